What follows belongs to an exercise in optimizing a design on an open flow for small area, a short achievable clock period and few clock cycles; a production flow would make more cautious choices.
RTL that was checked went through simulation tests only; none was proved equivalent to the original.
Order is by start time. A run may have started before the one above it ended, and the first run may already hold edits.
Some runs may be left out. An edit can pass the tests and still lose a function that they never use.
For run 3, only the layout was checked, not whether the RTL still works.

==> design.v <==
module padder1(in, byte_num, out);
  input      [31:0] in;
  input      [1:0]  byte_num;
  output reg [31:0] out;
  always @ (*)
    case (byte_num)
    0: out = 32'h6000000;
    1: out = {in[31:24], 24'h060000};
    2: out = {in[31:16], 16'h0600};
    3: out = {in[31:8],   8'h06};
    endcase
endmodule
module padder(clk, reset, in, in_ready, is_last, byte_num, buffer_full, out, out_ready, f_ack);
    input              clk, reset;
    input      [31:0]  in;
    input              in_ready, is_last;
    input      [1:0]   byte_num;
    output             buffer_full;  
    output reg [575:0] out;          
    output             out_ready;    
    input              f_ack;        
    reg                state;       
    reg                done;         
    reg        [17:0]  i;            
    wire       [31:0]  v0;           
    reg        [31:0]  v1;           
    wire               accept,       
                       update;
    assign buffer_full = i[17];
    assign out_ready = buffer_full;
    assign accept = (~ state) & in_ready & (~ buffer_full);  
    assign update = (accept | (state & (~ buffer_full))) & (~ done);  
    always @ (posedge clk)
      if (reset)
        out <= 0;
      else if (update)
        out <= {out[575-32:0], v1};
    always @ (posedge clk)
      if (reset)
        i <= 0;
      else if (f_ack | update)
        i <= {i[16:0], 1'b1} & {18{~ f_ack}};
    always @ (posedge clk)
      if (reset)
        state <= 0;
      else if (is_last)
        state <= 1;
    always @ (posedge clk)
      if (reset)
        done <= 0;
      else if (state & out_ready)
        done <= 1;
    padder1 p0 (in, byte_num, v0);
    always @ (*)
      begin
        if (state)
          begin
            v1 = 0;
            v1[7] = v1[7] | i[16];  
          end
        else if (is_last == 0)
          v1 = in;
        else
          begin
            v1 = v0;
            v1[7] = v1[7] | i[16];
          end
      end
endmodule
module rconst(i, rc);
    input      [23:0] i;
    output reg [63:0] rc;
    always @ (i)
      begin
        rc = 0;
        rc[0] = i[0] | i[4] | i[5] | i[6] | i[7] | i[10] | i[12] | i[13] | i[14] | i[15] | i[20] | i[22];
        rc[1] = i[1] | i[2] | i[4] | i[8] | i[11] | i[12] | i[13] | i[15] | i[16] | i[18] | i[19];
        rc[3] = i[2] | i[4] | i[7] | i[8] | i[9] | i[10] | i[11] | i[12] | i[13] | i[14] | i[18] | i[19] | i[23];
        rc[7] = i[1] | i[2] | i[4] | i[6] | i[8] | i[9] | i[12] | i[13] | i[14] | i[17] | i[20] | i[21];
        rc[15] = i[1] | i[2] | i[3] | i[4] | i[6] | i[7] | i[10] | i[12] | i[14] | i[15] | i[16] | i[18] | i[20] | i[21] | i[23];
        rc[31] = i[3] | i[5] | i[6] | i[10] | i[11] | i[12] | i[19] | i[20] | i[22] | i[23];
        rc[63] = i[2] | i[3] | i[6] | i[7] | i[13] | i[14] | i[15] | i[16] | i[17] | i[19] | i[20] | i[21] | i[23];
      end
endmodule
module round(in, round_const, out);
    input  [1599:0] in;
    input  [63:0]   round_const;
    output [1599:0] out;
    wire   [63:0]   a[4:0][4:0];
    wire   [63:0]   b[4:0];
    wire   [63:0]   c[4:0][4:0], d[4:0][4:0], e[4:0][4:0], f[4:0][4:0], g[4:0][4:0];
    genvar x, y;
    generate
      for(y=0; y<5; y=y+1)
        begin : L0
          for(x=0; x<5; x=x+1)
            begin : L1
              assign a[x][y] = in[1599 - 64*(5*y+x) : 1599 - 64*(5*y+x) - 63];
            end
        end
    endgenerate
    generate
      for(x=0; x<5; x=x+1)
        begin : L2
          assign b[x] = a[x][0] ^ a[x][1] ^ a[x][2] ^ a[x][3] ^ a[x][4];
        end
    endgenerate
    generate
      for(y=0; y<5; y=y+1)
        begin : L3
          for(x=0; x<5; x=x+1)
            begin : L4
              assign c[x][y] = a[x][y] ^ b[(x == 0 ? 4 : x - 1)] ^ {b[(x == 4 ? 0 : x + 1)][62:0], b[(x == 4 ? 0 : x + 1)][63]};
            end
        end
    endgenerate
    assign d[0][0] = c[0][0];
    assign d[1][0] = {c[1][0][62:0], c[1][0][63]};
    assign d[2][0] = {c[2][0][63-62:0], c[2][0][63:63-62+1]};
    assign d[3][0] = {c[3][0][63-28:0], c[3][0][63:63-28+1]};
    assign d[4][0] = {c[4][0][63-27:0], c[4][0][63:63-27+1]};
    assign d[0][1] = {c[0][1][63-36:0], c[0][1][63:63-36+1]};
    assign d[1][1] = {c[1][1][63-44:0], c[1][1][63:63-44+1]};
    assign d[2][1] = {c[2][1][63-6:0], c[2][1][63:63-6+1]};
    assign d[3][1] = {c[3][1][63-55:0], c[3][1][63:63-55+1]};
    assign d[4][1] = {c[4][1][63-20:0], c[4][1][63:63-20+1]};
    assign d[0][2] = {c[0][2][63-3:0], c[0][2][63:63-3+1]};
    assign d[1][2] = {c[1][2][63-10:0], c[1][2][63:63-10+1]};
    assign d[2][2] = {c[2][2][63-43:0], c[2][2][63:63-43+1]};
    assign d[3][2] = {c[3][2][63-25:0], c[3][2][63:63-25+1]};
    assign d[4][2] = {c[4][2][63-39:0], c[4][2][63:63-39+1]};
    assign d[0][3] = {c[0][3][63-41:0], c[0][3][63:63-41+1]};
    assign d[1][3] = {c[1][3][63-45:0], c[1][3][63:63-45+1]};
    assign d[2][3] = {c[2][3][63-15:0], c[2][3][63:63-15+1]};
    assign d[3][3] = {c[3][3][63-21:0], c[3][3][63:63-21+1]};
    assign d[4][3] = {c[4][3][63-8:0], c[4][3][63:63-8+1]};
    assign d[0][4] = {c[0][4][63-18:0], c[0][4][63:63-18+1]};
    assign d[1][4] = {c[1][4][63-2:0], c[1][4][63:63-2+1]};
    assign d[2][4] = {c[2][4][63-61:0], c[2][4][63:63-61+1]};
    assign d[3][4] = {c[3][4][63-56:0], c[3][4][63:63-56+1]};
    assign d[4][4] = {c[4][4][63-14:0], c[4][4][63:63-14+1]};
    assign e[0][0] = d[0][0];
    assign e[0][2] = d[1][0];
    assign e[0][4] = d[2][0];
    assign e[0][1] = d[3][0];
    assign e[0][3] = d[4][0];
    assign e[1][3] = d[0][1];
    assign e[1][0] = d[1][1];
    assign e[1][2] = d[2][1];
    assign e[1][4] = d[3][1];
    assign e[1][1] = d[4][1];
    assign e[2][1] = d[0][2];
    assign e[2][3] = d[1][2];
    assign e[2][0] = d[2][2];
    assign e[2][2] = d[3][2];
    assign e[2][4] = d[4][2];
    assign e[3][4] = d[0][3];
    assign e[3][1] = d[1][3];
    assign e[3][3] = d[2][3];
    assign e[3][0] = d[3][3];
    assign e[3][2] = d[4][3];
    assign e[4][2] = d[0][4];
    assign e[4][4] = d[1][4];
    assign e[4][1] = d[2][4];
    assign e[4][3] = d[3][4];
    assign e[4][0] = d[4][4];
    generate
      for(y=0; y<5; y=y+1)
        begin : L5
          for(x=0; x<5; x=x+1)
            begin : L6
              assign f[x][y] = e[x][y] ^ ((~ e[(x == 4 ? 0 : x + 1)][y]) & e[(x == 3 ? 0 : x == 4 ? 1 : x + 2)][y]);
            end
        end
    endgenerate
    generate
      for(x=0; x<64; x=x+1)
        begin : L60
          if(x==0 || x==1 || x==3 || x==7 || x==15 || x==31 || x==63)
            assign g[0][0][x] = f[0][0][x] ^ round_const[x];
          else
            assign g[0][0][x] = f[0][0][x];
        end
    endgenerate
    generate
      for(y=0; y<5; y=y+1)
        begin : L7
          for(x=0; x<5; x=x+1)
            begin : L8
              if(x!=0 || y!=0)
                assign g[x][y] = f[x][y];
            end
        end
    endgenerate
    generate
      for(y=0; y<5; y=y+1)
        begin : L99
          for(x=0; x<5; x=x+1)
            begin : L100
              assign out[1599 - 64*(5*y+x) : 1599 - 64*(5*y+x) - 63] = g[x][y];
            end
        end
    endgenerate
endmodule
module f_permutation(clk, reset, in, in_ready, ack, out, out_ready);
    input               clk, reset;
    input      [575:0]  in;
    input               in_ready;
    output              ack;
    output reg [1599:0] out;
    output reg          out_ready;
    reg        [22:0]   i;  
    wire       [1599:0] round_in, round_out;
    wire       [63:0]   rc;  
    wire                update;
    wire                accept;
    reg                 calc;  
    assign accept = in_ready & (~ calc);  
    always @ (posedge clk)
      if (reset) i <= 0;
      else       i <= {i[21:0], accept};
    always @ (posedge clk)
      if (reset) calc <= 0;
      else       calc <= (calc & (~ i[22])) | accept;
    assign update = calc | accept;
    assign ack = accept;
    always @ (posedge clk)
      if (reset)
        out_ready <= 0;
      else if (accept)
        out_ready <= 0;
      else if (i[22])  
        out_ready <= 1;
    assign round_in = accept ? {in ^ out[1599:1599-575], out[1599-576:0]} : out;
    rconst
      rconst_ ({i, accept}, rc);
    round
      round_ (round_in, rc, round_out);
    always @ (posedge clk)
      if (reset)
        out <= 0;
      else if (update)
        out <= round_out;
endmodule
module keccak(clk, reset, in, in_ready, is_last, byte_num, buffer_full, out, out_ready);
    input              clk, reset;
    input      [31:0]  in;
    input              in_ready, is_last;
    input      [1:0]   byte_num;
    output             buffer_full;  
    output     [511:0] out;
    output reg         out_ready;
    reg                state;     
    wire       [575:0] padder_out,
                       padder_out_1;  
    wire               padder_out_ready;
    wire               f_ack;
    wire      [1599:0] f_out;
    wire               f_out_ready;
    wire       [511:0] out1;       
    reg        [22:0]  i;          
    genvar w, b;
    assign out1 = f_out[1599:1599-511];
    always @ (posedge clk)
      if (reset)
        i <= 0;
      else
        i <= {i[21:0], state & f_ack};
    always @ (posedge clk)
      if (reset)
        state <= 0;
      else if (is_last)
        state <= 1;
    generate
      for(w=0; w<8; w=w+1)
        begin : L0
          for(b=0; b<8; b=b+1)
            begin : L1
              assign out[(((w)*64 + (b)*8) + 7):((w)*64 + (b)*8)] = out1[(((w)*64 + (7-b)*8) + 7):((w)*64 + (7-b)*8)];
            end
        end
    endgenerate
    generate
      for(w=0; w<9; w=w+1)
        begin : L2
          for(b=0; b<8; b=b+1)
            begin : L3
              assign padder_out[(((w)*64 + (b)*8) + 7):((w)*64 + (b)*8)] = padder_out_1[(((w)*64 + (7-b)*8) + 7):((w)*64 + (7-b)*8)];
            end
        end
    endgenerate
    always @ (posedge clk)
      if (reset)
        out_ready <= 0;
      else if (i[22])
        out_ready <= 1;
    padder
      padder_ (clk, reset, in, in_ready, is_last, byte_num, buffer_full, padder_out_1, padder_out_ready, f_ack);
    f_permutation
      f_permutation_ (clk, reset, padder_out, padder_out_ready, f_ack, f_out, f_out_ready);
endmodule
==> run.sh <==
#!/bin/bash
# synth_recipe.tcl (not shown) runs the flow's synth.tcl, then flattens the netlist and writes it again
# the make line also repeats each setting of config.mk as NAME=value (left out here)
make -C /OpenROAD-flow-scripts/flow DESIGN_CONFIG=/design/flow/config.mk WORK_HOME=/design/flow/orfs CLKGATE_MAP_FILE= SYNTH_SCRIPT=/design/flow/synth_recipe.tcl finish
==> config.mk <==
export PLATFORM = sky130hd
export DESIGN_NAME = keccak
export DESIGN_NICKNAME = keccak
export VERILOG_FILES = /design/flow/design.v
export SDC_FILE = /design/flow/constraint.sdc
export NUM_CORES = 4
export LEC_CHECK = 0
export CAP_MARGIN = 30
export CORE_MARGIN = 2
export CORE_UTILIZATION = 30
export PLACE_DENSITY = 0.35
export SLEW_MARGIN = 30
==> constraint.sdc <==
create_clock -name core_clock -period 6.0 [get_ports {clk}]
set_input_delay 1.2000 -clock core_clock [delete_from_list [all_inputs] [get_ports {clk}]]
set_output_delay 1.2000 -clock core_clock [all_outputs]
set_load 0.01 [all_outputs]
==> results_tabular.tex, run 1 <==
\begin{tabular}{lr}
\hline
Metric & Value \\
\hline
\multicolumn{2}{l}{\textbf{Routing}} \\
Final wirelength & 1600000 um \\
Number of search-and-repair iterations in the first detailed-routing pass & 8 \\
Detailed router's first-iteration violation count & 28758 \\
Average via count per standard cell & 6.07 \\
Routed length per instance & 62.9 um \\
Number of vias in the routed layout & 153942 \\
Final ANT Viol Nets & 0 \\
DRC viols & 0 \\
\multicolumn{2}{l}{\textbf{Final layout}} \\
Number of nets in the final layout & 17613 \\
Multi-input gate area in the final layout & 0.114 mm\^{}2 \\
Ratio of cells with drive above 1 in the final layout & 0.126 \\
Seq. cell area & 0.0450 mm\^{}2 \\
Number of fill cells in the layout & 56537 \\
Layout Area Growth over Synthesis & 17.9\% \\
\multicolumn{2}{l}{\textbf{Clocking}} \\
CTS buffer count & 323 \\
Clock latency on the worst-skew pair & 1100 ps \\
Clock tree sinks & 2244 \\
Resized Gates After CTS & 0 \\
Buffer levels on the longest clock path & 4 \\
Post-CTS setup buffer count & 0 \\
\# hold bufs at CTS & 0 \\
CTS tree & yes \\
CTS H-tree lvls & 5 \\
Clock input transition at the sequential cells of the worst setup and hold paths & 60 ps \\
Library cell used as clock root buffer & clkbuf\_16 \\
\multicolumn{2}{l}{\textbf{Yosys}} \\
Number of synthesized flops with an enable pin & 0 \\
Simple-gate portion of the synthesized area & 0.144 \\
Fraction of synthesized cell area in xor and xnor cells & 0.447 \\
Top-area cell type share of the netlist area & 0.269 \\
Ranking of synthesized cells by area & dfxtp\_1 27\%, xnor3\_1 25\%, xnor2\_1 8.8\% \\
Async set-reset flop share out of synthesis & 0 \\
Count of yosys warnings during synthesis & 6 \\
Compound-Gate Fraction of Synth Area & 0.0881 \\
Post-synthesis mux area share & 0.000240 \\
Synthesized area divided by synthesized cell count & 9.84 um\^{}2 \\
Most frequently used flop master after synthesis & dfxtp\_1 \\
Combinational family with the most area after synthesis & XOR/XNOR gates \\
Post-synthesis instance total & 16962 \\
Number of distinct library cells after synthesis & 62 \\
Area of the mapped netlist & 0.167 mm\^{}2 \\
Synthesized-area fraction occupied by adder cells & 0 \\
Sequential share of the synthesized area & 0.269 \\
Synth area leader & dfxtp\_1 \\
Number of storage elements in the synthesis netlist & 2244 \\
\multicolumn{2}{l}{\textbf{STA}} \\
Setup Skew & 78.1 ps \\
Number of pins with negative max-slew slack in the final report & 0 \\
Final Critical Period & 5300 ps \\
Slew of the pin with the lowest slew margin & 1290 ps \\
Setup repair after global routing missed its margin & false \\
Max transition margin & 0.142 \\
Final sum of negative setup slack & 0 ps \\
Final period util & 0.884 \\
Final setup violating endpoints & 0 \\
Final hold violation count & 0 \\
Max Clock Freq & 0.189 GHz \\
\multicolumn{2}{l}{\textbf{Worst setup path}} \\
Count of cells along the worst register-to-register path & 10 \\
Reg2Reg Launch Point & f\_permutation\_.calc\$\_SDFF\_PP0\_ \\
Critical path required time & 6880 ps \\
CP max-delay cell & xor3\_1 \\
Critical R2R Capture & f\_permutation\_.out[68]\$\_SDFFE\_PP0P\_ \\
Cell mode on critical path & buf\_4 \\
Cell depth of the worst setup path & 10 \\
Arr. time, crit path & 6180 ps \\
Family with the most delay on the worst path & XOR/XNOR gates \\
Sort of element at the start of the critical path & register \\
Critical Path Fanout Max & 45 \\
Startpoint-to-endpoint class of the critical path & register to register \\
Number of buffers and inverters on the critical path & 3 \\
Sequence of cells on the critical path & nand2b\_4, buf\_12, nor2\_1, xor3\_1, buf\_4, xnor3\_1, nor2b\_1, xnor2\_1, buf\_4, a211oi\_1 \\
Capturing element of the worst setup path & f\_permutation\_.out[68]\$\_SDFFE\_PP0P\_ \\
Crit end category & register \\
Startpoint of the most critical setup path & f\_permutation\_.calc\$\_SDFF\_PP0\_ \\
Register-to-register path setup slack & 700 ps \\
Critical Path Max Stage Delay & 920 ps \\
\multicolumn{2}{l}{\textbf{Floorplan}} \\
Starting utilization of the core area & 0.302 \\
Row cnt & 273 \\
Number of top-level pins & 552 \\
Die H & 750 um \\
Die X & 750 um \\
Floorplan die area & 0.562 mm\^{}2 \\
Placeable Area & 0.553 mm\^{}2 \\
\multicolumn{2}{l}{\textbf{Worst hold path}} \\
Hold Path Class & register to register \\
\multicolumn{2}{l}{\textbf{Placement}} \\
Dpl hpwl & 1370000 um \\
Gpl congestion & 1.15 \\
IO Port Bufs & 551 \\
\multicolumn{2}{l}{\textbf{Global routing}} \\
Pin count of the biggest net entering global routing & 183 \\
First-pass GRT wire length & 1880000 um \\
Via count of the first global-routing pass & 128473 \\
Total grt overflow & 0 \\
Global routing usage summed across all routing layers & 0.548 \\
Antenna violations before repair & 283 \\
\multicolumn{2}{l}{\textbf{Outcome}} \\
Status & timing/DRC/antenna clean \\
\multicolumn{2}{l}{\textbf{Run}} \\
Max-capacitance violation count & 0 \\
\hline
\end{tabular}
[how the worst min path moves through the flow]
stage | to | slack, ps | startpoint | cells past startpoint
2_1_floorplan | out_ready$_SDFFE_PP0P_ | 410 | i[22]$_SDFF_PP0_ | 2
3_3_place_gp | i[14]$_SDFF_PP0_ | 420 | i[13]$_SDFF_PP0_ | 1
3_5_place_dp | i[18]$_SDFF_PP0_ | 420 | i[17]$_SDFF_PP0_ | 1
4_1_cts | i[18]$_SDFF_PP0_ | 440 | i[17]$_SDFF_PP0_ | 1
5_1_grt | i[4]$_SDFF_PP0_ | 450 | i[3]$_SDFF_PP0_ | 1
6_report | out_ready$_SDFFE_PP0P_ | 430 | i[22]$_SDFF_PP0_ | 2
[cell usage in the layout, fill, tap and decap left out, types with 78 or more instances in the layout]
master           netlist  layout
nand3b_1             102     102
or3_1                128     128
buf_4                549    1247
xor2_1              1514    1506
xor3_1               104      97
diode_2                0     224
clkdlybuf4s50_1        0     550
clkbuf_16              0     324
nand3_1              634     633
dfxtp_1             2244    2207
clkbuf_1             775      78
xnor3_1             1834    1750
o21ai_0              520     517
a21oi_1              613     613
nor2b_1              257     256
nand2b_1             139     138
nand2_1             2255    2254
nor2_1              1757    1755
xnor3_2                2      84
clkbuf_8               0      89
a211oi_1             907     907
xnor2_1             1677    1617
[cells in the mapped netlist, types with 20 or more instances]
library cell	number
nand2_1	2255
dfxtp_1	2244
xnor3_1	1834
nor2_1	1757
xnor2_1	1677
xor2_1	1514
a211oi_1	907
clkbuf_1	775
nand3_1	634
a21oi_1	613
buf_4	549
o21ai_0	520
nor2b_1	257
buf_2	251
nand2b_1	139
or3_1	128
xor3_1	104
nand3b_1	102
a311o_1	69
nor3_1	67
and3_1	66
a311oi_1	60
xor2_2	43
xor2_4	41
and2_1	33
nor4_1	29
o211ai_1	26
buf_1	20
[metal layers]
metal  track usage  wire length [um]
met3         0.303            237000
met4         0.542            193000
met1         0.629            580000
met2         0.692            582000
met5        0.0198              2150
[state kept, by name, indices dropped and copies added (netlist names)]
signal,cells
out_ready,1
padder_.state,1
padder_.i,18
padder_.done,1
padder_.out,576
f_permutation_.i,23
f_permutation_.calc,1
i,23
f_permutation_.out,1600
[through the flow]
step | util | hold WS [ps] | cell area, um^2 | setup slack [ps] | instances
after floorplan | - | 411 | 167000 | 3180 | 16962
after global placement | 0.333 | 417 | 184000 | 592 | 24498
after detailed placement | 0.334 | 424 | 185000 | 1040 | 24535
after CTS | 0.354 | 436 | 196000 | 939 | 25122
after global routing | 0.354 | 451 | 196000 | 1070 | 25134
final | 0.355 | 430 | 197000 | 698 | 25348
[layout make-up]
type,count,share of cell area
clock inverter,96,0.00652
multi-input combinational,13087,0.580
timing repair buffer,1906,0.0861
inverter,13,0.000286
clock buffer,491,0.0489
sequential,2244,0.229
antenna,224,0.00285
tap,7287,0.0464
[worst register-to-register path, stage by stage (launching register included)]
cell and delay [ps]:
dfxtp_4 870, nand2b_4 640, buf_12 360, nor2_1 510, xor3_1 920, buf_4 290, xnor3_1 360, nor2b_1 170
xnor2_1 720, buf_4 230, a211oi_1 60
[kinds of logic (layout without fill, tap and decap cells)]
logic type	count (synthesis)	in the layout
flops	2244	2244
other cells	0	224
simple gates	5533	5533
buf+inv	1631	2506
compound gates	2292	2292
mux	4	4
xor+xnor	5258	5258
Testbench counts, summed over its fixed seeds: cycles 8,304.
Power of run 1 is not shown: the default activity estimate is doubtful for this run.
==> inputs of run 2 (changes only) <==
==> design.v (replaced) <==
module padder1(in, byte_num, out);
  input      [31:0] in;
  input      [1:0]  byte_num;
  output reg [31:0] out;
  always @ (*)
    case (byte_num)
    0: out = 32'h6000000;
    1: out = {in[31:24], 24'h060000};
    2: out = {in[31:16], 16'h0600};
    3: out = {in[31:8],   8'h06};
    endcase
endmodule
module padder(s, w, mask, pad, y);
    input      [575:0] s;
    input      [575:0] w;
    input      [17:0]  mask;
    input              pad;
    output     [575:0] y;
    genvar k, b, i;
    generate
      for (k = 0; k < 9; k = k + 1) begin : L
        for (b = 0; b < 8; b = b + 1) begin : B
          for (i = 0; i < 8; i = i + 1) begin : I
            localparam integer P = 575-64*k-63+8*b+i;      
            localparam integer J = 2*k + b/4;              
            localparam integer Q = 32*J + 31-8*(b%4)-7+i;   
            if (k == 8 && b == 7 && i == 7) begin : PD
              kabs a (s[P] ^ pad, w[Q], mask[J], y[P]);
            end else begin : N
              kabs a (s[P], w[Q], mask[J], y[P]);
            end
          end
        end
      end
    endgenerate
endmodule
module rconst(r, rc);
    input      [4:0]  r;
    output reg [63:0] rc;
    always @ (*)
      case (r)
        5'd0:  rc = 64'h0000000000000001;  5'd1:  rc = 64'h0000000000008082;
        5'd2:  rc = 64'h800000000000808A;  5'd3:  rc = 64'h8000000080008000;
        5'd4:  rc = 64'h000000000000808B;  5'd5:  rc = 64'h0000000080000001;
        5'd6:  rc = 64'h8000000080008081;  5'd7:  rc = 64'h8000000000008009;
        5'd8:  rc = 64'h000000000000008A;  5'd9:  rc = 64'h0000000000000088;
        5'd10: rc = 64'h0000000080008009;  5'd11: rc = 64'h000000008000000A;
        5'd12: rc = 64'h000000008000808B;  5'd13: rc = 64'h800000000000008B;
        5'd14: rc = 64'h8000000000008089;  5'd15: rc = 64'h8000000000008003;
        5'd16: rc = 64'h8000000000008002;  5'd17: rc = 64'h8000000000000080;
        5'd18: rc = 64'h000000000000800A;  5'd19: rc = 64'h800000008000000A;
        5'd20: rc = 64'h8000000080008081;  5'd21: rc = 64'h8000000000008080;
        5'd22: rc = 64'h0000000080000001;  5'd23: rc = 64'h8000000080008008;
        default: rc = 64'h0;
      endcase
endmodule
module round(in, round_const, en, hold, s, out);
    input  [1599:0] in;
    input  [63:0]   round_const;
    input           en, hold;
    input  [1599:0] s;
    output [1599:0] out;
    wire   [63:0]   a[0:24];    
    wire   [63:0]   c[0:4];     
    wire   [63:0]   d[0:4];     
    wire   [63:0]   b[0:24];    
    wire   [63:0]   f[0:24];    
    localparam [8*25-1:0] ROT = {8'd14, 8'd56, 8'd61, 8'd2,  8'd18,
                                 8'd8,  8'd21, 8'd15, 8'd45, 8'd41,
                                 8'd39, 8'd25, 8'd43, 8'd10, 8'd3,
                                 8'd20, 8'd55, 8'd6,  8'd44, 8'd36,
                                 8'd27, 8'd28, 8'd62, 8'd1,  8'd0};
    localparam [4:0] INV = 5'b01010;   
    genvar x, y, z;
    generate
      for (y = 0; y < 5; y = y + 1) begin : L0
        for (x = 0; x < 5; x = x + 1) begin : L1
          assign a[5*y+x] = in[1599-64*(5*y+x) -: 64];
        end
      end
      for (x = 0; x < 5; x = x + 1) begin : L2
        for (z = 0; z < 64; z = z + 1) begin : Z
          wire p0, p1, p2;
          kx2 c0 (a[x][z], a[x+5][z], p0);
          kx2 c1 (a[x+10][z], a[x+15][z], p1);
          kx2 c2 (p1, a[x+20][z], p2);
          kx2 c3 (p0, p2, c[x][z]);
        end
      end
      for (x = 0; x < 5; x = x + 1) begin : L3
        for (z = 0; z < 64; z = z + 1) begin : Z
          kx2 q (c[(x+4)%5][z], c[(x+1)%5][(z+63)%64], d[x][z]);
        end
      end
      for (y = 0; y < 5; y = y + 1) begin : L4
        for (x = 0; x < 5; x = x + 1) begin : L5
          localparam integer R = ROT[8*(5*y+x) +: 8];
          localparam integer T = 5*((2*x+3*y)%5) + y;
          wire [63:0] e;
          for (z = 0; z < 64; z = z + 1) begin : Z
            if (INV[y]) begin : I
              kxn2 t (a[5*y+x][z], d[x][z], e[z]);
            end else begin : P
              kx2 t (a[5*y+x][z], d[x][z], e[z]);
            end
          end
          if (R == 0) begin : N
            assign b[T] = e;
          end else begin : Y
            assign b[T] = {e[63-R:0], e[63:64-R]};
          end
        end
      end
      for (y = 0; y < 5; y = y + 1) begin : L6
        for (x = 0; x < 5; x = x + 1) begin : L7
          localparam integer X1 = (x+1)%5;
          localparam integer X2 = (x+2)%5;
          localparam integer QT = (!INV[X1] && INV[X2]) ? 0 : 1;
          localparam integer FI = (INV[x] ? 1 : 0) ^ QT;   
          for (z = 0; z < 64; z = z + 1) begin : Z
            wire t, a0;
            if (INV[X1] && !INV[X2]) begin : NA
              kna n (b[5*y+X1][z], b[5*y+X2][z], t);
            end else if (!INV[X1] && INV[X2]) begin : NO
              kno n (b[5*y+X1][z], b[5*y+X2][z], t);
            end else if (!INV[X1]) begin : OB0
              kob n (b[5*y+X1][z], b[5*y+X2][z], t);
            end else begin : OB1
              kob n (b[5*y+X2][z], b[5*y+X1][z], t);
            end
            if (y == 0 && x == 0 && (z == 0 || z == 1 || z == 3 || z == 7 || z == 15 || z == 31 || z == 63)) begin : IO
              kx2 i (b[0][z], round_const[z], a0);
            end else begin : NI
              assign a0 = b[5*y+x][z];
            end
            if (FI) begin : XN
              kxn2 h (a0, t, f[5*y+x][z]);
            end else begin : XP
              kx2 h (a0, t, f[5*y+x][z]);
            end
            kmux m (f[5*y+x][z], en, s[1599-64*(5*y+x)-63+z], hold, out[1599-64*(5*y+x)-63+z]);
          end
        end
      end
    endgenerate
endmodule
module kx2(a, b, y);
    input  a, b;
    output y;
    assign y = a ^ b;
endmodule
module kxn2(a, b, y);
    input  a, b;
    output y;
    assign y = ~(a ^ b);
endmodule
module kna(a, b, y);
    input  a, b;
    output y;
    assign y = ~(a & b);
endmodule
module kno(a, b, y);
    input  a, b;
    output y;
    assign y = ~(a | b);
endmodule
module kob(a, b, y);
    input  a, b;
    output y;
    assign y = a | ~b;
endmodule
module kmux(a, b, c, d, y);
    input  a, b, c, d;
    output y;
    assign y = (a & b) | (c & d);
endmodule
module kabs(s, w, m, y);
    input  s, w, m;
    output y;
    assign y = s ^ (w & m);
endmodule
module f_permutation(s, w, mask, pad, en, hold, rnd, next);
    input      [1599:0] s;
    input      [575:0]  w;
    input      [17:0]   mask;
    input               pad;
    input               en, hold;
    input      [4:0]    rnd;
    output     [1599:0] next;
    wire       [575:0]  absorbed;
    wire       [63:0]   rc;
    padder padder_ (s[1599:1024], w, mask, pad, absorbed);
    rconst rconst_ (rnd, rc);
    round round_ ({absorbed, s[1023:0]}, rc, en, hold, s, next);
endmodule
module keccak(clk, reset, in, in_ready, is_last, byte_num, buffer_full, out, out_ready);
    input              clk, reset;
    input      [31:0]  in;
    input              in_ready, is_last;
    input      [1:0]   byte_num;
    output             buffer_full;
    output     [511:0] out;
    output reg         out_ready;
    reg       [1599:0] s;          
    reg        [575:0] w;          
    reg        [17:0]  wv;         
    reg                blk_full;   
    reg                last_in;    
    reg                go;         
    reg                run;        
    reg                en, hold;   
    reg        [4:0]   rnd;
    reg                fin;        
    wire               take;
    wire       [17:0]  wsel, we;
    wire       [31:0]  v0, din;
    wire               blk_full_n, run_n, go_n, en_n;
    wire               rnd_last;
    wire      [1599:0] s_n;
    wire       [511:0] out1;
    assign buffer_full = blk_full;
    assign take = in_ready & ~blk_full & ~last_in;
    assign wsel = {wv[16:0], 1'b1} & ~wv;
    assign we = wsel & {18{take}};
    padder1 p0 (in, byte_num, v0);
    assign din = is_last ? v0 : in;
    assign rnd_last = (rnd == 5'd23);
    assign blk_full_n = (blk_full & ~go) | (take & (is_last | wv[16]));
    assign run_n = go | (run & ~rnd_last);
    assign go_n = blk_full_n & ~run_n;
    assign en_n = go_n | run_n;
    always @ (posedge clk)
      if (reset) begin
        wv <= 0;
        blk_full <= 0;
        last_in <= 0;
        go <= 0;
        run <= 0;
        en <= 0;
        hold <= 0;
        rnd <= 0;
        fin <= 0;
        out_ready <= 0;
      end else begin
        if (go)
          wv <= 0;
        else if (take)
          wv <= {wv[16:0], 1'b1};
        blk_full <= blk_full_n;
        last_in <= last_in | (take & is_last);
        go <= go_n;
        run <= run_n;
        en <= en_n;
        hold <= ~en_n;
        if (go | run)
          rnd <= rnd_last ? 5'd0 : rnd + 5'd1;
        if (go)
          fin <= last_in;
        if (run & rnd_last & fin)
          out_ready <= 1;
      end
    genvar j;
    generate
      for (j = 0; j < 18; j = j + 1) begin : W
        always @ (posedge clk)
          if (we[j])
            w[32*j +: 32] <= din;
      end
    endgenerate
    f_permutation f_permutation_ (s, w, wv & {18{go}}, go & last_in, en, hold, rnd, s_n);
    always @ (posedge clk)
      s <= s_n;
    assign out1 = s[1599:1599-511];
    genvar x, b;
    generate
      for (x = 0; x < 8; x = x + 1) begin : L0
        for (b = 0; b < 8; b = b + 1) begin : L1
          assign out[(((x)*64 + (b)*8) + 7):((x)*64 + (b)*8)] = out1[(((x)*64 + (7-b)*8) + 7):((x)*64 + (7-b)*8)];
        end
      end
    endgenerate
endmodule
--- a/config.mk
+++ b/config.mk
@@ -9,4 +9,5 @@
 export CORE_MARGIN = 2
-export CORE_UTILIZATION = 30
-export PLACE_DENSITY = 0.35
+export CORE_UTILIZATION = 55
+export PLACE_DENSITY = 0.65
 export SLEW_MARGIN = 30
+export SYNTH_HIERARCHICAL = 1
==> results_tabular.tex, run 2 <==
\begin{tabular}{lr}
\hline
Metric & Value \\
\hline
\multicolumn{2}{l}{\textbf{Routing}} \\
Number of vias in the routed layout & 116726 \\
Routed length per instance & 44.8 um \\
DRC viols & 0 \\
Detailed router's first-iteration violation count & 23970 \\
Average via count per standard cell & 6.74 \\
Final ANT Viol Nets & 0 \\
Final wirelength & 776000 um \\
Number of search-and-repair iterations in the first detailed-routing pass & 13 \\
\multicolumn{2}{l}{\textbf{STA}} \\
Setup repair after global routing missed its margin & false \\
Final setup violating endpoints & 0 \\
Slack of the critical path & 398 ps \\
Final-layout worst hold slack & 492 ps \\
Slew of the pin with the lowest slew margin & 1340 ps \\
Max Clock Freq & 0.179 GHz \\
Final period util & 0.934 \\
Number of pins with negative max-slew slack in the final report & 0 \\
Final Critical Period & 5600 ps \\
Final hold violation count & 0 \\
Max transition margin & 0.109 \\
Setup Skew & 56.5 ps \\
\multicolumn{2}{l}{\textbf{Floorplan}} \\
Die H & 482 um \\
Number of top-level pins & 552 \\
Floorplan die area & 0.233 mm\^{}2 \\
Row cnt & 175 \\
Placeable Area & 0.227 mm\^{}2 \\
Starting utilization of the core area & 0.553 \\
Die X & 482 um \\
\multicolumn{2}{l}{\textbf{Worst hold path}} \\
Hold Path Class & register to register \\
\multicolumn{2}{l}{\textbf{Final layout}} \\
Number of nets in the final layout & 14054 \\
Largest reg by FF count & s \\
Most frequent cells in the layout & 3117 x xor2\_1, 2055 x xnor2\_1, 1629 x dfxtp\_1 \\
Ratio of cells with drive above 1 in the final layout & 0.161 \\
Post-layout utilization of the core & 0.680 \\
Layout Area Growth over Synthesis & 22.9\% \\
Final standard cell count with taps included and fillers excluded & 17323 \\
Number of fill cells in the layout & 17808 \\
Most common library cell in the layout ignoring fill and taps & xor2\_1 \\
Biggest regs & s (1600), w (576), wv (18) \\
Flip-flop count of the largest register, all copies and words added & 1600 \\
\multicolumn{2}{l}{\textbf{Global routing}} \\
Via count of the first global-routing pass & 103464 \\
First-pass GRT wire length & 987000 um \\
Pin count of the biggest net entering global routing & 169 \\
Total grt overflow & 0 \\
Global routing usage summed across all routing layers & 0.644 \\
Antenna violations before repair & 54 \\
\multicolumn{2}{l}{\textbf{Yosys}} \\
Count of yosys warnings during synthesis & 10 \\
Synthesized area divided by synthesized cell count & 10.4 um\^{}2 \\
Area of the mapped netlist & 0.126 mm\^{}2 \\
Post-synthesis instance total & 12154 \\
\multicolumn{2}{l}{\textbf{Clocking}} \\
\# hold bufs at CTS & 0 \\
Clock input transition at the sequential cells of the worst setup and hold paths & 60 ps \\
Clock tree sinks & 2207 \\
Post-CTS setup buffer count & 0 \\
Resized Gates After CTS & 0 \\
Buffer levels on the longest clock path & 3 \\
Library cell used as clock root buffer & clkbuf\_16 \\
Clock latency on the worst-skew pair & 950 ps \\
CTS tree & yes \\
CTS buffer count & 241 \\
CTS H-tree lvls & 4 \\
\multicolumn{2}{l}{\textbf{Placement}} \\
Dpl hpwl & 631000 um \\
Gpl congestion & 1.29 \\
Post-Place Cells & 16771 \\
IO Port Bufs & 551 \\
Place WS & 858 ps \\
\multicolumn{2}{l}{\textbf{Worst setup path}} \\
Critical Path Fanout Max & 20 \\
Arr. time, crit path & 6410 ps \\
Crit end category & register \\
Critical path required time & 6810 ps \\
Sort of element at the start of the critical path & register \\
Startpoint-to-endpoint class of the critical path & register to register \\
\multicolumn{2}{l}{\textbf{Run}} \\
Max-capacitance violation count & 0 \\
\multicolumn{2}{l}{\textbf{Outcome}} \\
Status & timing/DRC/antenna clean \\
\hline
\end{tabular}
run 2: changes by cell type in the layout (fill, tap and decap cells not counted), sizes merged, moves of 906 or more:
cell,delta
a211oi,-906
a22o,+1600
nand2,-994
nor2,-1117
xnor3,-1836
xor2,+1611
run 2: worst max-delay path, stage by stage, from the launching register on:
cell,delay (ps)
dfxtp_1,690
and2_4,540
buf_12,270
nand2_1,260
xnor2_1,620
xor2_1,250
xor2_1,630
xor2_1,780
xor2_1,400
buf_4,320
xnor2_1,150
buf_4,150
a22o_1,210
run 2: worst paths after layout:
check	slack (ps)	depth (start not counted)	endpoint	startpoint
worst min register to register	490	2	out_ready$_SDFFE_PP0P_	out_ready$_SDFFE_PP0P_
worst min-delay path	490	2	out_ready$_SDFFE_PP0P_	out_ready$_SDFFE_PP0P_
worst max-delay path	400	12	s[1137]$_DFF_P_	wv[9]$_SDFFE_PP0P_
worst max register to register	400	12	s[1137]$_DFF_P_	wv[9]$_SDFFE_PP0P_
run 2: area by class of cell:
cell class	instances	area, um^2	share of cell area
Multi-Input combinational cell	9403	73900	0.478
Sequential cell	2207	50000	0.323
Timing Repair Buffer	2145	18500	0.120
Clock buffer	352	7110	0.0459
Tap cell	3009	3760	0.0243
Clock inverter	107	1200	0.00774
Antenna cell	90	225	0.00146
Inverter	10	37.5	0.000243
run 2: metal layers:
| layer | GRT usage | vias up | wire length (um) |
|---|---|---|---|
| met2 | 0.815 | 12406 | 278000 |
| met4 | 0.643 | 62 | 104000 |
| met3 | 0.427 | 3749 | 147000 |
| li1 | - | 44124 | - |
| met5 | 0.0862 | - | 4600 |
| met1 | 0.688 | 56385 | 243000 |
run 2: per-stage QoR:
step	TNS, ps	instance area [um^2]
5_1_grt	0	155000
4_1_cts	0	154000
3_5_place_dp	0	146000
2_1_floorplan	-4475880	126000
3_3_place_gp	0	146000
6_report	0	155000
Testbench counts for the RTL of run 2, summed over its fixed seeds: cycles 8,129.
Power of run 2 is left out: the tool's default activity adds up to more than one toggle a clock period on the data nets, which glitch-free logic cannot reach.
==> inputs of run 3 (changes only) <==
--- a/design.v
+++ b/design.v
@@ -213,2 +213,4 @@
     reg                fin;        
+    reg        [17:0]  mask;       
+    reg                pad;        
     wire               take;
@@ -216,3 +218,4 @@
     wire       [31:0]  v0, din;
-    wire               blk_full_n, run_n, go_n, en_n;
+    wire               blk_full_n, run_n, go_n, en_n, last_in_n;
+    wire       [17:0]  wv_n;
     wire               rnd_last;
@@ -231,2 +234,4 @@
     assign en_n = go_n | run_n;
+    assign wv_n = go ? 18'd0 : take ? {wv[16:0], 1'b1} : wv;
+    assign last_in_n = last_in | (take & is_last);
     always @ (posedge clk)
@@ -242,10 +247,11 @@
         fin <= 0;
+        mask <= 0;
+        pad <= 0;
         out_ready <= 0;
       end else begin
-        if (go)
-          wv <= 0;
-        else if (take)
-          wv <= {wv[16:0], 1'b1};
+        wv <= wv_n;
+        mask <= wv_n & {18{go_n}};
+        pad <= last_in_n & go_n;
         blk_full <= blk_full_n;
-        last_in <= last_in | (take & is_last);
+        last_in <= last_in_n;
         go <= go_n;
@@ -269,3 +275,3 @@
     endgenerate
-    f_permutation f_permutation_ (s, w, wv & {18{go}}, go & last_in, en, hold, rnd, s_n);
+    f_permutation f_permutation_ (s, w, mask, pad, en, hold, rnd, s_n);
     always @ (posedge clk)
--- a/config.mk
+++ b/config.mk
@@ -11,2 +11,3 @@
 export PLACE_DENSITY = 0.65
+export SETUP_SLACK_MARGIN = 3.0
 export SLEW_MARGIN = 30
==> results_tabular.tex, run 3 <==
\begin{tabular}{lr}
\hline
Metric & Value \\
\hline
\multicolumn{2}{l}{\textbf{Floorplan}} \\
Number of top-level pins & 552 \\
Row cnt & 175 \\
Die X & 483 um \\
Starting utilization of the core area & 0.554 \\
Die H & 483 um \\
\multicolumn{2}{l}{\textbf{Clocking}} \\
Buffer levels on the longest clock path & 3 \\
\# hold bufs at CTS & 0 \\
Clock tree sinks & 2226 \\
CTS buffer count & 238 \\
CTS H-tree lvls & 4 \\
Library cell used as clock root buffer & clkbuf\_16 \\
\multicolumn{2}{l}{\textbf{Yosys}} \\
Count of yosys warnings during synthesis & 10 \\
Post-synthesis instance total & 12158 \\
Synthesized area divided by synthesized cell count & 10.4 um\^{}2 \\
Area of the mapped netlist & 0.126 mm\^{}2 \\
\multicolumn{2}{l}{\textbf{Placement}} \\
Dpl hpwl & 632000 um \\
Post-detailed-placement cell area & 0.139 mm\^{}2 \\
IO Port Bufs & 551 \\
Gpl congestion & 1.28 \\
Place WS & 888 ps \\
\multicolumn{2}{l}{\textbf{Global routing}} \\
Global routing usage summed across all routing layers & 0.996 \\
Total grt overflow & 12611 \\
Via count of the first global-routing pass & 171732 \\
Pin count of the biggest net entering global routing & 205 \\
First-pass GRT wire length & 1670000 um \\
\multicolumn{2}{l}{\textbf{Outcome}} \\
Stop stage & global routing (5\_1\_grt) \\
Status & aborted with a tool error \\
First error & [ERROR GRT-0116] Global routing finished with congestion. Check the congestion regions in the DRC Viewer. \\
\hline
\end{tabular}
[run 3: worst max-delay path by stage]
| stage | cells past startpoint | from | to | slack, ps |
|---|---|---|---|---|
| detailed placement | 9 | mask[7]$_SDFF_PP0_ | s[405]$_DFF_P_ | 890 |
| floorplan | 1 | hold$_SDFF_PP0_ | s[0]$_DFF_P_ | -2800 |
| CTS | 13 | mask[6]$_SDFF_PP0_ | s[671]$_DFF_P_ | 2730 |
| global placement | 10 | mask[15]$_SDFF_PP0_ | s[1530]$_DFF_P_ | 60 |
[run 3: stage by stage]
step / instances / hold WS (ps) / utilization
3_3_place_gp: 15655 / 460 / 0.602
3_5_place_dp: 15665 / 469 / 0.610
4_1_cts: 18506 / 483 / 0.960
2_1_floorplan: 12163 / 460 / -
[run 3: repair_timing]
item                       in CTS
buffers inserted             2363
gates cloned                   21
pin swaps                    1438
resized for setup            6564
setup endpoints to repair    2485
hold endpoints to repair        0
[run 3: per-layer routing]
metal,global-route usage,overflow
met5,0.760,47
met4,1.03,2956
met3,0.887,382
met2,1.16,8710
met1,0.933,516
==> inputs of run 4 (changes only) <==
--- a/design.v
+++ b/design.v
@@ -189,7 +189,8 @@
     output     [1599:0] next;
-    wire       [575:0]  absorbed;
+    wire       [1599:0] r;
     wire       [63:0]   rc;
-    padder padder_ (s[1599:1024], w, mask, pad, absorbed);
     rconst rconst_ (rnd, rc);
-    round round_ ({absorbed, s[1023:0]}, rc, en, hold, s, next);
+    round round_ (s, rc, en, hold, s, r);
+    padder padder_ (r[1599:1024], w, mask, pad, next[1599:1024]);
+    assign next[1023:0] = r[1023:0];
 endmodule
@@ -208,3 +209,3 @@
     reg                last_in;    
-    reg                go;         
+    reg                ab;         
     reg                run;        
@@ -218,3 +219,3 @@
     wire       [31:0]  v0, din;
-    wire               blk_full_n, run_n, go_n, en_n, last_in_n;
+    wire               blk_full_n, run_n, ab_n, last_in_n;
     wire       [17:0]  wv_n;
@@ -230,7 +231,6 @@
     assign rnd_last = (rnd == 5'd23);
-    assign blk_full_n = (blk_full & ~go) | (take & (is_last | wv[16]));
-    assign run_n = go | (run & ~rnd_last);
-    assign go_n = blk_full_n & ~run_n;
-    assign en_n = go_n | run_n;
-    assign wv_n = go ? 18'd0 : take ? {wv[16:0], 1'b1} : wv;
+    assign blk_full_n = (blk_full & ~ab) | (take & (is_last | wv[16]));
+    assign run_n = ab | (run & ~rnd_last);
+    assign ab_n = blk_full_n & (~run_n | (run & (rnd == 5'd22)));
+    assign wv_n = ab ? 18'd0 : take ? {wv[16:0], 1'b1} : wv;
     assign last_in_n = last_in | (take & is_last);
@@ -241,3 +241,3 @@
         last_in <= 0;
-        go <= 0;
+        ab <= 0;
         run <= 0;
@@ -252,13 +252,15 @@
         wv <= wv_n;
-        mask <= wv_n & {18{go_n}};
-        pad <= last_in_n & go_n;
+        mask <= wv_n & {18{ab_n}};
+        pad <= last_in_n & ab_n;
         blk_full <= blk_full_n;
         last_in <= last_in_n;
-        go <= go_n;
+        ab <= ab_n;
         run <= run_n;
-        en <= en_n;
-        hold <= ~en_n;
-        if (go | run)
-          rnd <= rnd_last ? 5'd0 : rnd + 5'd1;
-        if (go)
+        en <= run_n;
+        hold <= ~run_n;
+        if (ab)
+          rnd <= 5'd0;
+        else if (run)
+          rnd <= rnd + 5'd1;
+        if (ab)
           fin <= last_in;
--- a/config.mk
+++ b/config.mk
@@ -11,3 +11,3 @@
 export PLACE_DENSITY = 0.65
-export SETUP_SLACK_MARGIN = 3.0
+export SETUP_SLACK_MARGIN = 2.0
 export SLEW_MARGIN = 30
==> results_tabular.tex, run 4 <==
\begin{tabular}{lr}
\hline
Metric & Value \\
\hline
\multicolumn{2}{l}{\textbf{Clocking}} \\
Clock tree sinks & 2225 \\
CTS buffer count & 275 \\
CTS H-tree lvls & 5 \\
Clock input transition at the sequential cells of the worst setup and hold paths & 60 ps \\
CTS tree & yes \\
\# hold bufs at CTS & 0 \\
Clock latency on the worst-skew pair & 1020 ps \\
Library cell used as clock root buffer & clkbuf\_16 \\
Buffer levels on the longest clock path & 4 \\
\multicolumn{2}{l}{\textbf{Routing}} \\
Routed length per instance & 49.0 um \\
Final wirelength & 789000 um \\
DRC viols & 0 \\
Number of search-and-repair iterations in the first detailed-routing pass & 10 \\
Number of vias in the routed layout & 113426 \\
Average via count per standard cell & 7.04 \\
Final ANT Viol Nets & 0 \\
Detailed router's first-iteration violation count & 23744 \\
\multicolumn{2}{l}{\textbf{Final layout}} \\
Largest reg by FF count & s \\
Most common library cell in the layout ignoring fill and taps & xor2\_1 \\
Number of fill cells in the layout & 18180 \\
Flip-flop count of the largest register, all copies and words added & 1600 \\
Layout Area Growth over Synthesis & 17.6\% \\
Ratio of cells with drive above 1 in the final layout & 0.104 \\
Most frequent cells in the layout & 2917 x xor2\_1, 1996 x xnor2\_1, 1629 x dfxtp\_1 \\
Multi-input gate area in the final layout & 0.0766 mm\^{}2 \\
Final standard cell count with taps included and fillers excluded & 16120 \\
Post-route cell area & 0.148 mm\^{}2 \\
Number of nets in the final layout & 12892 \\
Seq. cell area & 0.0504 mm\^{}2 \\
Biggest regs & s (1600), w (576) \\
\multicolumn{2}{l}{\textbf{Global routing}} \\
Global routing usage summed across all routing layers & 0.649 \\
Antenna violations before repair & 66 \\
Total grt overflow & 0 \\
Via count of the first global-routing pass & 99359 \\
First-pass GRT wire length & 996000 um \\
Pin count of the biggest net entering global routing & 189 \\
\multicolumn{2}{l}{\textbf{Floorplan}} \\
Die H & 483 um \\
Die X & 483 um \\
Number of top-level pins & 552 \\
Row cnt & 175 \\
Floorplan die area & 0.233 mm\^{}2 \\
Placeable Area & 0.228 mm\^{}2 \\
Starting utilization of the core area & 0.554 \\
\multicolumn{2}{l}{\textbf{STA}} \\
Setup repair after global routing missed its margin & true \\
Final sum of negative setup slack & 0 ps \\
Final hold violation count & 0 \\
Setup Skew & 58.7 ps \\
Final Critical Period & 4370 ps \\
Number of pins with negative max-slew slack in the final report & 0 \\
Max transition margin & 0.0606 \\
Slew of the pin with the lowest slew margin & 1410 ps \\
Final-layout worst hold slack & 502 ps \\
Final setup violating endpoints & 0 \\
Final period util & 0.729 \\
Max Clock Freq & 0.229 GHz \\
\multicolumn{2}{l}{\textbf{Placement}} \\
Post-detailed-placement cell area & 0.138 mm\^{}2 \\
Dpl hpwl & 635000 um \\
IO Port Bufs & 551 \\
Gpl congestion & 1.29 \\
Post-Place Cells & 15574 \\
\multicolumn{2}{l}{\textbf{Yosys}} \\
Synthesized area divided by synthesized cell count & 10.4 um\^{}2 \\
Area of the mapped netlist & 0.126 mm\^{}2 \\
Count of yosys warnings during synthesis & 10 \\
Post-synthesis instance total & 12166 \\
\multicolumn{2}{l}{\textbf{Worst setup path}} \\
Critical path required time & 6940 ps \\
Arr. time, crit path & 5310 ps \\
Crit end category & register \\
Critical Path Fanout Max & 5 \\
Sort of element at the start of the critical path & register \\
Startpoint-to-endpoint class of the critical path & register to register \\
Register-to-register path setup slack & 1630 ps \\
\multicolumn{2}{l}{\textbf{Worst hold path}} \\
Hold Path Class & register to register \\
\multicolumn{2}{l}{\textbf{Run}} \\
Max-capacitance violation count & 0 \\
\multicolumn{2}{l}{\textbf{Outcome}} \\
Status & timing/DRC/antenna clean \\
\hline
\end{tabular}
-- run 4: timing repair --
action,CTS,global route
resized for setup,8,27
setup buffers,0,0
setup endpoints to repair,17,48
-- run 4: final timing paths --
path,startpoint,end,cells past startpoint
setup reg to reg,s[551]$_DFF_P_,s[502]$_DFF_P_,8
setup / recovery,s[551]$_DFF_P_,s[502]$_DFF_P_,8
hold / removal,out_ready$_SDFFE_PP0P_,out_ready$_SDFFE_PP0P_,2
hold reg to reg,out_ready$_SDFFE_PP0P_,out_ready$_SDFFE_PP0P_,2
-- run 4: metal layers --
metal | global-route usage | part of all wire
met5 | 0.0680 | 0.0045
met4 | 0.658 | 0.14
met3 | 0.432 | 0.19
met2 | 0.819 | 0.36
met1 | 0.691 | 0.31
-- run 4: through the flow --
stage / setup slack, ps / util
3_3_place_gp: 534 / 0.598
5_1_grt: 1850 / 0.651
4_1_cts: 2010 / 0.645
6_report: 1630 / 0.652
2_1_floorplan: -3180 / -
3_5_place_dp: 1660 / 0.607
-- run 4: critical path: stages, from the launching register on --
cell and delay, ps:
dfxtp_1 550, xor2_1 260, xor2_1 200, xor2_1 600, xor2_1 500, xnor2_1 910, nand2_1 170, xnor2_1 870
a22o_1 270
-- run 4: layout make-up --
class / count / share of cell area
multi-input cells: 9397 / 0.516
well taps: 3009 / 0.0254
inverters: 12 / 0.000304
flip-flops and latches: 2225 / 0.339
clock buffers: 390 / 0.0524
clock inverters: 90 / 0.00583
repair buffers: 934 / 0.0596
diodes: 63 / 0.00106
Testbench counts for the RTL of run 4, summed over its fixed seeds: cycles 8,225.
Power of run 4 is left out for the same reason.
==> inputs of run 5 (changes only) <==
==> flow/run.sh (new file) <==
#!/bin/bash
# The standard layout (standard.sh), with the ports buffered by buf_2 cells
# instead of the delay buffers buffer_ports picks by default.
set -euo pipefail
export BUFFER_PORTS_ARGS="-buffer_cell sky130_fd_sc_hd__buf_2"
bash standard.sh > standard_flow.log 2>&1
==> standard.sh (new file) <==
#!/bin/bash
# synth_recipe.tcl (not shown) runs the flow's synth.tcl, then flattens the netlist and writes it again
# the make line also repeats each setting of config.mk as NAME=value (left out here)
make -C /OpenROAD-flow-scripts/flow DESIGN_CONFIG=/design/flow/config.mk WORK_HOME=/design/flow/orfs CLKGATE_MAP_FILE= SYNTH_SCRIPT=/design/flow/synth_recipe.tcl "${@:-finish}"
--- a/config.mk
+++ b/config.mk
@@ -9,5 +9,5 @@
 export CORE_MARGIN = 2
-export CORE_UTILIZATION = 55
-export PLACE_DENSITY = 0.65
-export SETUP_SLACK_MARGIN = 2.0
+export CORE_UTILIZATION = 50
+export PLACE_DENSITY = 0.6
+export SETUP_SLACK_MARGIN = 2.8
 export SLEW_MARGIN = 30
removed: run.sh
==> results_tabular.tex, run 5 <==
\begin{tabular}{lr}
\hline
Metric & Value \\
\hline
\multicolumn{2}{l}{\textbf{Routing}} \\
DRC viols & 0 \\
Average via count per standard cell & 6.75 \\
Final ANT Viol Nets & 0 \\
Routed length per instance & 49.0 um \\
Final wirelength & 830000 um \\
Number of vias in the routed layout & 114297 \\
Detailed router's first-iteration violation count & 22995 \\
Number of search-and-repair iterations in the first detailed-routing pass & 8 \\
\multicolumn{2}{l}{\textbf{Worst setup path}} \\
Family with the most delay on the worst path & XOR/XNOR gates \\
CP max-delay cell & xnor2\_4 \\
Startpoint-to-endpoint class of the critical path & register to register \\
Critical path required time & 6900 ps \\
Sequence of cells on the critical path & xor2\_1, xor2\_1, xor2\_4, xor2\_2, xor2\_2, nor2\_1, xnor2\_4, a22o\_1 \\
Sort of element at the start of the critical path & register \\
Arr. time, crit path & 4460 ps \\
Critical Path Fanout Max & 5 \\
Number of buffers and inverters on the critical path & 0 \\
Crit end category & register \\
Critical Path Max Stage Delay & 540 ps \\
\multicolumn{2}{l}{\textbf{Final layout}} \\
Most common library cell in the layout ignoring fill and taps & xor2\_1 \\
Most frequent cells in the layout & 1999 x xor2\_1, 1789 x xnor2\_1, 1600 x a22o\_1 \\
Ratio of cells with drive above 1 in the final layout & 0.261 \\
Biggest regs & s (1600), w (576) \\
Largest reg by FF count & s \\
Layout Area Growth over Synthesis & 33.4\% \\
Flip-flop count of the largest register, all copies and words added & 1600 \\
Number of nets in the final layout & 13355 \\
\multicolumn{2}{l}{\textbf{STA}} \\
Final-layout worst hold slack & 505 ps \\
Setup Skew & 62.1 ps \\
Max transition margin & 0.161 \\
Final setup violating endpoints & 0 \\
Final period util & 0.594 \\
Setup repair after global routing missed its margin & true \\
Final Critical Period & 3560 ps \\
Slew of the pin with the lowest slew margin & 1260 ps \\
Number of pins with negative max-slew slack in the final report & 0 \\
Final hold violation count & 0 \\
Max Clock Freq & 0.281 GHz \\
Final sum of negative setup slack & 0 ps \\
\multicolumn{2}{l}{\textbf{Floorplan}} \\
Number of top-level pins & 552 \\
Starting utilization of the core area & 0.502 \\
Die X & 506 um \\
Row cnt & 184 \\
Placeable Area & 0.251 mm\^{}2 \\
Floorplan die area & 0.256 mm\^{}2 \\
Die H & 506 um \\
\multicolumn{2}{l}{\textbf{Yosys}} \\
Count of yosys warnings during synthesis & 10 \\
Area of the mapped netlist & 0.126 mm\^{}2 \\
Synthesized area divided by synthesized cell count & 10.4 um\^{}2 \\
Post-synthesis instance total & 12166 \\
\multicolumn{2}{l}{\textbf{Outcome}} \\
Status & timing/DRC/antenna clean \\
\multicolumn{2}{l}{\textbf{Global routing}} \\
First-pass GRT wire length & 1030000 um \\
Antenna violations before repair & 86 \\
Pin count of the biggest net entering global routing & 192 \\
Via count of the first global-routing pass & 101035 \\
Total grt overflow & 0 \\
Global routing usage summed across all routing layers & 0.622 \\
\multicolumn{2}{l}{\textbf{Clocking}} \\
Clock latency on the worst-skew pair & 970 ps \\
Library cell used as clock root buffer & clkbuf\_16 \\
Clock tree sinks & 2225 \\
CTS tree & yes \\
Clock input transition at the sequential cells of the worst setup and hold paths & 60 ps \\
\# hold bufs at CTS & 0 \\
CTS buffer count & 279 \\
Buffer levels on the longest clock path & 4 \\
CTS H-tree lvls & 5 \\
\multicolumn{2}{l}{\textbf{Placement}} \\
IO Port Bufs & 551 \\
Gpl congestion & 1.23 \\
Dpl hpwl & 665000 um \\
\multicolumn{2}{l}{\textbf{Run}} \\
Max-capacitance violation count & 0 \\
\multicolumn{2}{l}{\textbf{Worst hold path}} \\
Hold Path Class & register to register \\
\hline
\end{tabular}
[run 5: tightest hold or removal path, stage by stage, from the launching register on]
cell and delay [ps]:
dfxtp_1 330, a31oi_1 40, nor2_1 90
[run 5: area by class of cell]
class,instances,area [um^2]
tap,3348,4190
timing repair buffer,1393,11800
fill,18739,82800
clock inverter,107,1110
clock buffer,382,7710
sequential,2225,50400
multi-input combinational,9397,92900
antenna,73,183
inverter,12,45.0
[run 5: what timing repair did]
item                                    in CTS  in global routing
buffers inserted                           125                295
pin swaps                                  121                275
resized for setup                         1327                551
hold endpoints to repair                     0                  0
endpoints found under the setup margin    1498               1154
[run 5: final timing paths]
| path | start | endpoint | slack, ps | depth (start not counted) |
|---|---|---|---|---|
| worst max register to register | s[950]$_DFF_P_ | s[512]$_DFF_P_ | 2440 | 8 |
| worst min-delay path | out_ready$_SDFFE_PP0P_ | out_ready$_SDFFE_PP0P_ | 510 | 2 |
| worst min register to register | out_ready$_SDFFE_PP0P_ | out_ready$_SDFFE_PP0P_ | 510 | 2 |
| worst max-delay path | s[950]$_DFF_P_ | s[512]$_DFF_P_ | 2440 | 8 |
[run 5: stage by stage]
stage	setup WS (ps)	utilization	instances	cell area, um^2
after floorplan	-3180	-	12171	126000
after detailed placement	1790	0.547	15948	137000
after global placement	390	0.536	15928	135000
final	2440	0.670	16937	168000
after global routing	2580	0.670	16874	168000
after CTS	2520	0.635	16562	159000
[run 5: metal layers]
layer / vias up / routed length [um] / track usage
met4: 56 / 110000 / 0.630
met3: 3580 / 155000 / 0.395
li1: 41907 / - / -
met1: 56558 / 259000 / 0.672
met2: 12196 / 303000 / 0.787
met5: - / 3460 / 0.0963
Power of run 5 is left out for the same reason.
==> inputs of run 6 (changes only) <==
--- a/config.mk
+++ b/config.mk
@@ -11,3 +11,3 @@
 export PLACE_DENSITY = 0.6
-export SETUP_SLACK_MARGIN = 2.8
+export SETUP_SLACK_MARGIN = 3.1
 export SLEW_MARGIN = 30
==> results_tabular.tex, run 6 <==
\begin{tabular}{lr}
\hline
Metric & Value \\
\hline
\multicolumn{2}{l}{\textbf{Outcome}} \\
Status & timing/DRC/antenna clean \\
\multicolumn{2}{l}{\textbf{Worst setup path}} \\
Arr. time, crit path & 4050 ps \\
CP max-delay cell & xor2\_2 \\
Count of cells along the worst register-to-register path & 10 \\
Critical Path Max Stage Delay & 520 ps \\
Reg2Reg Launch Point & s[657]\$\_DFF\_P\_ \\
Sequence of cells on the critical path & xor2\_1, xor2\_1, xor2\_2, buf\_4, xor2\_4, xor2\_2, nand2b\_1, xor2\_1, a22o\_1, xnor2\_1 \\
Register-to-register path setup slack & 2810 ps \\
Crit end category & register \\
Critical Path Fanout Max & 3 \\
Critical path required time & 6850 ps \\
Critical R2R Capture & s[1070]\$\_DFF\_P\_ \\
Startpoint-to-endpoint class of the critical path & register to register \\
Sort of element at the start of the critical path & register \\
Cell mode on critical path & xor2\_1 \\
\multicolumn{2}{l}{\textbf{Final layout}} \\
Layout Area Growth over Synthesis & 50.8\% \\
Most frequent cells in the layout & 1680 x xnor2\_1, 1600 x a22o\_1, 1594 x xor2\_1 \\
Largest reg by FF count & s \\
Flip-flop count of the largest register, all copies and words added & 1600 \\
Ratio of cells with drive above 1 in the final layout & 0.388 \\
Number of fill cells in the layout & 15511 \\
Biggest regs & s (1600), w (576) \\
Most common library cell in the layout ignoring fill and taps & xnor2\_1 \\
Number of nets in the final layout & 14433 \\
\multicolumn{2}{l}{\textbf{Floorplan}} \\
Die X & 506 um \\
Floorplan die area & 0.256 mm\^{}2 \\
Starting utilization of the core area & 0.502 \\
Number of top-level pins & 552 \\
Die H & 506 um \\
Placeable Area & 0.251 mm\^{}2 \\
Row cnt & 184 \\
\multicolumn{2}{l}{\textbf{Routing}} \\
Detailed router's first-iteration violation count & 24371 \\
Routed length per instance & 48.0 um \\
Average via count per standard cell & 6.81 \\
Number of vias in the routed layout & 122812 \\
Final wirelength & 866000 um \\
Final ANT Viol Nets & 0 \\
Number of search-and-repair iterations in the first detailed-routing pass & 10 \\
DRC viols & 0 \\
\multicolumn{2}{l}{\textbf{Global routing}} \\
Via count of the first global-routing pass & 107753 \\
First-pass GRT wire length & 1070000 um \\
Antenna violations before repair & 70 \\
Global routing usage summed across all routing layers & 0.642 \\
Total grt overflow & 0 \\
Pin count of the biggest net entering global routing & 192 \\
\multicolumn{2}{l}{\textbf{STA}} \\
Number of pins with negative max-slew slack in the final report & 0 \\
Slew of the pin with the lowest slew margin & 1240 ps \\
Slack of the critical path & 2810 ps \\
Final hold violation count & 0 \\
Final period util & 0.532 \\
Setup Skew & 70.2 ps \\
Max transition margin & 0.170 \\
Final setup violating endpoints & 0 \\
Max Clock Freq & 0.313 GHz \\
Final Critical Period & 3190 ps \\
Setup repair after global routing missed its margin & true \\
\multicolumn{2}{l}{\textbf{Worst hold path}} \\
Worst hold path depth & 2 \\
Min-delay src & w[467]\$\_DFFE\_PP\_ \\
Hold Path Class & register to register \\
Destination of the worst hold path & s[1099]\$\_DFF\_P\_ \\
\multicolumn{2}{l}{\textbf{Yosys}} \\
Area of the mapped netlist & 0.126 mm\^{}2 \\
Count of yosys warnings during synthesis & 10 \\
Post-synthesis instance total & 12166 \\
Synthesized area divided by synthesized cell count & 10.4 um\^{}2 \\
\multicolumn{2}{l}{\textbf{Clocking}} \\
CTS tree & yes \\
Clock tree sinks & 2225 \\
\# hold bufs at CTS & 0 \\
Buffer levels on the longest clock path & 4 \\
Library cell used as clock root buffer & clkbuf\_16 \\
CTS H-tree lvls & 5 \\
Clock latency on the worst-skew pair & 970 ps \\
Clock input transition at the sequential cells of the worst setup and hold paths & 60 ps \\
CTS buffer count & 279 \\
\multicolumn{2}{l}{\textbf{Placement}} \\
Dpl hpwl & 665000 um \\
IO Port Bufs & 551 \\
Gpl congestion & 1.23 \\
Place WS & 1790 ps \\
\multicolumn{2}{l}{\textbf{Run}} \\
Max-capacitance violation count & 0 \\
\hline
\end{tabular}
## run 6: final cells by class
cell class | count | area, um^2 | share of cell area
antenna | 93 | 233 | 0.00122
clock inverter | 107 | 1110 | 0.00585
inverter | 12 | 45.0 | 0.000237
sequential | 2225 | 51200 | 0.269
tap | 3348 | 4190 | 0.0220
timing repair buffer | 2471 | 25400 | 0.133
clock buffer | 382 | 7710 | 0.0405
multi-input combinational | 9397 | 100000 | 0.528
## run 6: stage by stage
stage / TNS (ps) / utilization / hold slack [ps] / std cells / area [um^2]
2_1_floorplan: -4676630 / - / 450 / 12171 / 126000
5_1_grt: 0 / 0.757 / 524 / 17956 / 190000
6_report: 0 / 0.758 / 501 / 18035 / 190000
4_1_cts: 0 / 0.711 / 503 / 17404 / 178000
3_3_place_gp: 0 / 0.536 / 449 / 15928 / 135000
3_5_place_dp: 0 / 0.547 / 475 / 15948 / 137000
## run 6: critical path, delay by kind of cell (launching register included)
kind | cells | cell delay (ps)
compound gates | 1 | 300
xor+xnor | 7 | 1930
buf+inv | 1 | 200
flops | 1 | 500
simple gates | 1 | 160
## run 6: how the worst max path moves through the flow
stage / from / end / slack, ps / depth (start not counted)
final: s[657]$_DFF_P_ / s[1070]$_DFF_P_ / 2810 / 10
after CTS: s[692]$_DFF_P_ / s[1207]$_DFF_P_ / 2910 / 11
after global placement: s[768]$_DFF_P_ / s[1493]$_DFF_P_ / 390 / 9
after global routing: s[657]$_DFF_P_ / s[1070]$_DFF_P_ / 2840 / 10
after detailed placement: s[576]$_DFF_P_ / s[1359]$_DFF_P_ / 1790 / 9
after floorplan: hold$_SDFF_PP0_ / s[1087]$_DFF_P_ / -3180 / 3
## run 6: what timing repair did
item | 4_1_cts | 5_1_grt
buffers inserted | 967 | 532
endpoints found under the setup margin | 1741 | 1650
pin swaps | 656 | 270
resized for setup | 2453 | 929
## run 6: routing by layer
| metal | share of wire | global-route usage | wire length [um] |
|---|---|---|---|
| met1 | 0.30 | 0.683 | 259000 |
| met2 | 0.36 | 0.814 | 315000 |
| met3 | 0.19 | 0.424 | 165000 |
| met4 | 0.14 | 0.650 | 121000 |
| met5 | 0.0069 | 0.0728 | 6010 |
Power of run 6 is left out for the same reason.
==> inputs of run 7 (changes only) <==
--- a/design.v
+++ b/design.v
@@ -269,10 +269,13 @@
       end
-    genvar j;
+    wire       [575:0] w_n;
+    genvar j, i;
     generate
       for (j = 0; j < 18; j = j + 1) begin : W
-        always @ (posedge clk)
-          if (we[j])
-            w[32*j +: 32] <= din;
-      end
-    endgenerate
+        for (i = 0; i < 32; i = i + 1) begin : B
+          kmux m (din[i], we[j], w[32*j+i], ~we[j], w_n[32*j+i]);
+        end
+      end
+    endgenerate
+    always @ (posedge clk)
+      w <= w_n;
     f_permutation f_permutation_ (s, w, mask, pad, en, hold, rnd, s_n);
--- a/config.mk
+++ b/config.mk
@@ -10,4 +10,7 @@
 export CORE_UTILIZATION = 50
+export CTS_BUF_LIST = sky130_fd_sc_hd__clkbuf_16
+export CTS_CLUSTER_DIAMETER = 90
+export CTS_CLUSTER_SIZE = 24
 export PLACE_DENSITY = 0.6
-export SETUP_SLACK_MARGIN = 3.1
+export SETUP_SLACK_MARGIN = 2.8
 export SLEW_MARGIN = 30
==> results_tabular.tex, run 7 <==
\begin{tabular}{lr}
\hline
Metric & Value \\
\hline
\multicolumn{2}{l}{\textbf{Placement}} \\
Post-Place Cells & 16637 \\
Dpl hpwl & 685000 um \\
IO Port Bufs & 551 \\
Place WS & 1710 ps \\
Gpl congestion & 1.24 \\
\multicolumn{2}{l}{\textbf{STA}} \\
Setup Skew & 51.5 ps \\
Slack of the critical path & 2380 ps \\
Setup repair after global routing missed its margin & true \\
Final-layout worst hold slack & 483 ps \\
Final hold violation count & 0 \\
Final Critical Period & 3620 ps \\
Final setup violating endpoints & 0 \\
Number of pins with negative max-slew slack in the final report & 0 \\
Max Clock Freq & 0.276 GHz \\
Final period util & 0.603 \\
Max transition margin & 0.115 \\
Slew of the pin with the lowest slew margin & 1330 ps \\
\multicolumn{2}{l}{\textbf{Global routing}} \\
Pin count of the biggest net entering global routing & 186 \\
Antenna violations before repair & 69 \\
Total grt overflow & 0 \\
First-pass GRT wire length & 1090000 um \\
Via count of the first global-routing pass & 106845 \\
Global routing usage summed across all routing layers & 0.650 \\
\multicolumn{2}{l}{\textbf{Outcome}} \\
Status & timing/DRC/antenna clean \\
\multicolumn{2}{l}{\textbf{Worst setup path}} \\
Cell mode on critical path & xor2\_1 \\
Critical Path Fanout Max & 5 \\
Arr. time, crit path & 4390 ps \\
Sort of element at the start of the critical path & register \\
Count of cells along the worst register-to-register path & 8 \\
CP max-delay cell & xor2\_4 \\
Critical path required time & 6770 ps \\
Crit end category & register \\
Startpoint-to-endpoint class of the critical path & register to register \\
Sequence of cells on the critical path & xor2\_1, xor2\_1, xor2\_2, xor2\_4, xor2\_4, nand2b\_1, xor2\_1, a22o\_1 \\
Critical Path Max Stage Delay & 880 ps \\
\multicolumn{2}{l}{\textbf{Floorplan}} \\
Die X & 505 um \\
Floorplan die area & 0.255 mm\^{}2 \\
Starting utilization of the core area & 0.501 \\
Row cnt & 184 \\
Number of top-level pins & 552 \\
Placeable Area & 0.251 mm\^{}2 \\
Die H & 505 um \\
\multicolumn{2}{l}{\textbf{Routing}} \\
Final ANT Viol Nets & 0 \\
Final wirelength & 869000 um \\
Number of vias in the routed layout & 121394 \\
Detailed router's first-iteration violation count & 25059 \\
Routed length per instance & 49.8 um \\
Number of search-and-repair iterations in the first detailed-routing pass & 9 \\
DRC viols & 0 \\
Average via count per standard cell & 6.96 \\
\multicolumn{2}{l}{\textbf{Clocking}} \\
Clock tree sinks & 2225 \\
Buffer levels on the longest clock path & 3 \\
CTS tree & yes \\
CTS buffer count & 141 \\
\# hold bufs at CTS & 0 \\
Clock input transition at the sequential cells of the worst setup and hold paths & 100 ps \\
Library cell used as clock root buffer & clkbuf\_16 \\
CTS H-tree lvls & 4 \\
Clock latency on the worst-skew pair & 890 ps \\
\multicolumn{2}{l}{\textbf{Final layout}} \\
Most frequent cells in the layout & 2175 x a22o\_1, 2164 x dfxtp\_1, 2022 x xor2\_1 \\
Flip-flop count of the largest register, all copies and words added & 1600 \\
Number of nets in the final layout & 13964 \\
Layout Area Growth over Synthesis & 30.9\% \\
Final standard cell count with taps included and fillers excluded & 17435 \\
Largest reg by FF count & s \\
Ratio of cells with drive above 1 in the final layout & 0.248 \\
Biggest regs & s (1600), w (576) \\
Most common library cell in the layout ignoring fill and taps & a22o\_1 \\
\multicolumn{2}{l}{\textbf{Run}} \\
Max-capacitance violation count & 0 \\
\multicolumn{2}{l}{\textbf{Yosys}} \\
Synthesized area divided by synthesized cell count & 9.84 um\^{}2 \\
Post-synthesis instance total & 12761 \\
Count of yosys warnings during synthesis & 10 \\
Area of the mapped netlist & 0.126 mm\^{}2 \\
\multicolumn{2}{l}{\textbf{Worst hold path}} \\
Hold Path Class & register to register \\
Worst hold path depth & 1 \\
\hline
\end{tabular}
[run 7: cell type report]
| class | instances | area (um^2) |
|---|---|---|
| sequential | 2225 | 44700 |
| timing repair buffer | 1546 | 12800 |
| tap | 3348 | 4190 |
| clock inverter | 90 | 921 |
| multi-input combinational | 9973 | 97700 |
| fill | 19264 | 86300 |
| inverter | 30 | 120 |
| antenna | 72 | 180 |
| clock buffer | 151 | 3780 |
[run 7: worst paths after layout]
| check | slack, ps | end | startpoint |
|---|---|---|---|
| worst max-delay path | 2380 | s[418]$_DFF_P_ | s[711]$_DFF_P_ |
| worst min-delay path | 480 | w[518]$_DFF_P_ | w[518]$_DFF_P_ |
| worst min register to register | 480 | w[518]$_DFF_P_ | w[518]$_DFF_P_ |
| worst max register to register | 2380 | s[418]$_DFF_P_ | s[711]$_DFF_P_ |
[run 7: per-stage QoR]
stage,util,area [um^2],TNS (ps)
6_report,0.656,164000,0
5_1_grt,0.655,164000,0
4_1_cts,0.617,155000,0
3_5_place_dp,0.549,138000,0
3_3_place_gp,0.537,135000,0
2_1_floorplan,-,126000,-4676620
[run 7: critical path: cells and delay by family (launching register included)]
| kind | cells | cell delay (ps) |
|---|---|---|
| compound gates | 1 | 300 |
| xor+xnor | 6 | 2530 |
| flops | 1 | 480 |
| simple gates | 1 | 180 |
[run 7: timing repair]
action,CTS,global route
gates resized for setup,1223,597
pin swaps,123,292
setup endpoints to repair,1479,1261
gates cloned,0,0
setup buffers,132,349
[run 7: metal layers]
metal  track usage  vias up  part of all wire  routed length [um]
li1              -    44205                 -                   -
met1         0.686    59621              0.31              266000
met2         0.827    13318              0.36              314000
met3         0.434     4188              0.19              166000
met4         0.656       62              0.14              119000
met5        0.0676        -            0.0040                3520
Testbench counts for the RTL of run 7, summed over its fixed seeds: cycles 8,225.
Power of run 7 is left out for the same reason.
==> inputs of run 8 (changes only) <==
--- a/config.mk
+++ b/config.mk
@@ -7,5 +7,5 @@
 export LEC_CHECK = 0
-export CAP_MARGIN = 30
+export CAP_MARGIN = 20
 export CORE_MARGIN = 2
-export CORE_UTILIZATION = 50
+export CORE_UTILIZATION = 55
 export CTS_BUF_LIST = sky130_fd_sc_hd__clkbuf_16
@@ -13,5 +13,5 @@
 export CTS_CLUSTER_SIZE = 24
-export PLACE_DENSITY = 0.6
+export PLACE_DENSITY = 0.68
 export SETUP_SLACK_MARGIN = 2.8
-export SLEW_MARGIN = 30
+export SLEW_MARGIN = 20
 export SYNTH_HIERARCHICAL = 1
==> results_tabular.tex, run 8 <==
\begin{tabular}{lr}
\hline
Metric & Value \\
\hline
\multicolumn{2}{l}{\textbf{Outcome}} \\
Status & aborted with a tool error \\
Stop stage & global routing (5\_1\_grt) \\
First error & [ERROR GRT-0232] Routing congestion too high. Check the congestion heatmap in the GUI. \\
\multicolumn{2}{l}{\textbf{Placement}} \\
IO Port Bufs & 551 \\
Post-detailed-placement cell area & 0.134 mm\^{}2 \\
Gpl congestion & 1.27 \\
Post-Place Cells & 16263 \\
Dpl hpwl & 657000 um \\
\multicolumn{2}{l}{\textbf{Yosys}} \\
Count of yosys warnings during synthesis & 10 \\
Post-synthesis instance total & 12761 \\
Synthesized area divided by synthesized cell count & 9.84 um\^{}2 \\
Area of the mapped netlist & 0.126 mm\^{}2 \\
\multicolumn{2}{l}{\textbf{Clocking}} \\
Buffer levels on the longest clock path & 3 \\
Clock tree sinks & 2225 \\
CTS buffer count & 139 \\
Library cell used as clock root buffer & clkbuf\_16 \\
\# hold bufs at CTS & 0 \\
CTS H-tree lvls & 4 \\
\multicolumn{2}{l}{\textbf{Global routing}} \\
Total grt overflow & 32 \\
Pin count of the biggest net entering global routing & 193 \\
Global routing usage summed across all routing layers & 0.738 \\
\multicolumn{2}{l}{\textbf{Floorplan}} \\
Die X & 482 um \\
Die H & 482 um \\
Row cnt & 175 \\
Starting utilization of the core area & 0.553 \\
Number of top-level pins & 552 \\
\multicolumn{2}{l}{\textbf{STA}} \\
Worst\_ep kind & register input \\
Worst Endpoint after GRT Repair & s[1382]\$\_DFF\_P\_/D \\
\hline
\end{tabular}
run 8: what timing repair did:
action                                  in CTS
buffers inserted                           106
endpoints found under the setup margin    1446
resized for setup                         1403
pin swaps                                  107
run 8: worst max-delay path by stage:
stage | start | end | slack, ps | depth (start not counted)
after floorplan | hold$_SDFF_PP0_ | s[1087]$_DFF_P_ | -3180 | 3
after global placement | s[337]$_DFF_P_ | s[373]$_DFF_P_ | 1230 | 9
after detailed placement | s[849]$_DFF_P_ | s[1237]$_DFF_P_ | 1720 | 9
after CTS | s[346]$_DFF_P_ | s[1079]$_DFF_P_ | 2510 | 9
run 8: per-stage QoR:
stage	hold slack (ps)	setup TNS [ps]	worst slack [ps]	utilization
4_1_cts	477	0	2510	0.671
3_5_place_dp	454	0	1720	0.591
3_3_place_gp	449	0	1230	0.588
2_1_floorplan	443	-4676620	-3180	-
run 8: routing by layer:
| layer | track usage | overflow |
|---|---|---|
| met5 | 0.172 | 0 |
| met4 | 0.709 | 11 |
| met3 | 0.588 | 0 |
| met2 | 0.893 | 21 |
| met1 | 0.763 | 0 |
==> inputs of run 9 (changes only) <==
==> flow/run.sh (replaced) <==
#!/bin/bash
# The standard layout (standard.sh), with the ports buffered by buf_1 cells
# instead of the delay buffers buffer_ports picks by default.
set -euo pipefail
export BUFFER_PORTS_ARGS="-buffer_cell sky130_fd_sc_hd__buf_1"
bash standard.sh > standard_flow.log 2>&1
--- a/config.mk
+++ b/config.mk
@@ -7,5 +7,5 @@
 export LEC_CHECK = 0
-export CAP_MARGIN = 20
+export CAP_MARGIN = 30
 export CORE_MARGIN = 2
-export CORE_UTILIZATION = 55
+export CORE_UTILIZATION = 50
 export CTS_BUF_LIST = sky130_fd_sc_hd__clkbuf_16
@@ -13,5 +13,5 @@
 export CTS_CLUSTER_SIZE = 24
-export PLACE_DENSITY = 0.68
-export SETUP_SLACK_MARGIN = 2.8
-export SLEW_MARGIN = 20
+export PLACE_DENSITY = 0.6
+export SETUP_SLACK_MARGIN = 2.5
+export SLEW_MARGIN = 30
 export SYNTH_HIERARCHICAL = 1
==> results_tabular.tex, run 9 <==
\begin{tabular}{lr}
\hline
Metric & Value \\
\hline
\multicolumn{2}{l}{\textbf{Outcome}} \\
Status & timing/DRC/antenna clean \\
\multicolumn{2}{l}{\textbf{Worst setup path}} \\
Sort of element at the start of the critical path & register \\
Critical Path Fanout Max & 5 \\
Reg2Reg Launch Point & s[478]\$\_DFF\_P\_ \\
Cell mode on critical path & xor2\_2 \\
Critical path required time & 6820 ps \\
Critical R2R Capture & s[617]\$\_DFF\_P\_ \\
Family with the most delay on the worst path & XOR/XNOR gates \\
Arr. time, crit path & 4680 ps \\
Critical Path Max Stage Delay & 550 ps \\
CP max-delay cell & xor2\_2 \\
Register-to-register path setup slack & 2130 ps \\
Crit end category & register \\
Count of cells along the worst register-to-register path & 9 \\
Sequence of cells on the critical path & xor2\_1, xor2\_1, xor2\_2, xor2\_2, xor2\_2, buf\_4, nand2\_1, xnor2\_2, a22o\_1 \\
Number of buffers and inverters on the critical path & 1 \\
Startpoint-to-endpoint class of the critical path & register to register \\
\multicolumn{2}{l}{\textbf{Routing}} \\
Number of vias in the routed layout & 119232 \\
Number of search-and-repair iterations in the first detailed-routing pass & 15 \\
Detailed router's first-iteration violation count & 25575 \\
Final ANT Viol Nets & 0 \\
Average via count per standard cell & 7.01 \\
Routed length per instance & 50.9 um \\
Final wirelength & 866000 um \\
DRC viols & 0 \\
\multicolumn{2}{l}{\textbf{STA}} \\
Final Critical Period & 3870 ps \\
Max Clock Freq & 0.259 GHz \\
Final period util & 0.645 \\
Max transition margin & 0.132 \\
Final sum of negative setup slack & 0 ps \\
Final hold violation count & 0 \\
Number of pins with negative max-slew slack in the final report & 0 \\
Slew of the pin with the lowest slew margin & 1300 ps \\
Setup Skew & 40.7 ps \\
Setup repair after global routing missed its margin & true \\
Final setup violating endpoints & 0 \\
\multicolumn{2}{l}{\textbf{Yosys}} \\
Synthesized area divided by synthesized cell count & 9.84 um\^{}2 \\
Area of the mapped netlist & 0.126 mm\^{}2 \\
Count of yosys warnings during synthesis & 10 \\
Post-synthesis instance total & 12761 \\
\multicolumn{2}{l}{\textbf{Global routing}} \\
Antenna violations before repair & 70 \\
Total grt overflow & 0 \\
Global routing usage summed across all routing layers & 0.652 \\
Via count of the first global-routing pass & 105413 \\
First-pass GRT wire length & 1100000 um \\
Pin count of the biggest net entering global routing & 174 \\
\multicolumn{2}{l}{\textbf{Worst hold path}} \\
Destination of the worst hold path & w[201]\$\_DFF\_P\_ \\
Worst hold path depth & 1 \\
Hold Path Class & register to register \\
Min-delay src & w[201]\$\_DFF\_P\_ \\
\multicolumn{2}{l}{\textbf{Placement}} \\
Post-Place Cells & 16662 \\
Dpl hpwl & 695000 um \\
IO Port Bufs & 551 \\
Gpl congestion & 1.25 \\
\multicolumn{2}{l}{\textbf{Clocking}} \\
CTS tree & yes \\
Clock latency on the worst-skew pair & 890 ps \\
Buffer levels on the longest clock path & 3 \\
Library cell used as clock root buffer & clkbuf\_16 \\
Clock input transition at the sequential cells of the worst setup and hold paths & 100 ps \\
CTS buffer count & 140 \\
\# hold bufs at CTS & 0 \\
CTS H-tree lvls & 4 \\
Clock tree sinks & 2225 \\
\multicolumn{2}{l}{\textbf{Floorplan}} \\
Starting utilization of the core area & 0.501 \\
Placeable Area & 0.251 mm\^{}2 \\
Row cnt & 184 \\
Die X & 505 um \\
Number of top-level pins & 552 \\
Floorplan die area & 0.255 mm\^{}2 \\
Die H & 505 um \\
\multicolumn{2}{l}{\textbf{Final layout}} \\
Biggest regs & s (1600), w (576) \\
Flip-flop count of the largest register, all copies and words added & 1600 \\
Ratio of cells with drive above 1 in the final layout & 0.146 \\
Layout Area Growth over Synthesis & 19.1\% \\
Most frequent cells in the layout & 2449 x xor2\_1, 2201 x dfxtp\_1, 2176 x a22o\_1 \\
Number of nets in the final layout & 13551 \\
Most common library cell in the layout ignoring fill and taps & xor2\_1 \\
Final standard cell count with taps included and fillers excluded & 17020 \\
Largest reg by FF count & s \\
\multicolumn{2}{l}{\textbf{Run}} \\
Max-capacitance violation count & 0 \\
\hline
\end{tabular}
## run 9: worst max-delay path by stage
stage,from,depth (start not counted),end,slack [ps]
6_report,s[478]$_DFF_P_,9,s[617]$_DFF_P_,2130
5_1_grt,s[416]$_DFF_P_,8,s[95]$_DFF_P_,2320
4_1_cts,s[488]$_DFF_P_,8,s[746]$_DFF_P_,2300
3_5_place_dp,s[393]$_DFF_P_,9,s[1525]$_DFF_P_,1560
3_3_place_gp,s[393]$_DFF_P_,8,s[304]$_DFF_P_,1650
2_1_floorplan,hold$_SDFF_PP0_,3,s[1087]$_DFF_P_,-3180
## run 9: repair_timing
item,CTS,global route
resized for setup,357,381
setup buffers,7,35
endpoints found under the setup margin,637,733
pin swaps,7,43
## run 9: cell type report
| cell class | count | area (um^2) |
|---|---|---|
| inverter | 30 | 120 |
| timing repair buffer | 1134 | 7340 |
| sequential | 2225 | 44600 |
| antenna | 69 | 173 |
| multi-input combinational | 9973 | 88600 |
| clock inverter | 92 | 966 |
| tap | 3348 | 4190 |
| clock buffer | 149 | 3730 |
| fill | 21228 | 101000 |
## run 9: layer usage
metal	GRT usage	vias to the layer above	share of wire
li1	-	43653	-
met1	0.692	58748	0.31
met2	0.833	12987	0.36
met3	0.431	3786	0.19
met4	0.651	58	0.14
met5	0.0490	-	0.0032
## run 9: through the flow
stage                     setup slack [ps]  hold WS (ps)  instance area (um^2)  utilization
after floorplan                      -3180           443                126000            -
after global placement                1650           452                134000        0.536
after detailed placement              1560           454                137000        0.548
after CTS                             2300           482                145000        0.579
after global routing                  2320           488                150000        0.596
final                                 2130           479                150000        0.597
Power of run 9 is left out for the same reason.
==> inputs of run 10 (changes only) <==
--- a/design.v
+++ b/design.v
@@ -12,3 +12,3 @@
 endmodule
-module padder(s, w, mask, pad, y);
+module padder(s, w, mask, pad, rc, y);
     input      [575:0] s;
@@ -17,2 +17,3 @@
     input              pad;
+    input      [63:0]  rc;
     output     [575:0] y;
@@ -28,2 +29,5 @@
               kabs a (s[P] ^ pad, w[Q], mask[J], y[P]);
+            end else if (k == 0 && (8*b+i == 0 || 8*b+i == 1 || 8*b+i == 3 || 8*b+i == 7 ||
+                                    8*b+i == 15 || 8*b+i == 31 || 8*b+i == 63)) begin : RC
+              kabs a (s[P] ^ rc[8*b+i], w[Q], mask[J], y[P]);
             end else begin : N
@@ -56,6 +60,5 @@
 endmodule
-module round(in, round_const, en, hold, s, out);
+module round(in, en, enb, hold, s, out);
     input  [1599:0] in;
-    input  [63:0]   round_const;
-    input           en, hold;
+    input           en, enb, hold;
     input  [1599:0] s;
@@ -66,3 +69,2 @@
     wire   [63:0]   b[0:24];    
-    wire   [63:0]   f[0:24];    
     localparam [8*25-1:0] ROT = {8'd14, 8'd56, 8'd61, 8'd2,  8'd18,
@@ -72,3 +74,3 @@
                                  8'd27, 8'd28, 8'd62, 8'd1,  8'd0};
-    localparam [4:0] INV = 5'b01010;   
+    localparam [4:0] INV = 5'b00000;   
     genvar x, y, z;
@@ -122,21 +124,20 @@
             if (INV[X1] && !INV[X2]) begin : NA
-              kna n (b[5*y+X1][z], b[5*y+X2][z], t);
+              kna3 n (b[5*y+X1][z], b[5*y+X2][z], en, t);
             end else if (!INV[X1] && INV[X2]) begin : NO
-              kno n (b[5*y+X1][z], b[5*y+X2][z], t);
+              kno3 n (b[5*y+X1][z], b[5*y+X2][z], enb, t);
             end else if (!INV[X1]) begin : OB0
-              kob n (b[5*y+X1][z], b[5*y+X2][z], t);
+              kob3 n (b[5*y+X1][z], b[5*y+X2][z], en, t);
             end else begin : OB1
-              kob n (b[5*y+X2][z], b[5*y+X1][z], t);
-            end
-            if (y == 0 && x == 0 && (z == 0 || z == 1 || z == 3 || z == 7 || z == 15 || z == 31 || z == 63)) begin : IO
-              kx2 i (b[0][z], round_const[z], a0);
-            end else begin : NI
-              assign a0 = b[5*y+x][z];
+              kob3 n (b[5*y+X2][z], b[5*y+X1][z], en, t);
+            end
+            if (INV[x]) begin : MI
+              kmuxn m (enb, b[5*y+x][z], hold, s[1599-64*(5*y+x)-63+z], a0);
+            end else begin : MP
+              kmux m (b[5*y+x][z], en, s[1599-64*(5*y+x)-63+z], hold, a0);
             end
             if (FI) begin : XN
-              kxn2 h (a0, t, f[5*y+x][z]);
+              kxn2 h (a0, t, out[1599-64*(5*y+x)-63+z]);
             end else begin : XP
-              kx2 h (a0, t, f[5*y+x][z]);
-            end
-            kmux m (f[5*y+x][z], en, s[1599-64*(5*y+x)-63+z], hold, out[1599-64*(5*y+x)-63+z]);
+              kx2 h (a0, t, out[1599-64*(5*y+x)-63+z]);
+            end
           end
@@ -156,16 +157,16 @@
 endmodule
-module kna(a, b, y);
-    input  a, b;
-    output y;
-    assign y = ~(a & b);
-endmodule
-module kno(a, b, y);
-    input  a, b;
-    output y;
-    assign y = ~(a | b);
-endmodule
-module kob(a, b, y);
-    input  a, b;
-    output y;
-    assign y = a | ~b;
+module kna3(a, b, c, y);
+    input  a, b, c;
+    output y;
+    assign y = ~(a & b & c);
+endmodule
+module kno3(a, b, c, y);
+    input  a, b, c;
+    output y;
+    assign y = ~(a | b | c);
+endmodule
+module kob3(a, b, c, y);
+    input  a, b, c;
+    output y;
+    assign y = a | ~b | ~c;
 endmodule
@@ -176,2 +177,7 @@
 endmodule
+module kmuxn(a, b, c, d, y);
+    input  a, b, c, d;
+    output y;
+    assign y = ~((~a & ~b) | (c & d));
+endmodule
 module kabs(s, w, m, y);
@@ -181,3 +187,3 @@
 endmodule
-module f_permutation(s, w, mask, pad, en, hold, rnd, next);
+module f_permutation(s, w, mask, pad, en, enb, hold, rnd, next);
     input      [1599:0] s;
@@ -186,3 +192,3 @@
     input               pad;
-    input               en, hold;
+    input               en, enb, hold;
     input      [4:0]    rnd;
@@ -192,4 +198,4 @@
     rconst rconst_ (rnd, rc);
-    round round_ (s, rc, en, hold, s, r);
-    padder padder_ (r[1599:1024], w, mask, pad, next[1599:1024]);
+    round round_ (s, en, enb, hold, s, r);
+    padder padder_ (r[1599:1024], w, mask, pad, rc & {64{en}}, next[1599:1024]);
     assign next[1023:0] = r[1023:0];
@@ -211,3 +217,3 @@
     reg                run;        
-    reg                en, hold;   
+    reg                en, enb, hold;   
     reg        [4:0]   rnd;
@@ -244,2 +250,3 @@
         en <= 0;
+        enb <= 1;
         hold <= 0;
@@ -259,2 +266,3 @@
         en <= run_n;
+        enb <= ~run_n;
         hold <= ~run_n;
@@ -280,3 +288,3 @@
       w <= w_n;
-    f_permutation f_permutation_ (s, w, mask, pad, en, hold, rnd, s_n);
+    f_permutation f_permutation_ (s, w, mask, pad, en, enb, hold, rnd, s_n);
     always @ (posedge clk)
==> flow/run.sh (replaced) <==
#!/bin/bash
# The standard layout (standard.sh), with the ports buffered by buf_2 cells
# instead of the delay buffers buffer_ports picks by default.
set -euo pipefail
export BUFFER_PORTS_ARGS="-buffer_cell sky130_fd_sc_hd__buf_2"
bash standard.sh > standard_flow.log 2>&1
--- a/config.mk
+++ b/config.mk
@@ -14,3 +14,3 @@
 export PLACE_DENSITY = 0.6
-export SETUP_SLACK_MARGIN = 2.5
+export SETUP_SLACK_MARGIN = 2.8
 export SLEW_MARGIN = 30
==> results_tabular.tex, run 10 <==
\begin{tabular}{lr}
\hline
Metric & Value \\
\hline
\multicolumn{2}{l}{\textbf{Outcome}} \\
Status & timing/DRC/antenna clean \\
\multicolumn{2}{l}{\textbf{STA}} \\
Number of pins with negative max-slew slack in the final report & 0 \\
Final-layout worst hold slack & 462 ps \\
Final period util & 0.588 \\
Slew of the pin with the lowest slew margin & 1290 ps \\
Final setup violating endpoints & 0 \\
Max transition margin & 0.142 \\
Max Clock Freq & 0.283 GHz \\
Setup repair after global routing missed its margin & true \\
Setup Skew & 72.7 ps \\
Final hold violation count & 0 \\
Final sum of negative setup slack & 0 ps \\
Final Critical Period & 3530 ps \\
\multicolumn{2}{l}{\textbf{Worst setup path}} \\
Critical Path Fanout Max & 5 \\
Startpoint-to-endpoint class of the critical path & register to register \\
Crit end category & register \\
Arr. time, crit path & 4360 ps \\
Sort of element at the start of the critical path & register \\
Critical path required time & 6830 ps \\
\multicolumn{2}{l}{\textbf{Global routing}} \\
Total grt overflow & 0 \\
Via count of the first global-routing pass & 109397 \\
Antenna violations before repair & 126 \\
Global routing usage summed across all routing layers & 0.648 \\
First-pass GRT wire length & 1130000 um \\
Pin count of the biggest net entering global routing & 216 \\
\multicolumn{2}{l}{\textbf{Floorplan}} \\
Row cnt & 187 \\
Starting utilization of the core area & 0.503 \\
Die H & 516 um \\
Die X & 516 um \\
Placeable Area & 0.260 mm\^{}2 \\
Number of top-level pins & 552 \\
Floorplan die area & 0.266 mm\^{}2 \\
\multicolumn{2}{l}{\textbf{Final layout}} \\
Most common library cell in the layout ignoring fill and taps & dfxtp\_1 \\
Number of nets in the final layout & 13623 \\
Largest reg by FF count & s \\
Ratio of cells with drive above 1 in the final layout & 0.209 \\
Most frequent cells in the layout & 2191 x dfxtp\_1, 2177 x xnor2\_1, 2176 x a22o\_1 \\
Layout Area Growth over Synthesis & 23.9\% \\
Flip-flop count of the largest register, all copies and words added & 1600 \\
Number of fill cells in the layout & 20829 \\
Post-route cell area & 0.162 mm\^{}2 \\
Biggest regs & s (1600), w (576) \\
\multicolumn{2}{l}{\textbf{Yosys}} \\
Post-synthesis instance total & 12773 \\
Count of yosys warnings during synthesis & 10 \\
Area of the mapped netlist & 0.131 mm\^{}2 \\
Synthesized area divided by synthesized cell count & 10.2 um\^{}2 \\
\multicolumn{2}{l}{\textbf{Routing}} \\
Detailed router's first-iteration violation count & 28190 \\
DRC viols & 0 \\
Final ANT Viol Nets & 0 \\
Number of vias in the routed layout & 126116 \\
Average via count per standard cell & 7.27 \\
Routed length per instance & 51.8 um \\
Number of search-and-repair iterations in the first detailed-routing pass & 14 \\
Final wirelength & 899000 um \\
\multicolumn{2}{l}{\textbf{Placement}} \\
Post-detailed-placement cell area & 0.144 mm\^{}2 \\
Dpl hpwl & 716000 um \\
Gpl congestion & 1.22 \\
IO Port Bufs & 551 \\
\multicolumn{2}{l}{\textbf{Worst hold path}} \\
Hold Path Class & register to register \\
\multicolumn{2}{l}{\textbf{Clocking}} \\
Clock tree sinks & 2225 \\
CTS H-tree lvls & 4 \\
Buffer levels on the longest clock path & 3 \\
CTS tree & yes \\
CTS buffer count & 140 \\
Library cell used as clock root buffer & clkbuf\_16 \\
Clock latency on the worst-skew pair & 930 ps \\
\# hold bufs at CTS & 0 \\
Clock input transition at the sequential cells of the worst setup and hold paths & 110 ps \\
\multicolumn{2}{l}{\textbf{Run}} \\
Max-capacitance violation count & 0 \\
\hline
\end{tabular}
## run 10: changes by cell type in the layout (fill, tap and decap cells not counted), sizes merged, moves of 13 or more
| cell | before | now |
|---|---|---|
| buf | 1131 | 1199 |
| clkinv | 19 | 32 |
| nor3 | 18 | 3 |
| diode | 69 | 172 |
| nand3b | 4 | 1617 |
| inv | 91 | 74 |
| nand2 | 1238 | 598 |
| a21oi | 4 | 18 |
| nor2 | 690 | 20 |
| nand3 | 2 | 31 |
| nand2b | 325 | 7 |
| o21ai | 21 | 7 |
## run 10: layout make-up
cell class,count,area (um^2),area share
Clock buffer,150,3750,0.0231
Clock inverter,89,927,0.00572
Timing Repair Buffer,1199,8900,0.0549
Antenna cell,172,430,0.00265
Sequential cell,2225,44600,0.275
Multi-Input combinational cell,9980,99100,0.611
Inverter,30,113,0.000694
Tap cell,3496,4370,0.0270
## run 10: critical path: stages (launching register included)
cell	delay, ps
dfxtp_1	430
xor2_1	200
xor2_1	460
xor2_2	550
xor2_4	590
xor2_4	730
a22o_1	300
xnor2_1	150
## run 10: through the flow
step | utilization | std cells | setup slack [ps]
after floorplan | - | 12778 | -11970
after global routing | 0.622 | 17192 | 2610
after CTS | 0.597 | 17048 | 2520
final | 0.624 | 17341 | 2470
after global placement | 0.541 | 16792 | 1850
after detailed placement | 0.552 | 16794 | 1910
## run 10: timing repair
action,4_1_cts,5_1_grt
pin swaps,33,124
setup endpoints to repair,1320,1029
resized for setup,760,523
endpoints found under the hold margin,0,0
buffers inserted,15,118
## run 10: final timing paths
kind | cells after the start | slack (ps) | end | from
setup / recovery | 7 | 2470 | s[629]$_DFF_P_ | s[410]$_DFF_P_
hold / removal | 2 | 460 | s[1273]$_DFF_P_ | w[353]$_DFF_P_
setup reg to reg | 7 | 2470 | s[629]$_DFF_P_ | s[410]$_DFF_P_
hold reg to reg | 2 | 460 | s[1273]$_DFF_P_ | w[353]$_DFF_P_
## run 10: routing by layer
layer,up-vias,share of wire,track usage
li1,45090,-,-
met1,62488,0.31,0.684
met2,14247,0.36,0.825
met3,4217,0.19,0.428
met4,74,0.14,0.669
met5,-,0.0039,0.0457
Testbench counts for the RTL of run 10, summed over its fixed seeds: cycles 8,225.
Power of run 10 is left out for the same reason.
==> inputs of run 11 (changes only) <==
==> design.v: back to that of run 7 <==
==> flow/run.sh (replaced) <==
#!/bin/bash
# The standard layout (standard.sh), with the ports buffered by buf_1 cells
# instead of the delay buffers buffer_ports picks by default.
set -euo pipefail
export BUFFER_PORTS_ARGS="-buffer_cell sky130_fd_sc_hd__buf_1"
bash standard.sh > standard_flow.log 2>&1
--- a/config.mk
+++ b/config.mk
@@ -14,3 +14,3 @@
 export PLACE_DENSITY = 0.6
-export SETUP_SLACK_MARGIN = 2.8
+export SETUP_SLACK_MARGIN = 2.2
 export SLEW_MARGIN = 30
==> results_tabular.tex, run 11 <==
\begin{tabular}{lr}
\hline
Metric & Value \\
\hline
\multicolumn{2}{l}{\textbf{Outcome}} \\
Status & timing/DRC/antenna clean \\
\multicolumn{2}{l}{\textbf{Clocking}} \\
Library cell used as clock root buffer & clkbuf\_16 \\
CTS buffer count & 140 \\
\# hold bufs at CTS & 0 \\
Clock latency on the worst-skew pair & 890 ps \\
Clock input transition at the sequential cells of the worst setup and hold paths & 100 ps \\
CTS tree & yes \\
Buffer levels on the longest clock path & 3 \\
CTS H-tree lvls & 4 \\
Clock tree sinks & 2225 \\
\multicolumn{2}{l}{\textbf{Final layout}} \\
Number of fill cells in the layout & 21833 \\
Biggest regs & s (1600), w (576) \\
Most frequent cells in the layout & 2773 x xor2\_1, 2203 x dfxtp\_1, 2176 x a22o\_1 \\
Multi-input gate area in the final layout & 0.0839 mm\^{}2 \\
Flip-flop count of the largest register, all copies and words added & 1600 \\
Largest reg by FF count & s \\
Number of nets in the final layout & 13516 \\
Post-route cell area & 0.144 mm\^{}2 \\
Layout Area Growth over Synthesis & 15.0\% \\
Seq. cell area & 0.0446 mm\^{}2 \\
Ratio of cells with drive above 1 in the final layout & 0.117 \\
Most common library cell in the layout ignoring fill and taps & xor2\_1 \\
\multicolumn{2}{l}{\textbf{Worst setup path}} \\
Crit end category & register \\
Arr. time, crit path & 4960 ps \\
Register-to-register path setup slack & 1810 ps \\
Critical R2R Capture & s[869]\$\_DFF\_P\_ \\
Sort of element at the start of the critical path & register \\
Capturing element of the worst setup path & s[869]\$\_DFF\_P\_ \\
Critical Path Fanout Max & 5 \\
Reg2Reg Launch Point & s[543]\$\_DFF\_P\_ \\
Startpoint-to-endpoint class of the critical path & register to register \\
Count of cells along the worst register-to-register path & 7 \\
Startpoint of the most critical setup path & s[543]\$\_DFF\_P\_ \\
Critical path required time & 6770 ps \\
\multicolumn{2}{l}{\textbf{Routing}} \\
Number of search-and-repair iterations in the first detailed-routing pass & 10 \\
Final wirelength & 865000 um \\
Detailed router's first-iteration violation count & 25706 \\
DRC viols & 0 \\
Routed length per instance & 50.8 um \\
Average via count per standard cell & 6.99 \\
Final ANT Viol Nets & 0 \\
Number of vias in the routed layout & 118799 \\
\multicolumn{2}{l}{\textbf{Floorplan}} \\
Row cnt & 184 \\
Die X & 505 um \\
Die H & 505 um \\
Number of top-level pins & 552 \\
Starting utilization of the core area & 0.501 \\
Floorplan die area & 0.255 mm\^{}2 \\
Placeable Area & 0.251 mm\^{}2 \\
\multicolumn{2}{l}{\textbf{STA}} \\
Final period util & 0.698 \\
Final hold violation count & 0 \\
Max transition margin & 0.107 \\
Final setup violating endpoints & 0 \\
Slew of the pin with the lowest slew margin & 1340 ps \\
Max Clock Freq & 0.239 GHz \\
Final-layout worst hold slack & 479 ps \\
Setup repair after global routing missed its margin & true \\
Slack of the critical path & 1810 ps \\
Number of pins with negative max-slew slack in the final report & 0 \\
Setup Skew & 41.4 ps \\
Final Critical Period & 4190 ps \\
\multicolumn{2}{l}{\textbf{Yosys}} \\
Post-synthesis instance total & 12761 \\
Count of yosys warnings during synthesis & 10 \\
Synthesized area divided by synthesized cell count & 9.84 um\^{}2 \\
Area of the mapped netlist & 0.126 mm\^{}2 \\
\multicolumn{2}{l}{\textbf{Global routing}} \\
Via count of the first global-routing pass & 104444 \\
Met3 GRT Util & 0.419 \\
Global Route met2 Usage & 0.829 \\
Pin count of the biggest net entering global routing & 174 \\
First-pass GRT wire length & 1090000 um \\
Met1 Resource Use GR & 0.689 \\
Global route hottest layer & met2 \\
Antenna violations before repair & 83 \\
Global routing usage summed across all routing layers & 0.649 \\
Total grt overflow & 0 \\
\multicolumn{2}{l}{\textbf{Placement}} \\
Place WS & 1560 ps \\
Post-detailed-placement cell area & 0.137 mm\^{}2 \\
IO Port Bufs & 551 \\
Gpl congestion & 1.25 \\
Dpl hpwl & 695000 um \\
\multicolumn{2}{l}{\textbf{Worst hold path}} \\
Hold Path Class & register to register \\
\multicolumn{2}{l}{\textbf{Run}} \\
Max-capacitance violation count & 0 \\
\hline
\end{tabular}
run 11: per-stage QoR:
stage,instances,setup TNS [ps],util
CTS,16903,0,0.568
finish,17007,0,0.576
floorplan,12766,-4676620,-
detailed placement,16662,0,0.548
global route,16926,0,0.575
global placement,16652,0,0.536
run 11: per-layer routing:
metal | vias to the layer above | routed length [um]
li1 | 43841 | -
met1 | 58037 | 272000
met2 | 13021 | 309000
met3 | 3834 | 161000
met4 | 66 | 119000
met5 | - | 3490
run 11: worst max-delay path: stages (launching register included):
cell and delay [ps]:
dfxtp_1 520, xor2_1 200, xor2_1 250, xor2_2 830, xor2_1 500, xnor2_2 1020, xnor2_1 420, a22o_1 340
run 11: repair_timing:
| action | in CTS | in global routing |
|---|---|---|
| endpoints found under the setup margin | 104 | 178 |
| pin swaps | 1 | 4 |
| gates resized for setup | 45 | 85 |
| setup buffers | 0 | 2 |
run 11: layout make-up:
type	instances	share of cell area
multi-input combinational	9973	0.581
sequential	2225	0.309
timing repair buffer	1099	0.0469
tap	3348	0.0290
clock buffer	149	0.0258
clock inverter	92	0.00669
antenna	91	0.00158
inverter	30	0.000832
run 11: how the worst min path moves through the flow:
| stage | start | to | cells past startpoint | slack [ps] |
|---|---|---|---|---|
| 3_5_place_dp | out_ready$_SDFFE_PP0P_ | out_ready$_SDFFE_PP0P_ | 2 | 450 |
| 2_1_floorplan | w[0]$_DFF_P_ | w[0]$_DFF_P_ | 1 | 440 |
| 3_3_place_gp | out_ready$_SDFFE_PP0P_ | out_ready$_SDFFE_PP0P_ | 2 | 450 |
| 5_1_grt | w[150]$_DFF_P_ | w[150]$_DFF_P_ | 1 | 490 |
| 6_report | w[201]$_DFF_P_ | w[201]$_DFF_P_ | 1 | 480 |
| 4_1_cts | w[471]$_DFF_P_ | w[471]$_DFF_P_ | 1 | 480 |
Testbench counts for the RTL of run 11, summed over its fixed seeds: cycles 8,225.
Power of run 11 is left out for the same reason.
==> inputs of run 12 (changes only) <==
==> design.v: back to that of run 10 <==
--- a/config.mk
+++ b/config.mk
@@ -14,3 +14,3 @@
 export PLACE_DENSITY = 0.6
-export SETUP_SLACK_MARGIN = 2.2
+export SETUP_SLACK_MARGIN = 2.5
 export SLEW_MARGIN = 30
==> results_tabular.tex, run 12 <==
\begin{tabular}{lr}
\hline
Metric & Value \\
\hline
\multicolumn{2}{l}{\textbf{Floorplan}} \\
Row cnt & 187 \\
Starting utilization of the core area & 0.503 \\
Die X & 516 um \\
Die H & 516 um \\
Placeable Area & 0.260 mm\^{}2 \\
Floorplan die area & 0.266 mm\^{}2 \\
Number of top-level pins & 552 \\
\multicolumn{2}{l}{\textbf{Worst setup path}} \\
Critical path required time & 6840 ps \\
Family with the most delay on the worst path & XOR/XNOR gates \\
Critical Path Max Stage Delay & 1040 ps \\
Sequence of cells on the critical path & xor2\_1, xor2\_1, xor2\_1, xor2\_1, xor2\_1, a22o\_1, xnor2\_1, xnor2\_1 \\
Critical Path Fanout Max & 5 \\
Cell mode on critical path & xor2\_1 \\
Arr. time, crit path & 4740 ps \\
Crit end category & register \\
Sort of element at the start of the critical path & register \\
CP max-delay cell & xor2\_1 \\
Startpoint-to-endpoint class of the critical path & register to register \\
Number of buffers and inverters on the critical path & 0 \\
\multicolumn{2}{l}{\textbf{Final layout}} \\
Layout Area Growth over Synthesis & 15.3\% \\
Largest reg by FF count & s \\
Flip-flop count of the largest register, all copies and words added & 1600 \\
Most frequent cells in the layout & 2426 x xor2\_1, 2201 x dfxtp\_1, 2177 x xnor2\_1 \\
Ratio of cells with drive above 1 in the final layout & 0.120 \\
Biggest regs & s (1600), w (576) \\
Number of nets in the final layout & 13500 \\
Most common library cell in the layout ignoring fill and taps & xor2\_1 \\
\multicolumn{2}{l}{\textbf{Global routing}} \\
Total grt overflow & 0 \\
Pin count of the biggest net entering global routing & 220 \\
Global routing usage summed across all routing layers & 0.641 \\
Antenna violations before repair & 118 \\
Via count of the first global-routing pass & 108838 \\
First-pass GRT wire length & 1120000 um \\
\multicolumn{2}{l}{\textbf{Clocking}} \\
Clock tree sinks & 2225 \\
CTS tree & yes \\
Library cell used as clock root buffer & clkbuf\_16 \\
Clock latency on the worst-skew pair & 940 ps \\
Clock input transition at the sequential cells of the worst setup and hold paths & 100 ps \\
CTS buffer count & 146 \\
CTS H-tree lvls & 4 \\
Buffer levels on the longest clock path & 4 \\
\multicolumn{2}{l}{\textbf{STA}} \\
Final setup violating endpoints & 0 \\
Max Clock Freq & 0.257 GHz \\
Setup repair after global routing missed its margin & true \\
Final Critical Period & 3900 ps \\
Final sum of negative setup slack & 0 ps \\
Slew of the pin with the lowest slew margin & 1350 ps \\
Final period util & 0.650 \\
Max transition margin & 0.0974 \\
Final hold violation count & 0 \\
Setup Skew & 59.1 ps \\
Number of pins with negative max-slew slack in the final report & 0 \\
\multicolumn{2}{l}{\textbf{Yosys}} \\
Area of the mapped netlist & 0.131 mm\^{}2 \\
Synthesized area divided by synthesized cell count & 10.2 um\^{}2 \\
Post-synthesis instance total & 12773 \\
Count of yosys warnings during synthesis & 10 \\
\multicolumn{2}{l}{\textbf{Routing}} \\
Final ANT Viol Nets & 0 \\
Detailed router's first-iteration violation count & 27415 \\
DRC viols & 0 \\
Number of search-and-repair iterations in the first detailed-routing pass & 12 \\
Average via count per standard cell & 7.25 \\
Routed length per instance & 51.5 um \\
Final wirelength & 888000 um \\
Number of vias in the routed layout & 124828 \\
\multicolumn{2}{l}{\textbf{Placement}} \\
Gpl congestion & 1.22 \\
IO Port Bufs & 551 \\
Dpl hpwl & 718000 um \\
\multicolumn{2}{l}{\textbf{Run}} \\
Max-capacitance violation count & 0 \\
\multicolumn{2}{l}{\textbf{Worst hold path}} \\
Hold Path Class & register to register \\
\multicolumn{2}{l}{\textbf{Outcome}} \\
Status & timing/DRC/antenna clean \\
\hline
\end{tabular}
-- run 12: metrics by stage --
step           cell area (um^2)  hold WS (ps)  setup slack, ps   util  std cells
3_3_place_gp             139000           456              946  0.536      16789
6_report                 151000           472             2100  0.581      17221
5_1_grt                  150000           487             2310  0.579      17055
2_1_floorplan            131000           443           -11970      -      12778
3_5_place_dp             142000           454             1890  0.548      16798
4_1_cts                  148000           474             2400  0.569      17031
-- run 12: layout make-up --
cell class / count / area (um^2)
flip-flops and latches: 2225 / 44600
clock inverters: 79 / 865
diodes: 187 / 468
well taps: 3496 / 4370
inverters: 30 / 113
multi-input cells: 9980 / 90100
clock buffers: 154 / 3850
repair buffers: 1070 / 6540
fillers: 22270 / 109000
-- run 12: routing by layer --
metal	wire, um	part of all wire	vias up	GRT usage
li1	-	-	45222	-
met1	280000	0.32	61726	0.680
met2	319000	0.36	13763	0.818
met3	167000	0.19	4063	0.423
met4	120000	0.13	54	0.643
met5	1730	0.0019	-	0.0570
-- run 12: path summary, 6_finish.rpt --
check / startpoint / end / slack [ps] / depth (start not counted)
max: s[751]$_DFF_P_ / s[1435]$_DFF_P_ / 2100 / 8
max reg2reg: s[751]$_DFF_P_ / s[1435]$_DFF_P_ / 2100 / 8
min reg2reg: w[432]$_DFF_P_ / s[1192]$_DFF_P_ / 470 / 2
min: w[432]$_DFF_P_ / s[1192]$_DFF_P_ / 470 / 2
-- run 12: what timing repair did --
| item | 4_1_cts | 5_1_grt |
|---|---|---|
| gates resized for setup | 118 | 181 |
| pin swaps | 0 | 3 |
| buffers inserted | 0 | 1 |
| gates cloned | 0 | 0 |
| endpoints found under the setup margin | 276 | 391 |
| hold buffers | 0 | 0 |
-- run 12: worst min-delay path: stages (launching register included) --
cell     delay (ps)
dfxtp_1         320
nand2_1          70
xnor2_1          60
Testbench counts for the RTL of run 12, summed over its fixed seeds: cycles 8,225.
Power of run 12 is left out for the same reason.
==> inputs of run 13 (changes only) <==
--- a/config.mk
+++ b/config.mk
@@ -14,3 +14,3 @@
 export PLACE_DENSITY = 0.6
-export SETUP_SLACK_MARGIN = 2.5
+export SETUP_SLACK_MARGIN = 2.65
 export SLEW_MARGIN = 30
==> results_tabular.tex, run 13 <==
\begin{tabular}{lr}
\hline
Metric & Value \\
\hline
\multicolumn{2}{l}{\textbf{Floorplan}} \\
Die X & 516 um \\
Die H & 516 um \\
Starting utilization of the core area & 0.503 \\
Placeable Area & 0.260 mm\^{}2 \\
Row cnt & 187 \\
Number of top-level pins & 552 \\
Floorplan die area & 0.266 mm\^{}2 \\
\multicolumn{2}{l}{\textbf{Run}} \\
Max-capacitance violation count & 0 \\
\multicolumn{2}{l}{\textbf{Global routing}} \\
Global Route met2 Usage & 0.817 \\
Via count of the first global-routing pass & 109081 \\
Global route hottest layer & met2 \\
First-pass GRT wire length & 1120000 um \\
Total grt overflow & 0 \\
Met1 Resource Use GR & 0.684 \\
Met3 GRT Util & 0.417 \\
Global routing usage summed across all routing layers & 0.643 \\
Antenna violations before repair & 127 \\
Pin count of the biggest net entering global routing & 220 \\
\multicolumn{2}{l}{\textbf{Clocking}} \\
\# hold bufs at CTS & 0 \\
Clock input transition at the sequential cells of the worst setup and hold paths & 110 ps \\
CTS H-tree lvls & 4 \\
Clock tree sinks & 2225 \\
Library cell used as clock root buffer & clkbuf\_16 \\
Buffer levels on the longest clock path & 4 \\
CTS tree & yes \\
Clock latency on the worst-skew pair & 940 ps \\
CTS buffer count & 146 \\
\multicolumn{2}{l}{\textbf{Worst setup path}} \\
Critical R2R Capture & s[1478]\$\_DFF\_P\_ \\
Critical path required time & 6800 ps \\
Critical Path Max Stage Delay & 850 ps \\
Sequence of cells on the critical path & xor2\_1, xor2\_1, xor2\_2, xor2\_2, nand3b\_1, xnor2\_1, xnor2\_1 \\
CP max-delay cell & dfxtp\_1 \\
Arr. time, crit path & 4660 ps \\
Count of cells along the worst register-to-register path & 7 \\
Crit end category & register \\
Sort of element at the start of the critical path & register \\
Startpoint of the most critical setup path & s[1328]\$\_DFF\_P\_ \\
Startpoint-to-endpoint class of the critical path & register to register \\
Number of buffers and inverters on the critical path & 0 \\
Family with the most delay on the worst path & XOR/XNOR gates \\
Register-to-register path setup slack & 2140 ps \\
Critical Path Fanout Max & 5 \\
Reg2Reg Launch Point & s[1328]\$\_DFF\_P\_ \\
\multicolumn{2}{l}{\textbf{STA}} \\
Final hold violation count & 0 \\
Slew of the pin with the lowest slew margin & 1270 ps \\
Setup Skew & 57.7 ps \\
Final Critical Period & 3860 ps \\
Slack of the critical path & 2140 ps \\
Max transition margin & 0.153 \\
Max Clock Freq & 0.259 GHz \\
Final setup violating endpoints & 0 \\
Final-layout worst hold slack & 470 ps \\
Final period util & 0.643 \\
Final sum of negative setup slack & 0 ps \\
Number of pins with negative max-slew slack in the final report & 0 \\
Setup repair after global routing missed its margin & true \\
\multicolumn{2}{l}{\textbf{Final layout}} \\
Most common library cell in the layout ignoring fill and taps & dfxtp\_1 \\
Ratio of cells with drive above 1 in the final layout & 0.138 \\
Layout Area Growth over Synthesis & 18.0\% \\
Flip-flop count of the largest register, all copies and words added & 1600 \\
Biggest regs & s (1600), w (576) \\
Number of nets in the final layout & 13515 \\
Most frequent cells in the layout & 2198 x dfxtp\_1, 2194 x xor2\_1, 2177 x xnor2\_1 \\
Largest reg by FF count & s \\
Final standard cell count with taps included and fillers excluded & 17216 \\
\multicolumn{2}{l}{\textbf{Routing}} \\
DRC viols & 0 \\
Number of search-and-repair iterations in the first detailed-routing pass & 13 \\
Detailed router's first-iteration violation count & 27399 \\
Final ANT Viol Nets & 0 \\
Number of vias in the routed layout & 125377 \\
Average via count per standard cell & 7.28 \\
Final wirelength & 890000 um \\
Routed length per instance & 51.7 um \\
\multicolumn{2}{l}{\textbf{Yosys}} \\
Count of yosys warnings during synthesis & 10 \\
Area of the mapped netlist & 0.131 mm\^{}2 \\
Synthesized area divided by synthesized cell count & 10.2 um\^{}2 \\
Post-synthesis instance total & 12773 \\
\multicolumn{2}{l}{\textbf{Worst hold path}} \\
Destination of the worst hold path & s[1220]\$\_DFF\_P\_ \\
Hold Path Class & register to register \\
Min-delay src & w[348]\$\_DFF\_P\_ \\
Worst hold path depth & 2 \\
\multicolumn{2}{l}{\textbf{Placement}} \\
Post-Place Cells & 16798 \\
IO Port Bufs & 551 \\
Dpl hpwl & 718000 um \\
Place WS & 1890 ps \\
Gpl congestion & 1.22 \\
\multicolumn{2}{l}{\textbf{Outcome}} \\
Status & timing/DRC/antenna clean \\
\hline
\end{tabular}
[run 13: cell types whose count changed in the layout (fill, tap and decap cells not counted)]
cell / before / now
xor2_4: 176 / 312
buf_4: 474 / 476
xor2_2: 609 / 705
buf_12: 35 / 48
mux2_2: 17 / 13
dfxtp_1: 2201 / 2198
mux2_4: 16 / 20
dfxtp_2: 14 / 17
xor2_1: 2426 / 2194
diode_2: 187 / 167
[run 13: area by class of cell]
| cell class | count | area (um^2) |
|---|---|---|
| Fill cell | 21860 | 106000 |
| Multi-Input combinational cell | 9980 | 93400 |
| Sequential cell | 2225 | 44600 |
| Timing Repair Buffer | 1085 | 6810 |
| Tap cell | 3496 | 4370 |
| Clock buffer | 154 | 3850 |
| Clock inverter | 79 | 865 |
| Antenna cell | 167 | 418 |
| Inverter | 30 | 113 |
[run 13: per-stage QoR]
step	utilization	cell area, um^2
final	0.594	154000
after global placement	0.536	139000
after detailed placement	0.548	142000
after floorplan	-	131000
after CTS	0.577	150000
after global routing	0.593	154000
[run 13: worst min-delay path, stage by stage, from the launching register on]
cell     delay [ps]
dfxtp_1         320
nand2_1          70
xnor2_1          60
[run 13: metal layers]
metal	vias to the layer above	part of all wire
li1	45040	-
met1	62081	0.31
met2	14177	0.36
met3	4021	0.19
met4	58	0.14
met5	-	0.0034
[run 13: worst max-delay path by stage]
| stage | depth (start not counted) | to | slack [ps] |
|---|---|---|---|
| 2_1_floorplan | 6 | pad$_SDFF_PP0_ | -11970 |
| 3_3_place_gp | 7 | s[134]$_DFF_P_ | 950 |
| 3_5_place_dp | 8 | s[1122]$_DFF_P_ | 1890 |
| 4_1_cts | 6 | s[532]$_DFF_P_ | 2460 |
| 5_1_grt | 7 | s[168]$_DFF_P_ | 2170 |
| 6_report | 7 | s[1478]$_DFF_P_ | 2140 |
[run 13: timing repair]
action,4_1_cts,5_1_grt
pin swaps,3,20
resized for setup,343,376
setup buffers,0,17
endpoints found under the setup margin,691,800
Power of run 13 is left out for the same reason.

[afterwards: timing with drivers on the ports]
In the flow no input, the clock included, has a driving cell. The finished layouts below were timed again as built, in two steps.
Step 1 sets driving cells, clkbuf_16 on the clock port and buf_2 on the other inputs (assumed; they add their load-dependent delay and slew).
Step 2 also shifts input and output timing later by t, the mid clock arrival at the registers, as if the neighbouring blocks saw the same clock.
Three values: no drivers, after step 1, after step 2; two values: the first two.
run	shift t [ns]	slack for setup (ns)	clock arrival spread, ns	cell pins on the clock port's net
run 1	1.198	0.698 / 0.698 / 0.698	0.079 / 0.079	1
run 2	1.042	0.398 / 0.398 / 0.398	0.056 / 0.057	1
run 4	1.105	1.626 / 1.626 / 1.420	0.059 / 0.060	1
run 5	1.047	2.437 / 2.437 / 1.610	0.066 / 0.066	1
run 6	1.053	2.808 / 2.808 / 1.968	0.073 / 0.072	1
run 7	0.994	2.381 / 2.381 / 1.949	0.052 / 0.052	1
run 9	0.985	2.133 / 2.133 / 1.786	0.043 / 0.042	1
run 10	1.010	2.470 / 2.470 / 2.007	0.076 / 0.076	1
run 11	0.986	1.810 / 1.810 / 1.799	0.042 / 0.042	1
run 12	1.035	2.103 / 2.103 / 1.742	0.062 / 0.062	1
run 13	1.023	2.139 / 2.139 / 1.748	0.062 / 0.062	1
After both steps setup and hold are still met in every run listed. The setup slack of run 6, which loses most, moves by 0.000 ns with the drivers and by -0.840 ns with both steps.
